Context: an optimization exercise on an open-source flow, tuned for small area. The choices shown serve that exercise and are no tape-out recipe.
RTL that was checked went through simulation tests only; none was proved equivalent to the original.
Runs are listed by start time; runs that overlapped did not see each other's results, and the first one shown may already differ from the original design.
The series may have gaps, and a smaller design here may also do less where the tests do not look.
For runs 2 to 4, only the layout was checked, not whether the RTL still works.
The clock cells of runs 6 to 13 come from the design's own scripts or RTL, not from TritonCTS.
The flow treats the clock pin as an ideal source. Dropping or thinning the clock tree relies on that and would not hold on a real chip.
No activity file was given, so power comes from the tool's default toggle rates.

==> flow/design.v <==
module i2s(
    input               rst_i,
    input               lrck_i,
    input               bck_i,
    input               data_i,
    output reg          sync,
    output              sync2,
    output reg          sdo,
    output reg          sdo1,
    output reg          sdo2,
    output reg          sdo3
);
localparam  BIT = 16;
localparam  B= 0;
localparam  E = B+BIT;
localparam  IDLE = 0;
localparam  R_START = 1;
localparam  R_TRANSFER = 2;
localparam  R_DONE = 3;
localparam  L_START = 4;
localparam  L_TRANSFER = 5;
localparam  L_DONE = 6;
localparam  FLASH = 7;
reg     lrck_r;
reg     lrck_rr;
wire    left_start;
wire    right_start;
assign  left_start = lrck_r & ~lrck_rr;
assign  right_start = ~lrck_r & lrck_rr;
always @(negedge bck_i) begin
    if (!rst_i) begin
        lrck_r <= 0;
        lrck_rr <= 0;
    end
    else begin
        lrck_r <= lrck_i;
        lrck_rr <= lrck_r;
    end
end
reg             data_r;
reg[3:0]        state;
reg[5:0]        count;
reg[BIT-1:0]    val;
reg[BIT-1:0]    val_r;
reg[BIT-1:0]    val_rr;
reg[BIT-1:0]    l_val;
reg[BIT-1:0]    l_val_reverse;
reg[BIT-1:0]    r_val;
reg[BIT-1:0]    r_val_reverse;
always @(negedge bck_i) begin
    if (!rst_i) begin
        state <= IDLE;
        count <= 0;
        val <= 0;
        val_r <= 0;
        val_rr <= 0;
        l_val <= 0;
        r_val <= 0;
        data_r <= 0;
    end
    else begin
        data_r <= data_i;
        if (right_start)
            state <= R_TRANSFER;
        else if (left_start)
            state <= L_TRANSFER;
        else begin
            case(state)
                IDLE:
                    val <= 0;
                R_TRANSFER: begin
                    if (count == E) begin
                        count <= 0;
                        state <= R_DONE;
                    end
                    else if (count < E) begin
                        val <= {val, data_r};
                        count <= count + 1;
                    end
                end
                R_DONE: begin
                    val_r <= val;
                    val_rr <= val_r;
                    r_val <= {!val[BIT-1], val[BIT-2:0]};
                    r_val_reverse <= ~{!val[BIT-1], val[BIT-2:0]};
                    state <= IDLE;
                end
                L_TRANSFER: begin
                    if (count == E) begin
                        count <= 0;
                        state <= L_DONE;
                    end
                    else if (count < E) begin
                        val <= {val, data_r};
                        count <= count + 1;
                    end
                end
                L_DONE: begin
                    l_val <= {!val[BIT-1], val[BIT-2:0]};
                    l_val_reverse <= ~{!val[BIT-1], val[BIT-2:0]};
                    state <= IDLE;
                end
            endcase
        end
    end
end
localparam  WORD = BIT + 8;
reg [3:0]       state_w;
reg [5:0]       count_w;
reg [WORD-1:0]      key;
reg [WORD-1:0]      key1;
reg [WORD-1:0]      key2;
reg [WORD-1:0]      key3;
assign sync2= sync;
always @(posedge bck_i) begin
    if (!rst_i)  begin
        key <= {8'h06, WORD-1'h0};
        key1 <= {8'h06, WORD-1'h0};
        key2 <= {8'h06, WORD-1'h0};
        key3 <= {8'h06, WORD-1'h0};
        count_w <= 0;
        state_w <= FLASH;
    end
    else if (left_start) begin
        key <= {8'h08, l_val};
        key1 <= {8'h08, ~l_val+1'h1};
        key2 <= {8'h08, r_val};
        key3 <= {8'h08, ~r_val+1'h1};
        sync <= 0;
        state_w <= FLASH;
    end
    else if (right_start) begin
        key <= {8'h09, l_val};
        key1 <= {8'h09, ~l_val+1'h1};
        key2 <= {8'h09, r_val};
        key3 <= {8'h09, ~r_val+1'h1};
        sync <= 0;
        state_w <= FLASH;
    end
    else if (state_w == FLASH) begin
        if (count_w == WORD) begin
            state_w <= IDLE;
            count_w <= 0;
            sdo <= 0;
            sdo1 <= 0;
            sdo2 <= 0;
            sdo3 <= 0;
            sync <= 1;
        end
        else begin
            sdo <= key[WORD-1 - count_w];
            sdo1 <= key1[WORD-1 - count_w];
            sdo2 <= key2[WORD-1 - count_w];
            sdo3 <= key3[WORD-1 - count_w];
            count_w <= count_w + 1;
            sync <= 0;
        end
    end
end
endmodule
==> flow/run.sh <==
#!/bin/bash
# synth_recipe.tcl (not shown) runs the flow's synth.tcl, then flattens the netlist and writes it again
# the make line also repeats each setting of config.mk as NAME=value (left out here)
make -C /OpenROAD-flow-scripts/flow DESIGN_CONFIG=/design/flow/config.mk WORK_HOME=/design/flow/orfs CLKGATE_MAP_FILE= SYNTH_SCRIPT=/design/flow/synth_recipe.tcl finish
==> flow/config.mk <==
export PLATFORM = sky130hd
export DESIGN_NAME = i2s
export DESIGN_NICKNAME = i2s
export VERILOG_FILES = /design/flow/design.v
export SDC_FILE = /design/flow/constraint.sdc
export NUM_CORES = 4
export LEC_CHECK = 0
export CAP_MARGIN = 20
export CORE_MARGIN = 2
export CORE_UTILIZATION = 40
export SLEW_MARGIN = 20
==> flow/constraint.sdc <==
create_clock -name core_clock -period 10.0 [get_ports {bck_i}]
set_input_delay 2.0000 -clock core_clock [delete_from_list [all_inputs] [get_ports {bck_i}]]
set_output_delay 2.0000 -clock core_clock [all_outputs]
set_load 0.01 [all_outputs]
==> summary.md, run 1 <==
| Metric | Value |
|---|---|
| Outcome | complete, no violations |
| RSZ-0062 raised after global routing | no |
| DRT Wirelength | 14.8 mm |
| Initial core utilization | 0.409 |
| Hold Crit Start | key3[19] |
| Worst Path Required | 5.27 ns |
| Crit-path cells | clkdlybuf4s50_1, inv_2, a21oi_1 |
| Register-to-Register Path Depth | 7 |
| Share of the synthesized area in the top cell type | 0.423 |
| Residual DRC count | 0 |
| WHS Path Cells | 2 |
| VDD IR max | 131 uV |
| Gr usage total | 0.189 |
| CP max FO | 58 |
| Unique masters post-synth | 55 |
| CP max-delay cell | inv_2 |
| Ys async rst share | 0 |
| Die ar. | 0.0165 mm2 |
| Register share of total power | 0.411 |
| Logic gate share of total power | 0.069 |
| PostCTS Resize Cnt | 0 |
| Top-count cell post-synth | nand2_1 |
| Leakage | 2.78 nW |
| Routed via count | 5,352 |
| Reg2reg setup slack | ~2.5 ns |
| Core Box Area | around 0.015 mm2 |
| Input/output buffers | 9 |
| Die X | 128 um |
| Initial DRC count | 528 |
| Root Driver | clkbuf_16 |
| Max_cap viols | 0 |
| Syn Inst Count | ~740 |
| Net Sw Frac | 0.275 |
| Synth top cells by count | nand2_1 (151), dfxtp_1 (131), a21oi_1 (92) |
| Hpwl dp | between 10 and 15 mm |
| Largest net degree at the start of global routing | 59 |
| IO Pins | 10 |
| Post-synth top area cell | dfxtp_1 |
| Clk network pwr share | 0.520 |
| Worst-margin pin slew | 1.07 ns |
| CTS clk-pin slew, worst paths | about 0.060 ns |
| Worst slew margin | 0.285 |
| Die Y | 128 um |
| Fin worst setup slack | 1.87 ns |
| CP endpoint kind | flop |
| Initial antenna violation count | 0 |
| WHS Endpoint | key3[19] |
| P_int | 1.01 mW |
| CTS sink cnt | 136 |
| Final TNS setup | 0 ns |
| CTS buffer count | 17 |
| Clk Latency, worst-skew pair | 0.46 ns |
| Largest cells by area after synthesis | dfxtp_1 (42%), nand2_1 (9.1%), a21oi_1 (7.4%) |
| #FFs+latches synth | 136 |
| DP Worst Slack | ~1.4 ns |
| Family with the most delay on the worst path | buffers and inverters |
| Std cell rows | 45 |
| EDFF count, synth | 5 |
| Routed Antenna Nets | 0 |
| H-Tree Depth | 4 |
| Buf/Inv on CP | 2 |
| Post-CTS Setup Inserts | 0 |
| Final setup violation count | 0 |
| Clock Tree Buf Depth | 2 |
| Ys Warns | 1 |
| Crit-path max cell delay | 0.75 ns |
| Drt wl/cell | 15.1 um |
| Ant. Diodes | 0 |
| Worst Hold Class | flop to flop |
| Synthesized area per cell | around 8.4 um2 |
| # nets final | 792 |
| CTS tree | yes |
| Register area share after synthesis | 0.448 |
| Mapped Area | 0.00619 mm2 |
| Drt via density | between 5 and 6 |
| Layout cell share with drive strength beyond 1 | 0.0885 |
| GPL Wtd Cong | 0.855 |
| Primary FF master, synth | dfxtp_1 |
| Filler instances | ~1,400 |
| Worst Setup Start Kind | input port |
| Slew Viols, Final | 0 |
| Clock skew | 0.0404 ns |
| Grt total ovfl | 0 |
| First drt pass iteration count | 5 |
| Cell Pwr Density | 192 mW/mm2 |
| Crit path kind | input port to flop |
| Post-CTS Hold Buffers | 0 |
| Number of global-route vias before repair | 4,968 |
| Hold Slack | ~0.45 ns |
| Syn_nets | 749 |
| Layout area overhead | 16.4% |
| Tot Pwr | 1.39 mW |
| Critical R2R Launch | lrck_r |
| Worst flop-to-flop path endpoint | count_w[5] |
| Global-route wire length before repair | 24.7 mm |
| CP arrival | roughly 3.4 ns |
| Count of final hold-check violations | 0 |
| Psw | between 0.3 and 0.4 mW |
-- cell usage in the layout, fill, tap and decap left out, types with 4 or more instances in the layout --
| cell type | count |
|---|---|
| nor4_1 | 4 |
| buf_4 | 10 |
| ha_1 | 9 |
| dfxtp_1 | 131 |
| and2_1 | 6 |
| a21oi_1 | 92 |
| a22oi_1 | 10 |
| or3_1 | 9 |
| o211ai_1 | 4 |
| nor3_1 | 11 |
| nand2_1 | 151 |
| mux2i_1 | 9 |
| a31oi_1 | 5 |
| nor2_1 | 47 |
| clkbuf_16 | 18 |
| nand2b_1 | 4 |
| edfxtp_1 | 5 |
| o21ai_0 | 18 |
| mux2_2 | 4 |
| or4_1 | 4 |
| inv_1 | 78 |
| a32oi_1 | 4 |
| nand3b_1 | 28 |
| inv_4 | 5 |
| mux4_2 | 11 |
| xor2_1 | 11 |
| clkdlybuf4s50_1 | 9 |
| nand3_1 | 23 |
| xnor2_1 | 18 |
-- state kept, by name, summed over array words and instances (netlist names) --
name     count
sdo          1
state        3
l_val       16
val         16
key1        16
sdo3         1
sync         1
sdo1         1
state_w      1
lrck_r       1
sdo2         1
key2        15
r_val       16
key         16
data_r       1
lrck_rr      1
count_w      6
key3        17
count        6
-- power by group through the flow --
stage	Clock [mW]	Sequential (mW)	Combinational, mW
floorplan	0.0371	0.570	0.0802
global placement	0.0371	0.579	0.0941
detailed placement	0.0371	0.579	0.0955
CTS	0.735	0.570	0.0960
global route	0.774	0.571	0.106
finish	0.722	0.570	0.0955
-- tightest hold or removal path: cells and delay by family, from the launching register on --
| family | cells | cell delay, ns |
|---|---|---|
| buffers and inverters | 1 | 0.05 |
| AOI/OAI and AO/OA | 1 | 0.05 |
| DFF | 1 | 0.31 |
-- cells by family (layout without fill, tap and decap cells) --
| logic type | after synthesis | count (layout) | synth area share |
|---|---|---|---|
| DFF | 136 | 136 | 0.448 |
| buffers and inverters | 73 | 129 | 0.0454 |
| and+or+nand+nor | 305 | 305 | 0.233 |
| AOI/OAI and AO/OA | 158 | 158 | 0.150 |
| muxes | 24 | 24 | 0.0618 |
| adders and majority gates | 10 | 10 | 0.0202 |
| xor gates and xnor gates | 29 | 29 | 0.0410 |
-- how the worst max path moves through the flow --
stage / cells past startpoint / slack, ns / endpoint / from
after floorplan: 5 / 2.03 / count[1] / rst_i
after global placement: 3 / 1.46 / lrck_rr / rst_i
after detailed placement: 3 / 1.42 / r_val[13] / rst_i
after CTS: 3 / 1.88 / r_val[13] / rst_i
after global routing: 3 / 1.76 / r_val[13] / rst_i
final: 3 / 1.87 / r_val[13] / rst_i
-- stage by stage --
step | util | instance area, um2 | instances
floorplan | - | 6190 | 735
detailed placement | 0.422 | 6390 | 888
global placement | 0.422 | 6390 | 888
global route | 0.476 | 7210 | 979
finish | 0.476 | 7210 | 979
CTS | 0.476 | 7200 | 979
-- final cells by class --
cell class	instances	area (um2)	share of cell area
Timing Repair Buffer	19	165	0.0229
Tap cell	188	235	0.0326
Multi-Input combinational cell	526	3150	0.437
Inverter	18	67.6	0.00937
Clock inverter	74	368	0.0510
Sequential cell	136	2770	0.385
Clock buffer	18	450	0.0625
-- routing by layer --
metal	GRT usage	wire length, um	up-vias	part of all wire
li1	-	-	2637	-
met1	0.249	6850	2555	0.46
met2	0.296	6950	141	0.47
met3	0.0520	797	19	0.054
met4	0.0698	217	0	0.015
met5	0	0	-	0
==> run 2, diff against run 1 <==
==> flow/design.v (replaced) <==
module i2s(
    input               rst_i,
    input               lrck_i,
    input               bck_i,
    input               data_i,
    output              sync,
    output              sync2,
    output              sdo,
    output              sdo1,
    output              sdo2,
    output              sdo3
);
reg         lr;          
reg         rmode;       
reg [4:0]   cnt;
reg [8:0]   dl;          
reg [15:0]  ra;
reg [15:0]  rb;
wire        start = lrck_i ^ lr;
wire        data  = cnt[4];
wire [3:0]  m     = cnt[3:0];
wire [14:0] th;
assign th[0]  = ~(m[3] | m[2] | m[1] | m[0]);
assign th[1]  = ~(m[3] | m[2] | m[1]);
assign th[2]  = ~(m[3] | m[2] | (m[1] & m[0]));
assign th[3]  = ~(m[3] | m[2]);
assign th[4]  = ~(m[3] | (m[2] & (m[1] | m[0])));
assign th[5]  = ~(m[3] | (m[2] & m[1]));
assign th[6]  = ~(m[3] | (m[2] & m[1] & m[0]));
assign th[7]  = ~m[3];
assign th[8]  = ~(m[3] & (m[2] | m[1] | m[0]));
assign th[9]  = ~(m[3] & (m[2] | m[1]));
assign th[10] = ~(m[3] & (m[2] | (m[1] & m[0])));
assign th[11] = ~(m[3] & m[2]);
assign th[12] = ~(m[3] & m[2] & (m[1] | m[0]));
assign th[13] = ~(m[3] & m[2] & m[1]);
assign th[14] = ~(m[3] & m[2] & m[1] & m[0]);
wire        nza = |(ra[14:0] & th);
wire        nzb = |(rb[14:0] & th);
wire        din = dl[8] ^ (m == 4'd0);
wire        ra_in = !rmode & (lr ? din : ra[15]);
wire        rb_in = !rmode & (lr ? rb[15] : din);
always @(posedge bck_i) begin
    lr <= lrck_i;
    dl <= {dl[7:0], data_i};
    if (!rst_i) begin
        cnt <= 5'd7;
        rmode <= 1'b1;
    end else if (start) begin
        cnt <= 5'd7;
        rmode <= 1'b0;
    end else if (cnt != 5'd0) begin
        cnt <= cnt + 5'd1;
    end
    if (data) begin
        ra <= {ra[14:0], ra_in};
        rb <= {rb[14:0], rb_in};
    end
end
wire        hdr = rmode ? (cnt == 5'd27 || cnt == 5'd28)
                        : (cnt == 5'd12 || (cnt == 5'd15 && !lr));
wire        den = !rmode & data;
assign sync  = (cnt == 5'd0);
assign sync2 = sync;
assign sdo   = hdr | (den & ra[15]);
assign sdo1  = hdr | (den & (ra[15] ^ nza));
assign sdo2  = hdr | (den & rb[15]);
assign sdo3  = hdr | (den & (rb[15] ^ nzb));
endmodule
==> summary.md, run 2 <==
| Metric | Value |
|---|---|
| Layout cell share with drive strength beyond 1 | 0.0667 (was 0.0885) |
| Root Driver | clkbuf_8 (was clkbuf_16) |
| RSZ-0062 raised after global routing | no (unchanged) |
| # nets final | 158 (was 792) |
| Count of final hold-check violations | 0 (unchanged) |
| Commonest non-fill, non-tap cells in the layout | edfxtp_1 (32), dfxtp_1 (16), nand2_1 (13) (was nand2_1 (151), dfxtp_1 (131), a21oi_1 (92)) |
| Initial antenna violation count | 0 (unchanged) |
| Cell Pwr Density | 184 mW/mm2 (was 192 mW/mm2) |
| Crit-path cells | inv_2, ha_1, a22o_1, a221oi_1, o21ai_0, o31a_1, o31ai_1, clkdlybuf4s50_1 (was clkdlybuf4s50_1, inv_2, a21oi_1) |
| Drt via density | 5.65 (was 5.47) |
| Global-route wire length before repair | 5.58 mm (was 24.7 mm) |
| Leakage | 0.728 nW (was 2.78 nW) |
| Die X | 72.1 um (was 128 um) |
| Clock Tree Buf Depth | 2 (unchanged) |
| Synthesized area per cell | 13.5 um2 (was 8.43 um2) |
| IO Pins | 10 (unchanged) |
| CP arrival | 2.89 ns (was 3.40 ns) |
| Buf/Inv on CP | 2 (unchanged) |
| Input/output buffers | 9 (unchanged) |
| Fmax | roughly 0.20 GHz |
| Register-to-Register Path Depth | 6 (was 7) |
| Routed via count | 1,141 (was 5,352) |
| Commonest non-fill, non-tap cell in the layout | edfxtp_1 (was nand2_1) |
| Worst Hold Class | flop to flop (unchanged) |
| DRT Wirelength | 3.29 mm (was 14.8 mm) |
| Tot Pwr | 0.384 mW (was 1.39 mW) |
| GPL Wtd Cong | 0.904 (was 0.855) |
| Hpwl dp | 2.30 mm (was 10.0 mm) |
| Slew Viols, Final | 0 (unchanged) |
| H-Tree Depth | 2 (was 4) |
| Final min period | 4.89 ns |
| CP max-delay cell | clkdlybuf4s50_1 (was inv_2) |
| Initial core utilization | 0.420 (was 0.409) |
| Ant. Diodes | 0 (unchanged) |
| Biggest regs | ra (16), rb (16), dl (9) |
| Top-count cell post-synth | edfxtp_1 (was nand2_1) |
| Share of the synthesized area in the top cell type | 0.518 (was 0.423) |
| Routed Antenna Nets | 0 (unchanged) |
| Worst flop-to-flop path endpoint | cnt[1] (was count_w[5]) |
| Family with the most delay on the worst path | compound AO/OA/AOI/OAI gates (was buffers and inverters) |
| Primary FF master, synth | edfxtp_1 (was dfxtp_1) |
| Die ar. | 0.00520 mm2 (was 0.0165 mm2) |
| Post-synth top area cell | edfxtp_1 (was dfxtp_1) |
| Crit path kind | flop to output pin (was input port to flop) |
| First drt pass iteration count | 4 (was 5) |
| Grt total ovfl | 0 (unchanged) |
| Number of global-route vias before repair | 1,131 (was 4,968) |
| Max_cap viols | 0 (unchanged) |
| Ys async rst share | 0 (unchanged) |
| CTS sink cnt | 48 (was 136) |
| Post-CTS Hold Buffers | 0 (unchanged) |
| Final period util | 0.489 |
| Worst Setup Start Kind | flop (was input port) |
| Ys Warns | 1 (unchanged) |
| Reg2reg setup slack | 8.39 ns (was 2.49 ns) |
| Hold Slack | 0.332 ns (was 0.452 ns) |
| Syn Inst Count | 137 (was 735) |
| PostCTS Resize Cnt | 0 (unchanged) |
| Post-CTS Setup Inserts | 0 (unchanged) |
| Syn_nets | 146 (was 749) |
| Crit-path max cell delay | 0.59 ns (was 0.75 ns) |
| Residual DRC count | 0 (unchanged) |
| CTS clk-pin slew, worst paths | 0.09 ns (was 0.06 ns) |
| #FFs+latches synth | 48 (was 136) |
| EDFF count, synth | 32 (was 5) |
| Mapped Area | 0.00185 mm2 (was 0.00619 mm2) |
| Unique masters post-synth | 36 (was 55) |
| Outcome | complete, no violations (unchanged) |
| Crit path launch | cnt[1] (was rst_i) |
| Setup crit end | sdo1 (was r_val[13]) |
| Initial DRC count | 85 (was 528) |
| CP endpoint kind | output pin (was flop) |
| Clk Latency, worst-skew pair | 0.30 ns (was 0.46 ns) |
| Worst Path Required | 8.00 ns (was 5.27 ns) |
| Largest net degree at the start of global routing | 36 (was 59) |
| Die Y | 72.1 um (was 128 um) |
| Drt wl/cell | 16.3 um (was 15.1 um) |
| Worst path depth | 8 (was 3) |
| Worst-margin pin slew | 0.482 ns (was 1.07 ns) |
| Gr usage total | 0.142 (was 0.189) |
| Layout area overhead | 12.6% (was 16.4%) |
| Final Util | 0.473 (was 0.476) |
| CTS buffer count | 5 (was 17) |
| Synth top cells by count | edfxtp_1 (32), dfxtp_1 (16), nand2_1 (13) (was nand2_1 (151), dfxtp_1 (131), a21oi_1 (92)) |
| Std cell rows | 24 (was 45) |
| Clock skew | 0.00415 ns (was 0.0404 ns) |
| Largest cells by area after synthesis | edfxtp_1 (52%), dfxtp_1 (17%), ha_1 (3.4%) (was dfxtp_1 (42%), nand2_1 (9.1%), a21oi_1 (7.4%)) |
| Worst slew margin | 0.674 (was 0.285) |
| Core Box Area | 0.00441 mm2 (was 0.0151 mm2) |
| VDD IR max | 114 uV (was 131 uV) |
| Critical R2R Launch | cnt[1] (was lrck_r) |
| CTS tree | yes (unchanged) |
| Register area share after synthesis | 0.691 (was 0.448) |
| Final setup violation count | 0 (unchanged) |
| CP max FO | 8 (was 58) |
| Final TNS setup | 0 ns (unchanged) |
run 2: cell count changes after synthesis, moves of 10 or more:
cell,change
a22oi_1,-10
nand3_1,-21
mux4_2,-11
a21oi_1,-89
clkbuf_1,-45
edfxtp_1,+27
xnor2_1,-15
xor2_1,-10
nand2_1,-138
nand3b_1,-28
dfxtp_1,-115
nor2_1,-42
inv_1,-13
run 2: how the worst min path moves through the flow:
stage           from  endpoint  cells past startpoint  slack (ns)
2_1_floorplan  dl[0]     dl[1]                      0        0.31
3_3_place_gp   dl[0]     dl[1]                      0        0.32
3_5_place_dp   dl[0]     dl[1]                      0        0.31
4_1_cts        dl[0]     dl[1]                      0        0.33
5_1_grt        dl[7]     dl[8]                      0        0.34
6_report       dl[0]     dl[1]                      0        0.33
run 2: through the flow:
stage	instances	cell area, um2	setup slack (ns)
floorplan	137	1850	5.99
global placement	194	1980	5.44
detailed placement	194	1980	5.45
CTS	202	2090	5.10
global route	202	2090	4.92
finish	202	2090	5.11
run 2: layout make-up:
| type | instances | area (um2) |
|---|---|---|
| Fill cell | 398 | 2330 |
| Sequential cell | 48 | 1280 |
| Multi-Input combinational cell | 77 | 509 |
| Timing Repair Buffer | 10 | 97.6 |
| Clock buffer | 6 | 93.8 |
| Tap cell | 52 | 65.1 |
| Inverter | 7 | 26.3 |
| Clock inverter | 2 | 15.0 |
run 2: kinds of logic after synthesis:
group | after synthesis | synth area share
xor+xnor | 4 | 0.0189
flops | 48 | 0.691
compound gates | 33 | 0.129
simple gates | 35 | 0.0931
buf+inv | 12 | 0.0344
fa+ha+maj | 5 | 0.0337
run 2: where the power goes:
group / total (mW) / switching, mW / internal, mW
logic: 0.0282 / 0.0159 / 0.0123
registers: 0.227 / 0.00798 / 0.219
clock network: 0.129 / 0.0639 / 0.0654
total: 0.384 / 0.0878 / 0.296
run 2: worst register-to-register path, stage by stage (launching register included):
cell     delay (ns)
dfxtp_1        0.39
inv_2          0.15
ha_1           0.33
and3_1         0.38
nand2_1        0.08
o21ai_0        0.10
nand2_1        0.09
run 2: per-layer routing:
metal | global-route usage | vias to the layer above | routed length, um
met3 | 0.0431 | 6 | 180
li1 | - | 542 | -
met5 | 0 | - | 0
met2 | 0.205 | 40 | 1460
met4 | 0.0566 | 0 | 55
met1 | 0.201 | 553 | 1600
==> run 3, diff against run 2 <==
--- a/flow/config.mk
+++ b/flow/config.mk
@@ -10,2 +10,3 @@
 export CORE_UTILIZATION = 40
+export CTS_BUF_LIST = sky130_fd_sc_hd__clkbuf_4 sky130_fd_sc_hd__clkbuf_8
 export SLEW_MARGIN = 20
==> summary.md, run 3 <==
| Metric | Value |
|---|---|
| CTS sink cnt | 48 (unchanged) |
| CP max FO | 8 (unchanged) |
| Initial antenna violation count | 0 (unchanged) |
| Final TNS setup | 0 ns (unchanged) |
| CP endpoint kind | output pin (unchanged) |
| Syn_nets | 146 (unchanged) |
| DP Worst Slack | 5.45 ns (unchanged) |
| Final setup violation count | 0 (unchanged) |
| Commonest non-fill, non-tap cell in the layout | edfxtp_1 (unchanged) |
| Share of the synthesized area in the top cell type | 0.518 (unchanged) |
| PostCTS Resize Cnt | 0 (unchanged) |
| GPL Wtd Cong | 0.904 (unchanged) |
| Post-synth top area cell | edfxtp_1 (unchanged) |
| Final period util | 0.489 (unchanged) |
| Worst Setup Start Kind | flop (unchanged) |
| # nets final | 158 (unchanged) |
| H-Tree Depth | 2 (unchanged) |
| Worst Path Required | 8.00 ns (about the same) |
| Crit-path max cell delay | 0.59 ns (about the same) |
| VDD IR max | 114 uV (about the same) |
| CTS clk-pin slew, worst paths | 0.09 ns (about the same) |
| Core Box Area | 0.00441 mm2 (unchanged) |
| First drt pass iteration count | 4 (unchanged) |
| #FFs+latches synth | 48 (unchanged) |
| Drt via density | 5.65 (unchanged) |
| Hpwl dp | 2.30 mm (unchanged) |
| Post-CTS Hold Buffers | 0 (unchanged) |
| Max_cap viols | 0 (unchanged) |
| Biggest regs | ra (16), rb (16), dl (9) (unchanged) |
| Layout area overhead | 12.9% (was 12.6%) |
| IO Pins | 10 (unchanged) |
| CP max-delay cell | clkdlybuf4s50_1 (unchanged) |
| Initial core utilization | 0.420 (unchanged) |
| Routed via count | 1,141 (unchanged) |
| Critical R2R Launch | cnt[1] (unchanged) |
| CTS buffer count | 5 (unchanged) |
| EDFF count, synth | 32 (unchanged) |
| WHS Path Cells | 0 (unchanged) |
| Crit path kind | flop to output pin (unchanged) |
| Outcome | complete, no violations (unchanged) |
| Worst slew margin | 0.674 (unchanged) |
| Slew Viols, Final | 0 (unchanged) |
| WHS Endpoint | dl[1] (unchanged) |
| Worst flop-to-flop path endpoint | cnt[1] (unchanged) |
| Die ar. | 0.00520 mm2 (unchanged) |
| Fmax | 0.204 GHz (unchanged) |
| DRT Wirelength | 3.29 mm (about the same) |
| Final min period | 4.89 ns (unchanged) |
| Clock skew | 0.00415 ns (unchanged) |
| Ys Warns | 1 (unchanged) |
| Fin worst setup slack | 5.11 ns (unchanged) |
| Worst Hold Class | flop to flop (unchanged) |
| Grt total ovfl | 0 (unchanged) |
| Commonest non-fill, non-tap cells in the layout | edfxtp_1 (32), dfxtp_1 (16), nand2_1 (13) (unchanged) |
| Layout cell share with drive strength beyond 1 | 0.0667 (unchanged) |
| Count of final hold-check violations | 0 (unchanged) |
| Input/output buffers | 9 (unchanged) |
| Primary FF master, synth | edfxtp_1 (unchanged) |
| Ant. Diodes | 0 (unchanged) |
| Gr usage total | 0.142 (unchanged) |
| Post-CTS Setup Inserts | 0 (unchanged) |
| Unique masters post-synth | 36 (unchanged) |
| Mapped Area | 0.00185 mm2 (unchanged) |
| Global-route wire length before repair | 5.58 mm (unchanged) |
| Clock Tree Buf Depth | 2 (unchanged) |
| Final Util | 0.474 (was 0.473) |
| Die Y | 72.1 um (unchanged) |
| Ys async rst share | 0 (unchanged) |
| CP arrival | 2.89 ns (about the same) |
| Register-to-Register Path Depth | 6 (unchanged) |
| Cell Pwr Density | 188 mW/mm2 (was 184 mW/mm2) |
| Hold Crit Start | dl[0] (unchanged) |
| RSZ-0062 raised after global routing | no (unchanged) |
| Largest net degree at the start of global routing | 36 (unchanged) |
| Initial DRC count | 85 (unchanged) |
| Syn Inst Count | 137 (unchanged) |
| Die X | 72.1 um (unchanged) |
| Largest cells by area after synthesis | edfxtp_1 (52%), dfxtp_1 (17%), ha_1 (3.4%) (unchanged) |
| Reg2reg setup slack | 8.39 ns (about the same) |
| Drt wl/cell | 16.3 um (about the same) |
| Std cell rows | 24 (unchanged) |
| Root Driver | clkbuf_8 (unchanged) |
| Residual DRC count | 0 (unchanged) |
| Final Cell Area | 0.00209 mm2 (about the same) |
| Crit-path cells | inv_2, ha_1, a22o_1, a221oi_1, o21ai_0, o31a_1, o31ai_1, clkdlybuf4s50_1 (unchanged) |
| Placement Cell Area | 0.00198 mm2 (unchanged) |
| Leakage | 0.730 nW (was 0.728 nW) |
| Worst-margin pin slew | 0.482 ns (unchanged) |
| Top-count cell post-synth | edfxtp_1 (unchanged) |
| Synth top cells by count | edfxtp_1 (32), dfxtp_1 (16), nand2_1 (13) (unchanged) |
| Synthesized area per cell | 13.5 um2 (unchanged) |
| Clk Latency, worst-skew pair | 0.30 ns (about the same) |
| CTS tree | yes (unchanged) |
| Routed Antenna Nets | 0 (unchanged) |
| Register area share after synthesis | 0.691 (unchanged) |
| Number of global-route vias before repair | 1,131 (unchanged) |
-- run 3: worst max-delay path by stage --
stage,slack [ns],endpoint,startpoint
floorplan,5.99,sdo1,cnt[4]
global route,4.92,sdo1,cnt[1]
finish,5.11,sdo1,cnt[1]
global placement,5.44,sdo1,cnt[3]
CTS,5.10,sdo1,cnt[1]
detailed placement,5.45,sdo1,cnt[3]
-- run 3: stage by stage --
| stage | cells | total power, mW | hold slack (ns) |
|---|---|---|---|
| after floorplan | 137 | 0.250 | 0.310 |
| after global placement | 194 | 0.259 | 0.316 |
| after detailed placement | 194 | 0.259 | 0.312 |
| after CTS | 202 | 0.400 | 0.335 |
| after global routing | 202 | 0.411 | 0.344 |
| final | 202 | 0.394 | 0.332 |
-- run 3: logic make-up (layout without fill, tap and decap cells) --
kind of cell	Yosys count	after routing	synth area share
AO/OA/AOI/OAI	33	33	0.129
XOR/XNOR	4	4	0.0189
adder cells (fa/ha/maj)	5	5	0.0337
buffers and inverters	12	25	0.0344
flip-flops	48	48	0.691
AND/OR/NAND/NOR	35	35	0.0931
-- run 3: worst max-delay path: cells and delay by family, from the launching register on --
family / cells / cell delay, ns
buffers and inverters: 2 / 0.72
adder cells (fa/ha/maj): 1 / 0.30
flip-flops: 1 / 0.46
AO/OA/AOI/OAI: 5 / 1.12
-- run 3: layout make-up --
| type | count | area [um2] |
|---|---|---|
| Tap cell | 52 | 65.1 |
| Sequential cell | 48 | 1280 |
| Multi-Input combinational cell | 77 | 509 |
| Fill cell | 397 | 2320 |
| Inverter | 7 | 26.3 |
| Timing Repair Buffer | 10 | 97.6 |
| Clock inverter | 3 | 45.0 |
| Clock buffer | 5 | 68.8 |
-- run 3: per-layer routing --
layer	wire length [um]	up-vias	part of all wire	global-route usage
met3	180	6	0.055	0.0431
met1	1600	553	0.49	0.201
li1	-	542	-	-
met2	1460	40	0.44	0.205
met4	55	0	0.017	0.0566
met5	0	-	0	0
-- run 3: report_power, final --
| part | total, mW | leakage (nW) | switching, mW | internal, mW |
|---|---|---|---|---|
| Combinational | 0.0282 | 0.248 | 0.0159 | 0.0123 |
| Sequential | 0.227 | 0.423 | 0.00798 | 0.219 |
| Clock | 0.139 | 0.0591 | 0.0636 | 0.0755 |
==> run 4, diff against run 3 <==
==> flow/design.v (replaced) <==
module i2s(input rst_i, input lrck_i, input bck_i, input data_i,
    output sync, output sync2, output sdo, output sdo1, output sdo2, output sdo3);
reg lr; reg rmode; reg [4:0] cnt; reg [8:0] dl; reg [15:0] ra; reg [15:0] rb;
wire start = lrck_i ^ lr;
wire data = cnt[4];
wire [3:0] m = cnt[3:0];
wire [14:0] th;
assign th[0]  = ~(m[3] | m[2] | m[1] | m[0]);
assign th[1]  = ~(m[3] | m[2] | m[1]);
assign th[2]  = ~(m[3] | m[2] | (m[1] & m[0]));
assign th[3]  = ~(m[3] | m[2]);
assign th[4]  = ~(m[3] | (m[2] & (m[1] | m[0])));
assign th[5]  = ~(m[3] | (m[2] & m[1]));
assign th[6]  = ~(m[3] | (m[2] & m[1] & m[0]));
assign th[7]  = ~m[3];
assign th[8]  = ~(m[3] & (m[2] | m[1] | m[0]));
assign th[9]  = ~(m[3] & (m[2] | m[1]));
assign th[10] = ~(m[3] & (m[2] | (m[1] & m[0])));
assign th[11] = ~(m[3] & m[2]);
assign th[12] = ~(m[3] & m[2] & (m[1] | m[0]));
assign th[13] = ~(m[3] & m[2] & m[1]);
assign th[14] = ~(m[3] & m[2] & m[1] & m[0]);
wire nza = |(ra[14:0] & th);
wire nzb = |(rb[14:0] & th);
wire din = dl[8] ^ th[0];
wire ra_in = !rmode & (lr ? din : ra[15]);
wire rb_in = !rmode & (lr ? rb[15] : din);
always @(posedge bck_i) begin
    lr <= lrck_i;
    dl <= {dl[7:0], data_i};
    if (!rst_i) begin cnt <= 5'd7; rmode <= 1'b1; end
    else if (start) begin cnt <= 5'd7; rmode <= 1'b0; end
    else if (cnt != 5'd0) cnt <= cnt + 5'd1;
    if (data) begin ra <= {ra[14:0], ra_in}; rb <= {rb[14:0], rb_in}; end
end
wire hdr = rmode ? (cnt == 5'd27 || cnt == 5'd28) : (cnt == 5'd12 || (cnt == 5'd15 && !lr));
wire den = !rmode & data;
assign sync = (cnt == 5'd0);
assign sync2 = sync;
assign sdo  = hdr | (den & ra[15]);
assign sdo1 = hdr | (den & (ra[15] ^ nza));
assign sdo2 = hdr | (den & rb[15]);
assign sdo3 = hdr | (den & (rb[15] ^ nzb));
endmodule
==> flow/flow/run.sh (new file) <==
#!/bin/bash
# The standard layout (standard.sh: standard synthesis and the ORFS steps),
# with smaller port buffers and a clock tree without dummy loads.
set -euo pipefail
bash standard.sh \
  "BUFFER_PORTS_ARGS=-buffer_cell sky130_fd_sc_hd__buf_1" \
  "CTS_ARGS=-sink_clustering_enable -repair_clock_nets -dont_use_dummy_load -sink_clustering_size 50 -sink_clustering_max_diameter 300 -buf_list sky130_fd_sc_hd__clkbuf_8 -root_buf sky130_fd_sc_hd__clkbuf_8" \
  finish > standard_flow.log 2>&1
==> flow/standard.sh (new file) <==
#!/bin/bash
# synth_recipe.tcl (not shown) runs the flow's synth.tcl, then flattens the netlist and writes it again
# the make line also repeats each setting of config.mk as NAME=value (left out here)
make -C /OpenROAD-flow-scripts/flow DESIGN_CONFIG=/design/flow/config.mk WORK_HOME=/design/flow/orfs CLKGATE_MAP_FILE= SYNTH_SCRIPT=/design/flow/synth_recipe.tcl "${@:-finish}"
--- a/flow/config.mk
+++ b/flow/config.mk
@@ -10,3 +10,2 @@
 export CORE_UTILIZATION = 40
-export CTS_BUF_LIST = sky130_fd_sc_hd__clkbuf_4 sky130_fd_sc_hd__clkbuf_8
 export SLEW_MARGIN = 20
removed: flow/run.sh
==> summary.md, run 4 <==
| Metric | Value |
|---|---|
| WHS Path Cells | 0 (unchanged) |
| Mapped Area | 0.00184 mm2 (was 0.00185 mm2) |
| # nets final | 160 (was 158) |
| Register area | 0.00128 mm2 (unchanged) |
| Gr usage total | 0.140 (was 0.142) |
| Clock skew | 0.0193 ns (was 0.00415 ns) |
| Ant. Diodes | 0 (unchanged) |
| CTS clk-pin slew, worst paths | 0.07 ns (was 0.09 ns) |
| Worst Path Required | 8.00 ns (about the same) |
| #FFs+latches synth | 48 (unchanged) |
| Global-route wire length before repair | 5.32 mm (was 5.58 mm) |
| Hpwl dp | 2.30 mm (about the same) |
| Net Sw Frac | 0.223 (was 0.222) |
| GR Util met3 | 0.0436 (was 0.0431) |
| Compound-cell area share of the yosys netlist | 0.117 (was 0.129) |
| Final TNS setup | 0 ns (unchanged) |
| Clk network pwr share | 0.280 (was 0.353) |
| Initial antenna violation count | 0 (unchanged) |
| Register area share after synthesis | 0.695 (was 0.691) |
| Adder-cell area share of the yosys netlist | 0.0339 (was 0.0337) |
| Drt via density | 5.73 (was 5.65) |
| Post-CTS Setup Inserts | 0 (unchanged) |
| IO Pins | 10 (unchanged) |
| Root Driver | clkbuf_8 (unchanged) |
| Cell Pwr Density | 177 mW/mm2 (was 188 mW/mm2) |
| Core Box Area | 0.00438 mm2 (was 0.00441 mm2) |
| Worst slew margin | 0.504 (was 0.674) |
| Synthesized area per cell | 13.5 um2 (about the same) |
| Routed via count | 1,152 (was 1,141) |
| Max_cap viols | 0 (unchanged) |
| Die Y | 71.9 um (was 72.1 um) |
| Largest cells by area after synthesis | edfxtp_1 (52%), dfxtp_1 (17%), nand2_1 (3.7%) (was edfxtp_1 (52%), dfxtp_1 (17%), ha_1 (3.4%)) |
| Crit path kind | flop to output pin (unchanged) |
| Most Crowded Layer GR | met1 (was met2) |
| RSZ-0062 raised after global routing | no (unchanged) |
| Largest net degree at the start of global routing | 37 (was 36) |
| Logic gate share of total power | 0.077 (was 0.072) |
| Ys Warns | 1 (unchanged) |
| H-Tree Depth | 2 (unchanged) |
| CP arrival | 2.46 ns (was 2.89 ns) |
| Syn_nets | 146 (unchanged) |
| Final min period | 4.46 ns (was 4.89 ns) |
| Input/output buffers | 9 (unchanged) |
| Slew Viols, Final | 0 (unchanged) |
| Synth top cells by count | edfxtp_1 (32), nand2_1 (18), dfxtp_1 (16) (was edfxtp_1 (32), dfxtp_1 (16), nand2_1 (13)) |
| Worst-margin pin slew | 0.743 ns (was 0.482 ns) |
| CP max FO | 13 (was 8) |
| Largest family of logic cells by synthesized area | compound AO/OA/AOI/OAI gates (unchanged) |
| Fmax | 0.224 GHz (was 0.204 GHz) |
| VDD IR max | 92.4 uV (was 114 uV) |
| Worst Setup Start Kind | flop (unchanged) |
| CP endpoint kind | output pin (unchanged) |
| Drt wl/cell | 16.0 um (was 16.3 um) |
| Layout area overhead | 8.55% (was 12.9%) |
| Unique masters post-synth | 30 (was 36) |
| Routed Antenna Nets | 0 (unchanged) |
| Primary FF master, synth | edfxtp_1 (unchanged) |
| DRT Wirelength | 3.23 mm (was 3.29 mm) |
| Syn Inst Count | 137 (unchanged) |
| Die ar. | 0.00517 mm2 (was 0.00520 mm2) |
| Placement Cell Area | 0.00193 mm2 (was 0.00198 mm2) |
| GPL Wtd Cong | 0.867 (was 0.904) |
| Number of global-route vias before repair | 1,081 (was 1,131) |
| PostCTS Resize Cnt | 0 (unchanged) |
| Commonest non-fill, non-tap cells in the layout | edfxtp_1 (32), nand2_1 (18), dfxtp_1 (16) (was edfxtp_1 (32), dfxtp_1 (16), nand2_1 (13)) |
| CTS buffer count | 5 (unchanged) |
| EDFF count, synth | 32 (unchanged) |
| Std cell rows | 24 (unchanged) |
| Multi-input logic area | 522 um2 (was 509 um2) |
| Tot Pwr | 0.354 mW (was 0.394 mW) |
| Multiplexer share of the synthesized area | 0 (unchanged) |
| Clock Tree Buf Depth | 2 (unchanged) |
| Post-synth top area cell | edfxtp_1 (unchanged) |
| CTS sink cnt | 48 (unchanged) |
| Clk Latency, worst-skew pair | 0.30 ns (about the same) |
| Grt total ovfl | 0 (unchanged) |
| Final period util | 0.446 (was 0.489) |
| Filler instances | 400 (was 397) |
| First drt pass iteration count | 6 (was 4) |
| Share of the synthesized area in the top cell type | 0.521 (was 0.518) |
| Biggest regs | ra (16), rb (16), dl (9) (unchanged) |
| Leakage | 0.660 nW (was 0.730 nW) |
| Commonest non-fill, non-tap cell in the layout | edfxtp_1 (unchanged) |
| Initial core utilization | 0.420 (about the same) |
| Simple-Gate Fraction of Synth Area | 0.113 (was 0.0931) |
| GR Layer Usage met2 | 0.192 (was 0.205) |
| Worst Hold Class | flop to flop (unchanged) |
| Final Util | 0.456 (was 0.474) |
| P_int | 0.275 mW (was 0.306 mW) |
| Residual DRC count | 0 (unchanged) |
| Count of final hold-check violations | 0 (unchanged) |
| Initial DRC count | 159 (was 85) |
| Post-CTS Hold Buffers | 0 (unchanged) |
| Post-Synth XOR/XNOR Area | 0.0190 (was 0.0189) |
| Final Cell Area | 0.00200 mm2 (was 0.00209 mm2) |
| CTS tree | yes (unchanged) |
| Final setup violation count | 0 (unchanged) |
| Psw | 0.0790 mW (was 0.0875 mW) |
| Register share of total power | 0.643 (was 0.575) |
| Ys async rst share | 0 (unchanged) |
| Grt met1 use | 0.199 (was 0.201) |
| Die X | 71.9 um (was 72.1 um) |
| Register-to-Register Path Depth | 6 (unchanged) |
| Top-count cell post-synth | edfxtp_1 (unchanged) |
| Layout cell share with drive strength beyond 1 | 0.0537 (was 0.0667) |
| Outcome | complete, no violations (unchanged) |
==> run 4: cell type report <==
cell class / instances / share of cell area
clock buffer: 5 / 0.0344
sequential: 48 / 0.640
tap: 52 / 0.0325
timing repair buffer: 10 / 0.0206
multi-input combinational: 80 / 0.261
inverter: 6 / 0.0113
==> run 4: critical path: stages, from the launching register on <==
cell and delay [ns]:
dfxtp_1 0.61, nand3_1 0.14, ha_1 0.23, a222oi_1 0.33, o211ai_1 0.17, o31a_1 0.33, o31ai_1 0.19, buf_1 0.18
==> run 4: stage by stage <==
step | std cells | hold slack [ns] | setup slack (ns)
detailed placement | 196 | 0.313 | 5.87
floorplan | 137 | 0.310 | 5.98
global placement | 196 | 0.316 | 5.90
global route | 201 | 0.337 | 5.36
CTS | 201 | 0.334 | 5.56
finish | 201 | 0.330 | 5.54
==> run 4: cell families (layout without fill, tap and decap cells) <==
logic type / Yosys count / in the layout
AND/OR/NAND/NOR: 42 / 42
flip-flops: 48 / 48
XOR/XNOR: 4 / 4
buffers and inverters: 9 / 21
adder cells (fa/ha/maj): 5 / 5
AO/OA/AOI/OAI: 29 / 29
==> run 4: path summary, 6_finish.rpt <==
check	to	startpoint	slack [ns]
setup / recovery	sdo3	cnt[2]	5.54
hold reg to reg	dl[1]	dl[0]	0.33
hold / removal	dl[1]	dl[0]	0.33
setup reg to reg	cnt[1]	cnt[0]	8.11
==> run 4: power by group through the flow <==
stage | registers [mW] | logic [mW] | clock network (mW)
2_1_floorplan | 0.229 | 0.0218 | 0
3_3_place_gp | 0.232 | 0.0271 | 0
5_1_grt | 0.229 | 0.0310 | 0.110
4_1_cts | 0.228 | 0.0271 | 0.103
6_report | 0.228 | 0.0274 | 0.0990
3_5_place_dp | 0.232 | 0.0271 | 0
==> run 4: per-layer routing <==
| layer | wire length (um) | part of all wire |
|---|---|---|
| met1 | 1530 | 0.47 |
| met2 | 1280 | 0.40 |
| met3 | 282 | 0.087 |
| met4 | 129 | 0.040 |
| met5 | 0 | 0 |
==> run 5, diff against run 4 <==
==> flow/design.v (replaced) <==
module i2s(
    input               rst_i,
    input               lrck_i,
    input               bck_i,
    input               data_i,
    output              sync,
    output              sync2,
    output              sdo,
    output              sdo1,
    output              sdo2,
    output              sdo3
);
reg         lr;          
reg         rmode;       
reg [4:0]   cnt;
reg [8:0]   dl;          
reg [15:0]  ra;
reg [15:0]  rb;
wire        start = lrck_i ^ lr;
wire        data  = cnt[4];
wire [3:0]  m     = cnt[3:0];
wire [14:0] th;
assign th[0]  = ~(m[3] | m[2] | m[1] | m[0]);
assign th[1]  = ~(m[3] | m[2] | m[1]);
assign th[2]  = ~(m[3] | m[2] | (m[1] & m[0]));
assign th[3]  = ~(m[3] | m[2]);
assign th[4]  = ~(m[3] | (m[2] & (m[1] | m[0])));
assign th[5]  = ~(m[3] | (m[2] & m[1]));
assign th[6]  = ~(m[3] | (m[2] & m[1] & m[0]));
assign th[7]  = ~m[3];
assign th[8]  = ~(m[3] & (m[2] | m[1] | m[0]));
assign th[9]  = ~(m[3] & (m[2] | m[1]));
assign th[10] = ~(m[3] & (m[2] | (m[1] & m[0])));
assign th[11] = ~(m[3] & m[2]);
assign th[12] = ~(m[3] & m[2] & (m[1] | m[0]));
assign th[13] = ~(m[3] & m[2] & m[1]);
assign th[14] = ~(m[3] & m[2] & m[1] & m[0]);
wire        nza = |(ra[14:0] & th);
wire        nzb = |(rb[14:0] & th);
wire        din = dl[8] ^ th[0];
wire        ra_in = !rmode & (lr ? din : ra[15]);
wire        rb_in = !rmode & (lr ? rb[15] : din);
always @(posedge bck_i) begin
    lr <= lrck_i;
    dl <= {dl[7:0], data_i};
    if (!rst_i) begin
        cnt <= 5'd7;
        rmode <= 1'b1;
    end else if (start) begin
        cnt <= 5'd7;
        rmode <= 1'b0;
    end else if (cnt != 5'd0) begin
        cnt <= cnt + 5'd1;
    end
    if (data) begin
        ra <= {ra[14:0], ra_in};
        rb <= {rb[14:0], rb_in};
    end
end
wire        hdr = rmode ? (cnt == 5'd27 || cnt == 5'd28)
                        : (cnt == 5'd12 || (cnt == 5'd15 && !lr));
wire        den = !rmode & data;
assign sync  = (cnt == 5'd0);
assign sync2 = sync;
assign sdo   = hdr | (den & ra[15]);
assign sdo1  = hdr | (den & (ra[15] ^ nza));
assign sdo2  = hdr | (den & rb[15]);
assign sdo3  = hdr | (den & (rb[15] ^ nzb));
endmodule
==> summary.md, run 5 <==
| Metric | Value |
|---|---|
| Std cell rows | 24 (unchanged) |
| CP endpoint kind | output pin (unchanged) |
| Synth top cells by count | edfxtp_1 (32), nand2_1 (18), dfxtp_1 (16) (unchanged) |
| Worst Setup Start Kind | flop (unchanged) |
| Synthesized area per cell | 13.5 um2 (unchanged) |
| Mapped Area | 0.00184 mm2 (unchanged) |
| Final Util | 0.456 (unchanged) |
| Fmax | 0.224 GHz (unchanged) |
| GR Util met3 | 0.0436 (unchanged) |
| Worst-margin pin slew | 0.743 ns (unchanged) |
| Input/output buffers | 9 (unchanged) |
| Final setup violation count | 0 (unchanged) |
| Number of global-route vias before repair | 1,081 (unchanged) |
| Drt wl/cell | 16.0 um (unchanged) |
| First drt pass iteration count | 6 (unchanged) |
| Hold Slack | 0.330 ns (unchanged) |
| Final TNS setup | 0 ns (unchanged) |
| Largest net degree at the start of global routing | 37 (unchanged) |
| EDFF count, synth | 32 (unchanged) |
| Root Driver | clkbuf_8 (unchanged) |
| Largest cells by area after synthesis | edfxtp_1 (52%), dfxtp_1 (17%), nand2_1 (3.7%) (unchanged) |
| Commonest non-fill, non-tap cell in the layout | edfxtp_1 (unchanged) |
| Core Box Area | 0.00438 mm2 (unchanged) |
| Final min period | 4.46 ns (unchanged) |
| Buf/Inv on CP | 1 (unchanged) |
| Worst Hold Class | flop to flop (unchanged) |
| Count of final hold-check violations | 0 (unchanged) |
| Unique masters post-synth | 30 (unchanged) |
| PostCTS Resize Cnt | 0 (unchanged) |
| Layout area overhead | 8.55% (unchanged) |
| Final period util | 0.446 (unchanged) |
| Initial core utilization | 0.420 (unchanged) |
| Ant. Diodes | 0 (unchanged) |
| Routed via count | 1,152 (unchanged) |
| Syn Inst Count | 137 (unchanged) |
| VDD IR max | 92.4 uV (unchanged) |
| Syn_nets | 146 (unchanged) |
| CTS buffer count | 5 (unchanged) |
| Die X | 71.9 um (unchanged) |
| Tot Pwr | 0.354 mW (unchanged) |
| CTS sink cnt | 48 (unchanged) |
| CP arrival | 2.46 ns (about the same) |
| CP max-delay cell | dfxtp_1 (unchanged) |
| Biggest regs | ra (16), rb (16), dl (9) (unchanged) |
| Worst Path Required | 8.00 ns (about the same) |
| Final non-filler cell total | 201 (unchanged) |
| RSZ-0062 raised after global routing | no (unchanged) |
| CTS tree | yes (unchanged) |
| Commonest non-fill, non-tap cells in the layout | edfxtp_1 (32), nand2_1 (18), dfxtp_1 (16) (unchanged) |
| DRT Wirelength | 3.23 mm (unchanged) |
| Clock Tree Buf Depth | 2 (unchanged) |
| Primary FF master, synth | edfxtp_1 (unchanged) |
| Clock skew | 0.0193 ns (unchanged) |
| Family with the most delay on the worst path | compound AO/OA/AOI/OAI gates (unchanged) |
| Die ar. | 0.00517 mm2 (unchanged) |
| IO Pins | 10 (unchanged) |
| CP max FO | 13 (unchanged) |
| GR Layer Usage met2 | 0.192 (unchanged) |
| Post-synth top area cell | edfxtp_1 (unchanged) |
| Crit-path max cell delay | 0.61 ns (about the same) |
| Critical R2R Launch | cnt[0] (unchanged) |
| Crit path kind | flop to output pin (unchanged) |
| Residual DRC count | 0 (unchanged) |
| CTS clk-pin slew, worst paths | 0.07 ns (about the same) |
| Die Y | 71.9 um (unchanged) |
| Initial antenna violation count | 0 (unchanged) |
| Post-CTS Hold Buffers | 0 (unchanged) |
| Ys Warns | 1 (unchanged) |
| Routed Antenna Nets | 0 (unchanged) |
| # nets final | 160 (unchanged) |
| Slew Viols, Final | 0 (unchanged) |
| Most Crowded Layer GR | met1 (unchanged) |
| Hpwl dp | 2.30 mm (unchanged) |
| Layout cell share with drive strength beyond 1 | 0.0537 (unchanged) |
| Grt total ovfl | 0 (unchanged) |
| #FFs+latches synth | 48 (unchanged) |
| Gr usage total | 0.140 (unchanged) |
| Register area share after synthesis | 0.695 (unchanged) |
| Post-CTS Setup Inserts | 0 (unchanged) |
| GPL Wtd Cong | 0.867 (unchanged) |
| Grt met1 use | 0.199 (unchanged) |
| H-Tree Depth | 2 (unchanged) |
| Crit path launch | cnt[2] (unchanged) |
| Leakage | 0.660 nW (unchanged) |
| Drt via density | 5.73 (unchanged) |
| Clk Latency, worst-skew pair | 0.30 ns (about the same) |
| Top-count cell post-synth | edfxtp_1 (unchanged) |
| Global-route wire length before repair | 5.32 mm (unchanged) |
| Max_cap viols | 0 (unchanged) |
| Ys async rst share | 0 (unchanged) |
| Outcome | complete, no violations (unchanged) |
| Placed cells | 196 (unchanged) |
| Initial DRC count | 159 (unchanged) |
| Cell Pwr Density | 177 mW/mm2 (unchanged) |
| Filler instances | 400 (unchanged) |
| Worst slew margin | 0.504 (unchanged) |
| Share of the synthesized area in the top cell type | 0.521 (unchanged) |
| Hold Crit Start | dl[0] (unchanged) |
| Crit-path cells | nand3_1, ha_1, a222oi_1, o211ai_1, o31a_1, o31ai_1, buf_1 (unchanged) |
-- run 5: cell counts in the layout (fill, tap and decap cells not counted) --
Identical to the previous run, type by type.
-- run 5: per-stage QoR --
stage	instance area [um2]	setup WS, ns
5_1_grt	2000	5.36
3_5_place_dp	1930	5.87
3_3_place_gp	1930	5.90
2_1_floorplan	1840	5.98
6_report	2000	5.54
4_1_cts	2000	5.56
-- run 5: worst paths after layout --
check | to | cells after the start | slack (ns)
min | dl[1] | 0 | 0.33
max reg2reg | cnt[1] | 6 | 8.11
min reg2reg | dl[1] | 0 | 0.33
max | sdo3 | 7 | 5.54
-- run 5: cell type report --
type                            instances  area, um2  area share
Clock buffer                            5       68.8      0.0344
Tap cell                               52       65.1      0.0325
Timing Repair Buffer                   10       41.3      0.0206
Sequential cell                        48       1280       0.640
Multi-Input combinational cell         80        522       0.261
Inverter                                6       22.5      0.0113
-- run 5: cells by family (layout without fill, tap and decap cells) --
kind of cell | Yosys count | after routing | share of synthesized area
xor gates and xnor gates | 4 | 4 | 0.0190
and+or+nand+nor | 42 | 42 | 0.113
DFF | 48 | 48 | 0.695
adders and majority gates | 5 | 5 | 0.0339
AOI/OAI and AO/OA | 29 | 29 | 0.117
buffers and inverters | 9 | 21 | 0.0217
-- run 5: report_power, final --
part / internal (mW) / switching (mW) / leakage (nW) / total [mW]
clock: 0.0450 / 0.0540 / 0.0359 / 0.0990
combinational: 0.0115 / 0.0159 / 0.201 / 0.0274
sequential: 0.219 / 0.00910 / 0.423 / 0.228
total: 0.275 / 0.0790 / 0.660 / 0.354
-- run 5: layer usage --
metal / part of all wire / up-vias
met3: 0.087 / 11
met2: 0.40 / 59
li1: - / 546
met5: 0 / -
met1: 0.47 / 536
met4: 0.040 / 0
-- run 5: worst register-to-register path, cell delays in order, from the launching register on --
cell and delay, ns:
dfxtp_1 0.36, inv_1 0.17, ha_1 0.30, nor4b_2 0.66, nand2_1 0.10, o21ai_0 0.12
nand2_1 0.07
==> run 6, diff against run 5 <==
==> flow/flow/run.sh (replaced) <==
#!/bin/bash
# Own layout flow: the standard flow (standard.sh), with
#  - the standard synthesis, whose combinational logic is then mapped again
#    for area (flow/resyn.sh; flip-flops, their names and cell types kept),
#  - buf_1 port buffers instead of the default cell,
#  - a hand-made clock buffering (flow/pre_cts.tcl) in place of TritonCTS.
# Each tool's output goes to a log file in the work folder.
set -euo pipefail
work=$(pwd)
res=$work/orfs/results/$FLOW_PLATFORM/i2s/base
bash standard.sh synth > log_standard_synth.log 2>&1
cp "$res/1_2_yosys.v" "$work/standard_1_2_yosys.v"
bash flow/resyn.sh "$work/standard_1_2_yosys.v" "$work/resyn.v" > log_resyn.log 2>&1
cp "$work/resyn.v" "$res/1_2_yosys.v"
rm -f "$res/1_synth.odb"
bash standard.sh \
  "BUFFER_PORTS_ARGS=-buffer_cell sky130_fd_sc_hd__buf_1" \
  "PRE_CTS_TCL=$work/flow/pre_cts.tcl" \
  finish > log_standard_layout.log 2>&1
==> flow/flow/clkbuf.tcl (new file) <==
# Clock buffering for a small design: the clock port drives a few buffers,
# one per group of flip-flops (groups split by position), each buffer placed
# at its group's centre.
proc split_groups { items n } {
  # items: list of {x y obj}; split into n groups (n = 1, 2, 3, 4, 6, 8)
  if { $n <= 1 } { return [list $items] }
  set xs [lmap i $items {lindex $i 0}]
  set ys [lmap i $items {lindex $i 1}]
  set w [expr {[tcl::mathfunc::max {*}$xs] - [tcl::mathfunc::min {*}$xs]}]
  set h [expr {[tcl::mathfunc::max {*}$ys] - [tcl::mathfunc::min {*}$ys]}]
  set axis [expr {$w >= $h ? 0 : 1}]
  set sorted [lsort -integer -index $axis $items]
  set na [expr {$n / 2}]
  set nb [expr {$n - $na}]
  set cut [expr {int(round([llength $sorted] * double($na) / $n))}]
  return [concat [split_groups [lrange $sorted 0 [expr {$cut - 1}]] $na] \
                 [split_groups [lrange $sorted $cut end] $nb]]
}

proc my_clock_buffers { clk_port buf_cell n } {
  set block [ord::get_db_block]
  set clknet [[$block findBTerm $clk_port] getNet]
  set master [[ord::get_db] findMaster $buf_cell]
  set items {}
  foreach it [$clknet getITerms] {
    set inst [$it getInst]
    set bb [$inst getBBox]
    lappend items [list [expr {([$bb xMin] + [$bb xMax]) / 2}] [expr {([$bb yMin] + [$bb yMax]) / 2}] $it]
  }
  set i 0
  foreach grp [split_groups $items $n] {
    set net [odb::dbNet_create $block "clknet_leaf_$i"]
    $net setSigType CLOCK
    set b [odb::dbInst_create $block $master "clkbuf_leaf_$i"]
    set sx 0
    set sy 0
    foreach g $grp {
      set it [lindex $g 2]
      $it disconnect
      $it connect $net
      incr sx [lindex $g 0]
      incr sy [lindex $g 1]
    }
    set k [llength $grp]
    $b setLocation [expr {$sx / $k}] [expr {$sy / $k}]
    $b setPlacementStatus PLACED
    [$b findITerm A] connect $clknet
    [$b findITerm X] connect $net
    puts "clkbuf_leaf_$i: $buf_cell drives $k sinks"
    incr i
  }
}
==> flow/flow/pre_cts.tcl (new file) <==
# PRE_CTS hook: buffer the clock by hand (see clkbuf.tcl) and skip TritonCTS,
# which for this small design builds a two-level tree of five buffers.
source [file join [file dirname [info script]] clkbuf.tcl]
my_clock_buffers bck_i sky130_fd_sc_hd__clkbuf_8 3
proc clock_tree_synthesis { args } {
  puts "clock_tree_synthesis skipped: the clock is buffered by pre_cts.tcl"
}
==> flow/flow/resyn.sh (new file) <==
#!/bin/bash
# Re-maps the combinational logic of the standard synthesis netlist ($1) with
# an area-oriented ABC script and writes the result to $2. The flip-flops are
# kept as they are (same instances, names and cell types); every other cell is
# read as its liberty function and mapped again. Several ABC scripts are tried
# and the smallest result is kept.
set -euo pipefail
in=$1
out=$2
lib=$FLOW_HOME/platforms/sky130hd/lib/sky130_fd_sc_hd__tt_025C_1v80.lib
flops=$(grep -o 'sky130_fd_sc_hd__[a-z0-9]*df[a-z0-9]*_[0-9]*' "$in" | sort -u | tr '\n' ' ')
scripts=(
  "strash; dc2; dch -f; amap; topo"
  "strash; dch; amap; topo"
  "strash; balance; dc2; dch -f; amap; topo"
  "strash; irw; dc2; dch -f; amap; topo"
  "strash; dc2; dch -f; amap -m; topo"
)
best=""
best_area=""
i=0
for s in "${scripts[@]}"; do
  echo "$s" | tr ';' '\n' > resyn_$i.abc
  cat > resyn_$i.ys <<EOY
read_liberty -ignore_miss_func $lib
read_verilog $in
hierarchy -top $FLOW_TOP
blackbox $flops
flatten
opt_clean -purge
abc -liberty $lib -script resyn_$i.abc
opt_clean -purge
hilomap -singleton -hicell sky130_fd_sc_hd__conb_1 HI -locell sky130_fd_sc_hd__conb_1 LO
insbuf -buf sky130_fd_sc_hd__buf_4 A X
splitnets
opt_clean -purge
select $FLOW_TOP
write_verilog -noattr -nohex -nodec -selected resyn_$i.v
tee -o resyn_$i.stat stat -liberty $lib
EOY
  yosys -q resyn_$i.ys > resyn_$i.log 2>&1
  area=$(grep -o "Chip area for module.*: [0-9.]*" resyn_$i.stat | awk '{print $NF}')
  echo "script $i ($s): area $area"
  if [[ -z "$best_area" ]] || awk "BEGIN{exit !($area < $best_area)}"; then
    best=$i
    best_area=$area
  fi
  i=$((i + 1))
done
echo "kept script $best: area $best_area"
cp resyn_$best.v "$out"
==> summary.md, run 6 <==
| Metric | Value |
|---|---|
| Layout cell share with drive strength beyond 1 | 0.0274 (was 0.0537) |
| IO Pins | 10 (unchanged) |
| Largest net degree at the start of global routing | 23 (was 37) |
| Fmax | 0.213 GHz (was 0.224 GHz) |
| Placement Cell Area | 0.00182 mm2 (was 0.00193 mm2) |
| First drt pass iteration count | 4 (was 6) |
| Placed cells | 193 (was 196) |
| CP max FO | 7 (was 13) |
| Count of final hold-check violations | 0 (unchanged) |
| Crit-path cells | clkinv_1, nor2_1, clkinv_1, nor2_1, nor2_1, a222oi_1, o221ai_1, a2111oi_0, nand4_1, o311ai_0, buf_1 (was nand3_1, ha_1, a222oi_1, o211ai_1, o31a_1, o31ai_1, buf_1) |
| Crit path launch | cnt[1] (was cnt[2]) |
| Worst Hold Class | flop to flop (unchanged) |
| Worst Path Required | 8.00 ns (about the same) |
| Routed Antenna Nets | 0 (unchanged) |
| Die X | 69.6 um (was 71.9 um) |
| Most used cell, CP | nor2_1 |
| Syn_nets | 138 (was 146) |
| CP endpoint kind | output pin (unchanged) |
| Initial antenna violation count | 0 (unchanged) |
| CP arrival | 2.70 ns (was 2.46 ns) |
| Crit path kind | flop to output pin (unchanged) |
| Initial core utilization | 0.422 (was 0.420) |
| Global-route wire length before repair | 5.09 mm (was 5.32 mm) |
| Final period util | 0.470 (was 0.446) |
| Grt total ovfl | 0 (unchanged) |
| Layout area overhead | 7.99% (was 8.55%) |
| Drt wl/cell | 15.4 um (was 16.0 um) |
| Cell Pwr Density | 167 mW/mm2 (was 177 mW/mm2) |
| Routed via count | 1,082 (was 1,152) |
| Final min period | 4.70 ns (was 4.46 ns) |
| Leakage | 0.578 nW (was 0.660 nW) |
| Gr usage total | 0.125 (was 0.140) |
| Biggest regs | ra (16), rb (16), dl (9) (unchanged) |
| Slew Viols, Final | 0 (unchanged) |
| Core Box Area | 0.00409 mm2 (was 0.00438 mm2) |
| Ant. Diodes | 0 (unchanged) |
| Commonest non-fill, non-tap cell in the layout | edfxtp_1 (unchanged) |
| Clk Latency, worst-skew pair | 0.16 ns (was 0.30 ns) |
| Final non-filler cell total | 196 (was 201) |
| Crit-path max cell delay | 0.46 ns (was 0.61 ns) |
| Worst slew margin | 0.475 (was 0.504) |
| Residual DRC count | 0 (unchanged) |
| Post-CTS Setup Inserts | 0 (unchanged) |
| DP Worst Slack | 5.50 ns (was 5.87 ns) |
| Family with the most delay on the worst path | compound AO/OA/AOI/OAI gates (unchanged) |
| CP max-delay cell | a2111oi_0 (was dfxtp_1) |
| Hold Crit Start | dl[5] (was dl[0]) |
| Final Util | 0.455 (was 0.456) |
| Fin worst setup slack | 5.30 ns (was 5.54 ns) |
| Final TNS setup | 0 ns (unchanged) |
| Tot Pwr | 0.310 mW (was 0.354 mW) |
| Clock skew | 0.00702 ns (was 0.0193 ns) |
| RSZ-0062 raised after global routing | no (unchanged) |
| PostCTS Resize Cnt | 0 (unchanged) |
| Critical R2R Launch | cnt[4] (was cnt[0]) |
| Hold Slack | 0.334 ns (was 0.330 ns) |
| Final Cell Area | 0.00186 mm2 (was 0.00200 mm2) |
| Die Y | 69.6 um (was 71.9 um) |
| DRT Wirelength | 3.03 mm (was 3.23 mm) |
| Initial DRC count | 146 (was 159) |
| Hpwl dp | 2.20 mm (was 2.30 mm) |
| Filler instances | 391 (was 400) |
| Mapped Area | 0.00172 mm2 (was 0.00184 mm2) |
| Final setup violation count | 0 (unchanged) |
| Drt via density | 5.52 (was 5.73) |
| Buf/Inv on CP | 3 (was 1) |
| Die ar. | 0.00485 mm2 (was 0.00517 mm2) |
| CTS clk-pin slew, worst paths | 0.10 ns (was 0.07 ns) |
| Input/output buffers | 9 (unchanged) |
| Syn Inst Count | 134 (was 137) |
| Post-CTS Hold Buffers | 0 (unchanged) |
| Std cell rows | 23 (was 24) |
| Outcome | complete, no violations (unchanged) |
| Ys Warns | 1 (unchanged) |
| Max_cap viols | 0 (unchanged) |
| Synthesized area per cell | 12.9 um2 (was 13.5 um2) |
| Commonest non-fill, non-tap cells in the layout | edfxtp_1 (32), dfxtp_1 (16), nor2_1 (15) (was edfxtp_1 (32), nand2_1 (18), dfxtp_1 (16)) |
| Number of global-route vias before repair | 1,070 (was 1,081) |
| GPL Wtd Cong | 0.853 (was 0.867) |
| Worst-margin pin slew | 0.787 ns (was 0.743 ns) |
| Worst Setup Start Kind | flop (unchanged) |
| VDD IR max | 120 uV (was 92.4 uV) |
| # nets final | 152 (was 160) |
## run 6: final cells by class
class / count / area (um2) / area share
Sequential cell: 48 / 1280 / 0.689
Multi-Input combinational cell: 71 / 382 / 0.205
Timing Repair Buffer: 10 / 41.3 / 0.0222
Buffer: 3 / 41.3 / 0.0222
Tap cell: 50 / 62.6 / 0.0336
Inverter: 14 / 52.6 / 0.0282
## run 6: routing by layer
metal,track usage,routed length (um)
met5,0,0
met1,0.198,1470
met4,0.0128,31
met3,0.00872,109
met2,0.197,1410
## run 6: final timing paths
| path | slack [ns] | end | cells past startpoint |
|---|---|---|---|
| worst max-delay path | 5.30 | sdo1 | 11 |
| worst min-delay path | 0.33 | dl[6] | 0 |
| worst max register to register | 8.24 | cnt[3] | 3 |
| worst min register to register | 0.33 | dl[6] | 0 |
## run 6: report_power, final
part	total, mW	leakage (nW)	internal (mW)	switching [mW]
sequential	0.220	0.423	0.216	0.00386
clock	0.0747	0.0216	0.0278	0.0469
combinational	0.0157	0.133	0.00507	0.0107
==> run 7, diff against run 6 <==
--- a/flow/design.v
+++ b/flow/design.v
@@ -21,21 +21,17 @@
 wire [3:0]  m     = cnt[3:0];
-wire [14:0] th;
-assign th[0]  = ~(m[3] | m[2] | m[1] | m[0]);
-assign th[1]  = ~(m[3] | m[2] | m[1]);
-assign th[2]  = ~(m[3] | m[2] | (m[1] & m[0]));
-assign th[3]  = ~(m[3] | m[2]);
-assign th[4]  = ~(m[3] | (m[2] & (m[1] | m[0])));
-assign th[5]  = ~(m[3] | (m[2] & m[1]));
-assign th[6]  = ~(m[3] | (m[2] & m[1] & m[0]));
-assign th[7]  = ~m[3];
-assign th[8]  = ~(m[3] & (m[2] | m[1] | m[0]));
-assign th[9]  = ~(m[3] & (m[2] | m[1]));
-assign th[10] = ~(m[3] & (m[2] | (m[1] & m[0])));
-assign th[11] = ~(m[3] & m[2]);
-assign th[12] = ~(m[3] & m[2] & (m[1] | m[0]));
-assign th[13] = ~(m[3] & m[2] & m[1]);
-assign th[14] = ~(m[3] & m[2] & m[1] & m[0]);
-wire        nza = |(ra[14:0] & th);
-wire        nzb = |(rb[14:0] & th);
-wire        din = dl[8] ^ th[0];
+function automatic mor2(input [1:0] v, input s);
+    mor2 = s ? v[1] : (v[1] | v[0]);
+endfunction
+function automatic mor4(input [3:0] v, input [1:0] s);
+    mor4 = s[1] ? mor2(v[3:2], s[0]) : ((|v[3:2]) | mor2(v[1:0], s[0]));
+endfunction
+function automatic mor8(input [7:0] v, input [2:0] s);
+    mor8 = s[2] ? mor4(v[7:4], s[1:0]) : ((|v[7:4]) | mor4(v[3:0], s[1:0]));
+endfunction
+function automatic mor16(input [15:0] v, input [3:0] s);
+    mor16 = s[3] ? mor8(v[15:8], s[2:0]) : ((|v[15:8]) | mor8(v[7:0], s[2:0]));
+endfunction
+wire        nza = mor16({1'b0, ra[14:0]}, m);
+wire        nzb = mor16({1'b0, rb[14:0]}, m);
+wire        din = dl[8] ^ (m == 4'd0);
 wire        ra_in = !rmode & (lr ? din : ra[15]);
--- a/flow/flow/resyn.sh
+++ b/flow/flow/resyn.sh
@@ -29,2 +29,3 @@
 flatten
+rename -hide w:*.* w:_*
 opt_clean -purge
==> summary.md, run 7 <==
| Metric | Value |
|---|---|
| Outcome | complete, no violations (unchanged) |
| Psw | 0.0639 mW (was 0.0615 mW) |
| IO Pins | 10 (unchanged) |
| RSZ-0062 raised after global routing | no (unchanged) |
| Final period util | 0.439 (was 0.470) |
| Core Box Area | 0.00406 mm2 (was 0.00409 mm2) |
| # nets final | 146 (was 152) |
| Clock skew | 0.00828 ns (was 0.00702 ns) |
| CP max FO | 13 (was 7) |
| Logic gate share of total power | 0.057 (was 0.051) |
| P_int | 0.251 mW (was 0.249 mW) |
| Final setup violation count | 0 (unchanged) |
| Routed via count | 1,081 (was 1,082) |
| VDD IR max | 98.5 uV (was 120 uV) |
| Filler instances | 359 (was 391) |
| Post-CTS Setup Inserts | 0 (unchanged) |
| Leakage | 0.572 nW (was 0.578 nW) |
| GPL Wtd Cong | 0.868 (was 0.853) |
| Initial DRC count | 86 (was 146) |
| Layout area overhead | 8.08% (was 7.99%) |
| Final Cell Area | 0.00184 mm2 (was 0.00186 mm2) |
| Worst Setup Start Kind | flop (unchanged) |
| CTS clk-pin slew, worst paths | 0.09 ns (was 0.10 ns) |
| Biggest regs | ra (16), rb (16), dl (9) (unchanged) |
| Initial core utilization | 0.420 (was 0.422) |
| First drt pass iteration count | 4 (unchanged) |
| Syn_nets | 132 (was 138) |
| Number of global-route vias before repair | 1,069 (was 1,070) |
| Die X | 69.3 um (was 69.6 um) |
| Ys Warns | 1 (unchanged) |
| Family with the most delay on the worst path | simple AND/OR/NAND/NOR gates (was compound AO/OA/AOI/OAI gates) |
| Clk network pwr share | 0.233 (was 0.241) |
| Slew Viols, Final | 0 (unchanged) |
| Cell Pwr Density | 171 mW/mm2 (was 167 mW/mm2) |
| Mapped Area | 0.00170 mm2 (was 0.00172 mm2) |
| Worst slew margin | 0.536 (was 0.475) |
| DP Worst Slack | 5.85 ns (was 5.50 ns) |
| Global-route wire length before repair | 5.28 mm (was 5.09 mm) |
| Placement Cell Area | 0.00180 mm2 (was 0.00182 mm2) |
| Fin worst setup slack | 5.61 ns (was 5.30 ns) |
| Die Y | 69.3 um (was 69.6 um) |
| PostCTS Resize Cnt | 0 (unchanged) |
| Drt via density | 5.69 (was 5.52) |
| Max_cap viols | 0 (unchanged) |
| Setup crit end | sdo (was sdo1) |
| Routed Antenna Nets | 0 (unchanged) |
| Crit path launch | cnt[2] (was cnt[1]) |
| Residual DRC count | 0 (unchanged) |
| Worst path depth | 7 (was 11) |
| Final TNS setup | 0 ns (unchanged) |
| Fmax | 0.228 GHz (was 0.213 GHz) |
| Final min period | 4.39 ns (was 4.70 ns) |
| Tot Pwr | 0.315 mW (was 0.310 mW) |
| Post-CTS Hold Buffers | 0 (unchanged) |
| Worst-margin pin slew | 0.695 ns (was 0.787 ns) |
| Commonest non-fill, non-tap cells in the layout | edfxtp_1 (32), dfxtp_1 (16), o21ai_0 (15), a21oi_1 (15), clkinv_1 (11) (was edfxtp_1 (32), dfxtp_1 (16), nor2_1 (15)) |
| Drt wl/cell | 16.2 um (was 15.4 um) |
| Worst flop-to-flop path endpoint | cnt[4] (was cnt[3]) |
| Reg2reg setup slack | 8.11 ns (was 8.24 ns) |
| Clk Latency, worst-skew pair | 0.16 ns (about the same) |
| CP endpoint kind | output pin (unchanged) |
| Count of final hold-check violations | 0 (unchanged) |
| Net Sw Frac | 0.203 (was 0.198) |
| Ant. Diodes | 0 (unchanged) |
| Std cell rows | 23 (unchanged) |
| CP arrival | 2.39 ns (was 2.70 ns) |
| Commonest non-fill, non-tap cell in the layout | edfxtp_1 (unchanged) |
| Register-to-Register Path Depth | 6 (was 3) |
| Initial antenna violation count | 0 (unchanged) |
| Register share of total power | 0.709 (was 0.708) |
| Hpwl dp | 2.23 mm (was 2.20 mm) |
| Crit-path cells | clkinv_1, nor2_1, a22oi_1, or4_1, o41a_1, o21ai_0, buf_1 (was clkinv_1, nor2_1, clkinv_1, nor2_1, nor2_1, a222oi_1, o221ai_1, a2111oi_0, nand4_1, o311ai_0, buf_1) |
| Worst Hold Class | flop to flop (unchanged) |
| Syn Inst Count | 128 (was 134) |
| Die ar. | 0.00480 mm2 (was 0.00485 mm2) |
| Largest net degree at the start of global routing | 23 (unchanged) |
| Crit-path max cell delay | 0.52 ns (was 0.46 ns) |
| Crit path kind | flop to output pin (unchanged) |
| Gr usage total | 0.128 (was 0.125) |
| Layout cell share with drive strength beyond 1 | 0.0286 (was 0.0274) |
| Worst Path Required | 8.00 ns (about the same) |
| DRT Wirelength | 3.09 mm (was 3.03 mm) |
| Input/output buffers | 9 (unchanged) |
| Synthesized area per cell | 13.3 um2 (was 12.9 um2) |
| Critical R2R Launch | cnt[2] (was cnt[4]) |
| CP max-delay cell | dfxtp_1 (was a2111oi_0) |
| Buf/Inv on CP | 2 (was 3) |
| Grt total ovfl | 0 (unchanged) |
==> run 7: worst min-delay path by stage <==
stage           from     to  slack [ns]  cells past startpoint
2_1_floorplan  dl[0]  dl[1]        0.31                      0
3_3_place_gp   dl[5]  dl[6]        0.31                      0
3_5_place_dp   dl[6]  dl[7]        0.31                      0
4_1_cts        dl[6]  dl[7]        0.31                      0
5_1_grt        dl[3]  dl[4]        0.34                      0
6_report       dl[7]  dl[8]        0.33                      0
==> run 7: area by class of cell <==
type                            instances  area, um2  share of cell area
Tap cell                               50       62.6              0.0340
Inverter                               11       41.3              0.0224
Sequential cell                        48       1280               0.696
Timing Repair Buffer                   10       41.3              0.0224
Multi-Input combinational cell         68        374               0.203
Buffer                                  3       41.3              0.0224
==> run 7: power by group through the flow <==
stage | registers (mW) | clock network [mW] | logic (mW)
final | 0.224 | 0.0736 | 0.0180
after global routing | 0.225 | 0.0836 | 0.0206
after CTS | 0.228 | 0.0561 | 0.0178
after detailed placement | 0.228 | 0 | 0.0177
after global placement | 0.228 | 0 | 0.0169
after floorplan | 0.227 | 0 | 0.0122
==> run 7: per-layer routing <==
metal / vias to the layer above / track usage / wire length (um)
li1: 513 / - / -
met1: 521 / 0.189 / 1460
met5: - / 0 / 0
met3: 6 / 0.0116 / 124
met2: 41 / 0.202 / 1430
met4: 0 / 0.0414 / 71
==> run 7: per-stage QoR <==
step | hold WS [ns] | util | std cells
2_1_floorplan | 0.310 | - | 128
3_3_place_gp | 0.312 | 0.444 | 187
3_5_place_dp | 0.312 | 0.444 | 187
4_1_cts | 0.312 | 0.454 | 190
5_1_grt | 0.343 | 0.454 | 190
6_report | 0.333 | 0.454 | 190
==> run 8, diff against run 7 <==
--- a/flow/flow/pre_cts.tcl
+++ b/flow/flow/pre_cts.tcl
@@ -3,3 +3,3 @@
 source [file join [file dirname [info script]] clkbuf.tcl]
-my_clock_buffers bck_i sky130_fd_sc_hd__clkbuf_8 3
+my_clock_buffers bck_i sky130_fd_sc_hd__clkbuf_4 4
 proc clock_tree_synthesis { args } {
--- a/flow/config.mk
+++ b/flow/config.mk
@@ -9,3 +9,3 @@
 export CORE_MARGIN = 2
-export CORE_UTILIZATION = 40
+export CORE_UTILIZATION = 70
 export SLEW_MARGIN = 20
==> summary.md, run 8 <==
| Metric | Value |
|---|---|
| Worst-margin pin slew | 0.577 ns (was 0.695 ns) |
| Ant. Diodes | 0 (unchanged) |
| Final setup violation count | 0 (unchanged) |
| Syn_nets | 132 (unchanged) |
| VDD IR max | 153 uV (was 98.5 uV) |
| Layout cell share with drive strength beyond 1 | 0.0355 (was 0.0286) |
| Filler instances | 134 (was 359) |
| Final period util | 0.446 (was 0.439) |
| DP Worst Slack | 5.80 ns (was 5.85 ns) |
| Hold Slack | 0.344 ns (was 0.333 ns) |
| Die Y | 53.3 um (was 69.3 um) |
| Biggest regs | ra (16), rb (16), dl (9) (unchanged) |
| DRT Wirelength | 3.35 mm (was 3.09 mm) |
| Layout area overhead | 5.80% (was 8.08%) |
| Routed via count | 1,173 (was 1,081) |
| Fin worst setup slack | 5.54 ns (was 5.61 ns) |
| Psw | 0.0623 mW (was 0.0639 mW) |
| Die X | 53.3 um (was 69.3 um) |
| Routed Antenna Nets | 0 (unchanged) |
| Residual DRC count | 0 (unchanged) |
| Tot Pwr | 0.305 mW (was 0.315 mW) |
| Clk Latency, worst-skew pair | 0.17 ns (was 0.16 ns) |
| Outcome | complete, no violations (unchanged) |
| Drt via density | 6.94 (was 5.69) |
| Slew Viols, Final | 0 (unchanged) |
| Register share of total power | 0.732 (was 0.709) |
| Register area | 0.00128 mm2 (unchanged) |
| Net Sw Frac | 0.204 (was 0.203) |
| GPL Wtd Cong | 0.788 (was 0.868) |
| Initial core utilization | 0.756 (was 0.420) |
| Mapped Area | 0.00170 mm2 (unchanged) |
| Final TNS setup | 0 ns (unchanged) |
| Gr usage total | 0.266 (was 0.128) |
| Fmax | 0.224 GHz (was 0.228 GHz) |
| Worst slew margin | 0.612 (was 0.536) |
| CTS clk-pin slew, worst paths | 0.11 ns (was 0.09 ns) |
| Number of global-route vias before repair | 1,115 (was 1,069) |
| Worst Path Required | 8.00 ns (about the same) |
| Commonest non-fill, non-tap cells in the layout | edfxtp_1 (32), dfxtp_1 (16), o21ai_0 (15), a21oi_1 (15), clkinv_1 (11) (unchanged) |
| Clk network pwr share | 0.204 (was 0.233) |
| P_int | 0.243 mW (was 0.251 mW) |
| First drt pass iteration count | 4 (unchanged) |
| Initial antenna violation count | 0 (unchanged) |
| Post-CTS Setup Inserts | 0 (unchanged) |
| CP arrival | 2.46 ns (was 2.39 ns) |
| Global-route wire length before repair | 5.42 mm (was 5.28 mm) |
| Worst Setup Start Kind | flop (unchanged) |
| Die ar. | 0.00285 mm2 (was 0.00480 mm2) |
| Drt wl/cell | 19.8 um (was 16.2 um) |
| Multi-input logic area | 374 um2 (unchanged) |
| Crit path kind | flop to output pin (unchanged) |
| Clock skew | 0.00617 ns (was 0.00828 ns) |
| Cell Pwr Density | 169 mW/mm2 (was 171 mW/mm2) |
| Syn Inst Count | 128 (unchanged) |
| IO Pins | 10 (unchanged) |
| CP endpoint kind | output pin (unchanged) |
| Initial DRC count | 73 (was 86) |
| Input/output buffers | 9 (unchanged) |
| Std cell rows | 17 (was 23) |
| Grt total ovfl | 0 (unchanged) |
| Hpwl dp | 2.25 mm (was 2.23 mm) |
| Max_cap viols | 0 (unchanged) |
| Ys Warns | 1 (unchanged) |
| Final min period | 4.46 ns (was 4.39 ns) |
| # nets final | 147 (was 146) |
| Count of final hold-check violations | 0 (unchanged) |
| Commonest non-fill, non-tap cell in the layout | edfxtp_1 (unchanged) |
| Worst Hold Class | flop to flop (unchanged) |
| CP max FO | 13 (unchanged) |
| Leakage | 0.568 nW (was 0.572 nW) |
| Logic gate share of total power | 0.064 (was 0.057) |
| Synthesized area per cell | 13.3 um2 (unchanged) |
| Core Box Area | 0.00225 mm2 (was 0.00406 mm2) |
| PostCTS Resize Cnt | 0 (unchanged) |
| Largest net degree at the start of global routing | 39 (was 23) |
| Post-CTS Hold Buffers | 0 (unchanged) |
| RSZ-0062 raised after global routing | no (unchanged) |
run 8: cell type report:
cell class,count,area share
Tap cell,28,0.0194
Multi-Input combinational cell,68,0.207
Sequential cell,48,0.711
Buffer,4,0.0167
Timing Repair Buffer,10,0.0229
Inverter,11,0.0229
run 8: power by group through the flow:
stage                     logic (mW)  registers (mW)  clock network (mW)
after floorplan               0.0122           0.227                   0
after global placement        0.0174           0.227                   0
after detailed placement      0.0187           0.227                   0
after CTS                     0.0191           0.228              0.0479
after global routing          0.0216           0.224              0.0708
final                         0.0195           0.223              0.0623
run 8: metal layers:
layer	up-vias	track usage	share of wire
met4	0	0.0726	0.032
li1	524	-	-
met5	-	0	0
met1	542	0.373	0.37
met2	91	0.447	0.50
met3	16	0.0254	0.11
run 8: final timing paths:
| path | from | end | slack, ns | cells after the start |
|---|---|---|---|---|
| worst max register to register | cnt[1] | ra[0] | 7.89 | 7 |
| worst min-delay path | dl[3] | dl[4] | 0.34 | 0 |
| worst max-delay path | cnt[2] | sdo2 | 5.54 | 7 |
| worst min register to register | dl[3] | dl[4] | 0.34 | 0 |
run 8: worst max-delay path: stages (launching register included):
cell and delay [ns]:
dfxtp_1 0.55, clkinv_1 0.43, nor2_1 0.33, a22oi_1 0.11
or4_1 0.42, o41a_1 0.17, o21ai_0 0.11, buf_1 0.17
run 8: stage by stage:
stage / cell area [um2] / utilization / cells
after floorplan: 1700 / - / 128
after global placement: 1770 / 0.786 / 165
after detailed placement: 1770 / 0.786 / 165
after CTS: 1800 / 0.800 / 169
after global routing: 1800 / 0.800 / 169
final: 1800 / 0.800 / 169
==> run 9, diff against run 8 <==
--- a/flow/flow/resyn.sh
+++ b/flow/flow/resyn.sh
@@ -10,2 +10,4 @@
 lib=$FLOW_HOME/platforms/sky130hd/lib/sky130_fd_sc_hd__tt_025C_1v80.lib
+# the platform's don't-use cells (all lpflow and probe cells) stay out
+dont_use=$(grep -o 'cell *( *"sky130_fd_sc_hd__\(lpflow\|probe\)[a-z0-9_]*"' "$lib" | grep -o 'sky130_fd_sc_hd__[a-z0-9_]*' | sed 's/^/-dont_use /' | tr '\n' ' ')
 flops=$(grep -o 'sky130_fd_sc_hd__[a-z0-9]*df[a-z0-9]*_[0-9]*' "$in" | sort -u | tr '\n' ' ')
@@ -14,5 +16,8 @@
   "strash; dch; amap; topo"
+  "strash; dch; amap; strash; dch; amap; topo"
+  "strash; drw; drf; dch -f; amap; topo"
+  "strash; rewrite; refactor; dch -f; amap; topo"
+  "strash; dch -f; amap; mfs2 -a; strash; dch -f; amap; topo"
   "strash; balance; dc2; dch -f; amap; topo"
   "strash; irw; dc2; dch -f; amap; topo"
-  "strash; dc2; dch -f; amap -m; topo"
 )
@@ -31,3 +36,3 @@
 opt_clean -purge
-abc -liberty $lib -script resyn_$i.abc
+abc -liberty $lib $dont_use -script resyn_$i.abc
 opt_clean -purge
@@ -51,2 +56,12 @@
 echo "kept script $best: area $best_area"
+# the flip-flops must be the same instances, and no don't-use cell may appear
+regs() { grep -o "sky130_fd_sc_hd__[a-z0-9]*df[a-z0-9]*_[0-9]* *[^ (]*" "$1" | sort; }
+if [[ "$(regs "$in")" != "$(regs resyn_$best.v)" ]]; then
+  echo "flip-flops differ" >&2
+  exit 1
+fi
+if grep -q 'sky130_fd_sc_hd__\(lpflow\|probe\)' resyn_$best.v; then
+  echo "don't-use cell in the result" >&2
+  exit 1
+fi
 cp resyn_$best.v "$out"
--- a/flow/config.mk
+++ b/flow/config.mk
@@ -9,3 +9,4 @@
 export CORE_MARGIN = 2
-export CORE_UTILIZATION = 70
+export CORE_UTILIZATION = 80
+export GPL_TIMING_DRIVEN = 0
 export SLEW_MARGIN = 20
==> summary.md, run 9 <==
| Metric | Value |
|---|---|
| Outcome | complete, no violations (unchanged) |
| Post-CTS Hold Buffers | 0 (unchanged) |
| VDD IR max | 157 uV (was 153 uV) |
| Grt met1 use | 0.454 (was 0.373) |
| Initial DRC count | 84 (was 73) |
| Drt wl/cell | 20.5 um (was 19.8 um) |
| CTS clk-pin slew, worst paths | 0.11 ns (about the same) |
| Most Crowded Layer GR | met2 (unchanged) |
| Routed via count | 1,181 (was 1,173) |
| Most used cell, CP | o21ai_0 |
| # nets final | 148 (was 147) |
| Layout cell share with drive strength beyond 1 | 0.0423 (was 0.0355) |
| GR Layer Usage met2 | 0.513 (was 0.447) |
| Ys Warns | 1 (unchanged) |
| Syn_nets | 133 (was 132) |
| Final period util | 0.463 (was 0.446) |
| Layout area overhead | 5.83% (was 5.80%) |
| Routed Antenna Nets | 0 (unchanged) |
| Die Y | 50.0 um (was 53.3 um) |
| PostCTS Resize Cnt | 0 (unchanged) |
| Crit path kind | flop to output pin (unchanged) |
| Number of global-route vias before repair | 1,102 (was 1,115) |
| Final min period | 4.63 ns (was 4.46 ns) |
| Initial core utilization | 0.855 (was 0.756) |
| CP arrival | 2.63 ns (was 2.46 ns) |
| DRT Wirelength | 3.47 mm (was 3.35 mm) |
| Initial antenna violation count | 0 (unchanged) |
| Reg2reg setup slack | 8.07 ns (was 7.89 ns) |
| Core Box Area | 0.00198 mm2 (was 0.00225 mm2) |
| CP max-delay cell | dfxtp_1 (unchanged) |
| Input/output buffers | 9 (unchanged) |
| Count of final hold-check violations | 0 (unchanged) |
| Grt total ovfl | 0 (unchanged) |
| GPL Wtd Cong | 0.840 (was 0.788) |
| Biggest regs | ra (16), rb (16), dl (9) (unchanged) |
| Buf/Inv on CP | 2 (unchanged) |
| Largest net degree at the start of global routing | 38 (was 39) |
| Crit-path max cell delay | 0.58 ns (was 0.55 ns) |
| Hold Crit Start | dl[7] (was dl[3]) |
| Family with the most delay on the worst path | compound AO/OA/AOI/OAI gates (was simple AND/OR/NAND/NOR gates) |
| Commonest non-fill, non-tap cell in the layout | edfxtp_1 (unchanged) |
| Syn Inst Count | 129 (was 128) |
| Post-CTS Setup Inserts | 0 (unchanged) |
| Hold Slack | 0.337 ns (was 0.344 ns) |
| Residual DRC count | 0 (unchanged) |
| Max_cap viols | 0 (unchanged) |
| CP max FO | 12 (was 13) |
| Clock skew | 0.00887 ns (was 0.00617 ns) |
| Ant. Diodes | 0 (unchanged) |
| Hpwl dp | 2.42 mm (was 2.25 mm) |
| First drt pass iteration count | 5 (was 4) |
| Leakage | 0.570 nW (was 0.568 nW) |
| RSZ-0062 raised after global routing | no (unchanged) |
| Global-route wire length before repair | 5.71 mm (was 5.42 mm) |
| Worst-margin pin slew | 0.809 ns (was 0.577 ns) |
| Final setup violation count | 0 (unchanged) |
| Clk Latency, worst-skew pair | 0.17 ns (about the same) |
| Mapped Area | 0.00169 mm2 (was 0.00170 mm2) |
| Worst Hold Class | flop to flop (unchanged) |
| Worst Path Required | 8.00 ns (about the same) |
| Commonest non-fill, non-tap cells in the layout | edfxtp_1 (32), a21oi_1 (20), dfxtp_1 (15) (was edfxtp_1 (32), dfxtp_1 (16), o21ai_0 (15), a21oi_1 (15), clkinv_1 (11)) |
| Worst slew margin | 0.461 (was 0.612) |
| Register-to-Register Path Depth | 7 (unchanged) |
| WHS Endpoint | dl[8] (was dl[4]) |
| Die X | 50.0 um (was 53.3 um) |
| Final TNS setup | 0 ns (unchanged) |
| WHS Path Cells | 0 (unchanged) |
| IO Pins | 10 (unchanged) |
| CP endpoint kind | output pin (unchanged) |
| Critical R2R Launch | cnt[1] (unchanged) |
| Fmax | 0.216 GHz (was 0.224 GHz) |
| Synthesized area per cell | 13.1 um2 (was 13.3 um2) |
| Crit-path cells | clkinv_1, a21oi_1, nor2_1, o41ai_1, o21ai_0, o21ai_0, buf_1 (was clkinv_1, nor2_1, a22oi_1, or4_1, o41a_1, o21ai_0, buf_1) |
| Std cell rows | 16 (was 17) |
| GR Util met3 | 0.0182 (was 0.0254) |
| Gr usage total | 0.307 (was 0.266) |
| Die ar. | 0.00250 mm2 (was 0.00285 mm2) |
| Worst Setup Start Kind | flop (unchanged) |
| Slew Viols, Final | 0 (unchanged) |
| Drt via density | 6.99 (was 6.94) |
| Worst flop-to-flop path endpoint | ra[0] (unchanged) |
| Cell Pwr Density | 167 mW/mm2 (was 169 mW/mm2) |
-- run 9: layout make-up --
| class | instances | area (um2) |
|---|---|---|
| sequential | 48 | 1280 |
| multi-input combinational | 71 | 372 |
| fill | 67 | 189 |
| buffer | 5 | 37.5 |
| timing repair buffer | 9 | 33.8 |
| inverter | 9 | 33.8 |
| tap | 27 | 33.8 |
-- run 9: worst max path at each step --
| stage | start | end | slack [ns] | cells past startpoint |
|---|---|---|---|---|
| 5_1_grt | cnt[2] | sdo1 | 5.23 | 7 |
| 3_5_place_dp | cnt[2] | sdo1 | 5.79 | 7 |
| 2_1_floorplan | cnt[2] | sdo1 | 6.31 | 6 |
| 3_3_place_gp | cnt[2] | sdo1 | 5.99 | 7 |
| 6_report | cnt[2] | sdo1 | 5.37 | 7 |
| 4_1_cts | cnt[2] | sdo1 | 5.68 | 7 |
-- run 9: routing by layer --
| metal | vias up | routed length (um) |
|---|---|---|
| met5 | - | 0 |
| met4 | 0 | 45 |
| met3 | 8 | 454 |
| met2 | 114 | 1740 |
| met1 | 534 | 1220 |
| li1 | 525 | - |
-- run 9: stage by stage --
step | cells | cell area, um2 | setup slack, ns | utilization | power [mW]
2_1_floorplan | 129 | 1690 | 6.31 | - | 0.234
3_3_place_gp | 165 | 1760 | 5.99 | 0.889 | 0.238
3_5_place_dp | 165 | 1760 | 5.79 | 0.890 | 0.241
4_1_cts | 169 | 1790 | 5.68 | 0.905 | 0.289
5_1_grt | 169 | 1790 | 5.23 | 0.905 | 0.308
6_report | 169 | 1790 | 5.37 | 0.905 | 0.300
-- run 9: report_power, final --
part | total, mW | switching (mW) | internal [mW]
logic | 0.0155 | 0.0105 | 0.00494
clock network | 0.0619 | 0.0427 | 0.0192
registers | 0.222 | 0.00639 | 0.216
==> run 10, diff against run 9 <==
--- a/flow/config.mk
+++ b/flow/config.mk
@@ -8,5 +8,4 @@
 export CAP_MARGIN = 20
-export CORE_MARGIN = 2
-export CORE_UTILIZATION = 80
-export GPL_TIMING_DRIVEN = 0
+export CORE_AREA = 2.3 2.72 61.64 59.84
+export DIE_AREA = 0 0 64 64
 export SLEW_MARGIN = 20
==> summary.md, run 10 <==
| Metric | Value |
|---|---|
| Outcome | complete, no violations (unchanged) |
| Std cell rows | 21 (was 16) |
| Post-CTS Setup Inserts | 0 (unchanged) |
| Placement Cell Area | 0.00179 mm2 (was 0.00176 mm2) |
| Initial DRC count | 44 (was 84) |
| Clock skew | 0.00898 ns (was 0.00887 ns) |
| Initial core utilization | 0.500 (was 0.855) |
| Layout cell share with drive strength beyond 1 | 0.0352 (was 0.0423) |
| Drt via density | 5.39 (was 6.99) |
| Die Y | 64 um (was 50.0 um) |
| Synthesized area per cell | 13.1 um2 (unchanged) |
| CP arrival | 2.26 ns (was 2.63 ns) |
| Gr usage total | 0.147 (was 0.307) |
| Syn Inst Count | 129 (unchanged) |
| CP max FO | 12 (unchanged) |
| First drt pass iteration count | 4 (was 5) |
| Leakage | 0.570 nW (about the same) |
| Reg2reg setup slack | 8.30 ns (was 8.07 ns) |
| Worst Setup Start Kind | flop (unchanged) |
| DRT Wirelength | 2.82 mm (was 3.47 mm) |
| Final non-filler cell total | 188 (was 169) |
| Crit-path max cell delay | 0.53 ns (was 0.58 ns) |
| CP endpoint kind | output pin (unchanged) |
| IO Pins | 10 (unchanged) |
| Number of global-route vias before repair | 1,030 (was 1,102) |
| Final period util | 0.426 (was 0.463) |
| Ys Warns | 1 (unchanged) |
| Global-route wire length before repair | 4.96 mm (was 5.71 mm) |
| Largest net degree at the start of global routing | 25 (was 38) |
| Worst-margin pin slew | 0.556 ns (was 0.809 ns) |
| Final min period | 4.26 ns (was 4.63 ns) |
| CP max-delay cell | dfxtp_1 (unchanged) |
| Max_cap viols | 0 (unchanged) |
| DP Worst Slack | 6.00 ns (was 5.79 ns) |
| Routed Antenna Nets | 0 (unchanged) |
| Die X | 64 um (was 50.0 um) |
| Worst Path Required | 8.00 ns (about the same) |
| Final Cell Area | 0.00182 mm2 (was 0.00179 mm2) |
| Crit-path cells | clkinv_1, a21oi_1, nor2_1, o41ai_1, o21ai_0, o21ai_0, buf_1 (unchanged) |
| Hpwl dp | 1.93 mm (was 2.42 mm) |
| Clk Latency, worst-skew pair | 0.17 ns (about the same) |
| Biggest regs | ra (16), rb (16), dl (9) (unchanged) |
| Most used cell, CP | o21ai_0 (unchanged) |
| Mapped Area | 0.00169 mm2 (unchanged) |
| Slew Viols, Final | 0 (unchanged) |
| VDD IR max | 115 uV (was 157 uV) |
| Fmax | 0.235 GHz (was 0.216 GHz) |
| Cell Pwr Density | 164 mW/mm2 (was 167 mW/mm2) |
| Fin worst setup slack | 5.74 ns (was 5.37 ns) |
| Commonest non-fill, non-tap cells in the layout | edfxtp_1 (32), a21oi_1 (20), dfxtp_1 (16) (was edfxtp_1 (32), a21oi_1 (20), dfxtp_1 (15)) |
| Final TNS setup | 0 ns (unchanged) |
| Drt wl/cell | 15.0 um (was 20.5 um) |
| Routed via count | 1,014 (was 1,181) |
| Worst slew margin | 0.629 (was 0.461) |
| Count of final hold-check violations | 0 (unchanged) |
| GPL Wtd Cong | 0.794 (was 0.840) |
| Final Util | 0.536 (was 0.905) |
| PostCTS Resize Cnt | 0 (unchanged) |
| Final setup violation count | 0 (unchanged) |
| Initial antenna violation count | 0 (unchanged) |
| Ant. Diodes | 0 (unchanged) |
| RSZ-0062 raised after global routing | no (unchanged) |
| # nets final | 148 (unchanged) |
| CTS clk-pin slew, worst paths | 0.12 ns (was 0.11 ns) |
| Commonest non-fill, non-tap cell in the layout | edfxtp_1 (unchanged) |
| Post-CTS Hold Buffers | 0 (unchanged) |
| Placed cells | 184 (was 165) |
| Syn_nets | 133 (unchanged) |
| Crit path kind | flop to output pin (unchanged) |
| Grt total ovfl | 0 (unchanged) |
| Worst Hold Class | flop to flop (unchanged) |
| Input/output buffers | 9 (unchanged) |
| Layout area overhead | 7.16% (was 5.83%) |
| Die ar. | 0.00410 mm2 (was 0.00250 mm2) |
| Core Box Area | 0.00339 mm2 (was 0.00198 mm2) |
| Residual DRC count | 0 (unchanged) |
==> run 10: power breakdown <==
part	total, mW	internal [mW]	switching [mW]	leakage [nW]
clock	0.0634	0.0192	0.0442	0.0184
combinational	0.0143	0.00504	0.00930	0.129
sequential	0.221	0.216	0.00472	0.423
total	0.298	0.240	0.0582	0.570
==> run 10: per-layer routing <==
| metal | GRT usage | share of wire |
|---|---|---|
| met4 | 0.0163 | 0 |
| met1 | 0.233 | 0.52 |
| met2 | 0.225 | 0.44 |
| met3 | 0.0158 | 0.039 |
| met5 | 0 | 0 |
==> run 10: metrics by stage <==
step | total power, mW | hold slack [ns]
after detailed placement | 0.239 | 0.314
after floorplan | 0.234 | 0.310
after CTS | 0.287 | 0.318
final | 0.298 | 0.340
after global placement | 0.239 | 0.312
after global routing | 0.311 | 0.348
==> run 10: final cells by class <==
| type | count | area [um2] |
|---|---|---|
| timing repair buffer | 10 | 41.3 |
| buffer | 4 | 30.0 |
| fill | 295 | 1570 |
| tap | 46 | 57.6 |
| inverter | 9 | 33.8 |
| multi-input combinational | 71 | 372 |
| sequential | 48 | 1280 |
==> run 10: path summary, 6_finish.rpt <==
check,cells past startpoint,start,to
setup reg to reg,5,cnt[2],cnt[4]
hold / removal,0,dl[3],dl[4]
setup / recovery,7,cnt[2],sdo1
hold reg to reg,0,dl[3],dl[4]
==> run 10: worst max-delay path: cells and delay by family (launching register included) <==
family	cells	cell delay [ns]
simple gates	1	0.06
buf+inv	2	0.55
flops	1	0.53
compound gates	4	0.95
==> run 11, diff against run 10 <==
--- a/flow/flow/pre_cts.tcl
+++ b/flow/flow/pre_cts.tcl
@@ -3,3 +3,3 @@
 source [file join [file dirname [info script]] clkbuf.tcl]
-my_clock_buffers bck_i sky130_fd_sc_hd__clkbuf_4 4
+my_clock_buffers bck_i sky130_fd_sc_hd__clkbuf_8 3
 proc clock_tree_synthesis { args } {
==> summary.md, run 11 <==
| Metric | Value |
|---|---|
| Outcome | complete, no violations (unchanged) |
| Worst-margin pin slew | 0.561 ns (was 0.556 ns) |
| Commonest non-fill, non-tap cell in the layout | edfxtp_1 (unchanged) |
| Std cell rows | 21 (unchanged) |
| Residual DRC count | 0 (unchanged) |
| Number of global-route vias before repair | 1,030 (unchanged) |
| Layout cell share with drive strength beyond 1 | 0.0284 (was 0.0352) |
| Mapped Area | 0.00169 mm2 (unchanged) |
| Final TNS setup | 0 ns (unchanged) |
| Leakage | 0.573 nW (was 0.570 nW) |
| Post-CTS Hold Buffers | 0 (unchanged) |
| Clock skew | 0.00610 ns (was 0.00898 ns) |
| Commonest non-fill, non-tap cells in the layout | edfxtp_1 (32), a21oi_1 (20), dfxtp_1 (16) (unchanged) |
| Worst slew margin | 0.626 (was 0.629) |
| Fmax | 0.237 GHz (was 0.235 GHz) |
| Drt wl/cell | 15.2 um (was 15.0 um) |
| Initial DRC count | 44 (unchanged) |
| Register share of total power | 0.715 (was 0.739) |
| Most used cell, CP | o21ai_0 (unchanged) |
| Syn_nets | 133 (unchanged) |
| Post-CTS Setup Inserts | 0 (unchanged) |
| GPL Wtd Cong | 0.794 (unchanged) |
| RSZ-0062 raised after global routing | no (unchanged) |
| Die Y | 64 um (unchanged) |
| Hpwl dp | 1.93 mm (unchanged) |
| Clk network pwr share | 0.238 (was 0.213) |
| Final min period | 4.22 ns (was 4.26 ns) |
| CP arrival | 2.22 ns (was 2.26 ns) |
| Placed cells | 184 (unchanged) |
| Family with the most delay on the worst path | compound AO/OA/AOI/OAI gates (unchanged) |
| CP max-delay cell | dfxtp_1 (unchanged) |
| Logic gate share of total power | 0.046 (was 0.048) |
| Hold Slack | 0.336 ns (was 0.340 ns) |
| Crit-path cells | clkinv_1, a21oi_1, nor2_1, o41ai_1, o21ai_0, o21ai_0, buf_1 (unchanged) |
| Gr usage total | 0.148 (was 0.147) |
| Crit-path max cell delay | 0.52 ns (was 0.53 ns) |
| Synthesized area per cell | 13.1 um2 (unchanged) |
| P_int | 0.249 mW (was 0.240 mW) |
| Count of final hold-check violations | 0 (unchanged) |
| First drt pass iteration count | 5 (was 4) |
| Ys Warns | 1 (unchanged) |
| Core Box Area | 0.00339 mm2 (unchanged) |
| Final setup violation count | 0 (unchanged) |
| Grt total ovfl | 0 (unchanged) |
| Input/output buffers | 9 (unchanged) |
| Layout area overhead | 7.83% (was 7.16%) |
| Filler instances | 299 (was 295) |
| Buf/Inv on CP | 2 (unchanged) |
| Global-route wire length before repair | 5.01 mm (was 4.96 mm) |
| PostCTS Resize Cnt | 0 (unchanged) |
| DRT Wirelength | 2.84 mm (was 2.82 mm) |
| Die ar. | 0.00410 mm2 (unchanged) |
| # nets final | 147 (was 148) |
| Slew Viols, Final | 0 (unchanged) |
| Initial antenna violation count | 0 (unchanged) |
| Drt via density | 5.58 (was 5.39) |
| Cell Pwr Density | 169 mW/mm2 (was 164 mW/mm2) |
| Initial core utilization | 0.500 (unchanged) |
| CP max FO | 12 (unchanged) |
| Worst Setup Start Kind | flop (unchanged) |
| Clk Latency, worst-skew pair | 0.15 ns (was 0.17 ns) |
| Die X | 64 um (unchanged) |
| Final period util | 0.422 (was 0.426) |
| Worst Path Required | 8.00 ns (about the same) |
| CTS clk-pin slew, worst paths | 0.10 ns (was 0.12 ns) |
| Ant. Diodes | 0 (unchanged) |
| Syn Inst Count | 129 (unchanged) |
| CP endpoint kind | output pin (unchanged) |
| Crit path kind | flop to output pin (unchanged) |
| Net Sw Frac | 0.194 (was 0.195) |
| Largest net degree at the start of global routing | 25 (unchanged) |
| IO Pins | 10 (unchanged) |
| Max_cap viols | 0 (unchanged) |
| Psw | 0.0597 mW (was 0.0582 mW) |
| Worst Hold Class | flop to flop (unchanged) |
| Final non-filler cell total | 187 (was 188) |
| Routed via count | 1,044 (was 1,014) |
| Biggest regs | ra (16), rb (16), dl (9) (unchanged) |
| Routed Antenna Nets | 0 (unchanged) |
| VDD IR max | 104 uV (was 115 uV) |
run 11: path summary, 6_finish.rpt:
path,start,slack [ns],cells after the start,end
setup / recovery,cnt[2],5.78,7,sdo1
hold / removal,dl[3],0.34,0,dl[4]
setup reg to reg,cnt[1],8.31,6,ra[0]
hold reg to reg,dl[3],0.34,0,dl[4]
run 11: power groups by stage:
| stage | clock network, mW | logic [mW] | registers [mW] |
|---|---|---|---|
| 5_1_grt | 0.0842 | 0.0167 | 0.221 |
| 6_report | 0.0734 | 0.0143 | 0.220 |
| 3_5_place_dp | 0 | 0.0142 | 0.225 |
| 4_1_cts | 0.0561 | 0.0143 | 0.225 |
| 2_1_floorplan | 0 | 0.0102 | 0.224 |
| 3_3_place_gp | 0 | 0.0140 | 0.225 |
run 11: area by class of cell:
cell class / instances / area (um2) / share of cell area
flip-flops and latches: 48 / 1280 / 0.701
multi-input cells: 71 / 372 / 0.203
well taps: 46 / 57.6 / 0.0315
repair buffers: 10 / 41.3 / 0.0226
plain buffers: 3 / 41.3 / 0.0226
inverters: 9 / 33.8 / 0.0185
run 11: stage by stage:
stage               power [mW]  utilization  setup WS [ns]  area (um2)
floorplan                0.234            -           6.31        1690
global placement         0.239        0.527           6.04        1790
detailed placement       0.239        0.527           6.00        1790
CTS                      0.296        0.539           5.98        1830
global route             0.322        0.539           5.41        1830
finish                   0.308        0.539           5.78        1830
run 11: metal layers:
metal	share of wire	vias up	global-route usage	wire, um
li1	-	515	-	-
met1	0.51	500	0.243	1460
met2	0.44	23	0.224	1260
met3	0.030	6	0.0106	86
met4	0.014	0	0.0136	39
met5	0	-	0	0
run 11: worst register-to-register path: cells and delay by family (launching register included):
kind	cells	cell delay, ns
compound gates	3	0.36
buf+inv	1	0.22
flops	1	0.38
simple gates	2	0.49
==> run 12, diff against run 11 <==
==> flow/flow/clkbuf.tcl (replaced) <==
# Clock buffering for a small design: the clock port drives a few buffers,
# one per group of flip-flops, each buffer placed at its group's centre. The
# groups come from splitting the flip-flops by position in turn along the
# longer side, in proportion to each buffer's weight (its share of the sinks).

# items: list of {x y obj}; bufs: list of {cell weight}. Returns a list of
# {cell items} pairs.
proc split_groups { items bufs } {
  if { [llength $bufs] <= 1 } { return [list [list [lindex $bufs 0 0] $items]] }
  set xs [lmap i $items {lindex $i 0}]
  set ys [lmap i $items {lindex $i 1}]
  set w [expr {[tcl::mathfunc::max {*}$xs] - [tcl::mathfunc::min {*}$xs]}]
  set h [expr {[tcl::mathfunc::max {*}$ys] - [tcl::mathfunc::min {*}$ys]}]
  set axis [expr {$w >= $h ? 0 : 1}]
  set sorted [lsort -integer -index $axis $items]
  set nb [llength $bufs]
  set half [expr {$nb / 2}]
  set ba [lrange $bufs 0 [expr {$half - 1}]]
  set bb [lrange $bufs $half end]
  set wa 0.0
  foreach b $ba { set wa [expr {$wa + [lindex $b 1]}] }
  set wt $wa
  foreach b $bb { set wt [expr {$wt + [lindex $b 1]}] }
  set cut [expr {int(round([llength $sorted] * $wa / $wt))}]
  return [concat [split_groups [lrange $sorted 0 [expr {$cut - 1}]] $ba] \
                 [split_groups [lrange $sorted $cut end] $bb]]
}

proc my_clock_buffers { clk_port bufs } {
  set block [ord::get_db_block]
  set clknet [[$block findBTerm $clk_port] getNet]
  set items {}
  foreach it [$clknet getITerms] {
    set inst [$it getInst]
    set bb [$inst getBBox]
    lappend items [list [expr {([$bb xMin] + [$bb xMax]) / 2}] [expr {([$bb yMin] + [$bb yMax]) / 2}] $it]
  }
  set i 0
  foreach grp [split_groups $items $bufs] {
    lassign $grp cell members
    set master [[ord::get_db] findMaster $cell]
    set net [odb::dbNet_create $block "clknet_leaf_$i"]
    $net setSigType CLOCK
    set b [odb::dbInst_create $block $master "clkbuf_leaf_$i"]
    set sx 0
    set sy 0
    foreach g $members {
      set it [lindex $g 2]
      $it disconnect
      $it connect $net
      incr sx [lindex $g 0]
      incr sy [lindex $g 1]
    }
    set k [llength $members]
    $b setLocation [expr {$sx / $k}] [expr {$sy / $k}]
    $b setPlacementStatus PLACED
    [$b findITerm A] connect $clknet
    [$b findITerm X] connect $net
    puts "clkbuf_leaf_$i: $cell drives $k sinks"
    incr i
  }
}
--- a/flow/flow/pre_cts.tcl
+++ b/flow/flow/pre_cts.tcl
@@ -3,3 +3,8 @@
 source [file join [file dirname [info script]] clkbuf.tcl]
-my_clock_buffers bck_i sky130_fd_sc_hd__clkbuf_8 3
+my_clock_buffers bck_i {
+  {sky130_fd_sc_hd__clkbuf_8 1.8}
+  {sky130_fd_sc_hd__clkbuf_4 1.0}
+  {sky130_fd_sc_hd__clkbuf_4 1.0}
+  {sky130_fd_sc_hd__clkbuf_4 1.0}
+}
 proc clock_tree_synthesis { args } {
==> summary.md, run 12 <==
| Metric | Value |
|---|---|
| Net Sw Frac | 0.195 (was 0.194) |
| DRT Wirelength | 2.84 mm (about the same) |
| Highest routed metal layer | met4 (unchanged) |
| Placement Cell Area | 0.00179 mm2 (unchanged) |
| WHS Path Cells | 0 (unchanged) |
| Placed cells | 184 (unchanged) |
| Crit-path max cell delay | 0.53 ns (was 0.52 ns) |
| Tot Pwr | 0.304 mW (was 0.308 mW) |
| Wire length on met2 | 1.18 mm (was 1.26 mm) |
| Buf/Inv on CP | 2 (unchanged) |
| Hold Crit Start | dl[3] (unchanged) |
| Global-route wire length before repair | 5.02 mm (was 5.01 mm) |
| VDD IR max | 103 uV (was 104 uV) |
| CP arrival | 2.24 ns (was 2.22 ns) |
| Initial DRC count | 52 (was 44) |
| Filler instances | 295 (was 299) |
| Final setup violation count | 0 (unchanged) |
| Biggest regs | ra (16), rb (16), dl (9) (unchanged) |
| CP max FO | 12 (unchanged) |
| Worst flop-to-flop path endpoint | ra[0] (unchanged) |
| Crit path kind | flop to output pin (unchanged) |
| Final Cell Area | 0.00182 mm2 (was 0.00183 mm2) |
| Worst Hold Class | flop to flop (unchanged) |
| Input/output buffers | 9 (unchanged) |
| P_int | 0.245 mW (was 0.249 mW) |
| Family with the most delay on the worst path | compound AO/OA/AOI/OAI gates (unchanged) |
| PostCTS Resize Cnt | 0 (unchanged) |
| First drt pass iteration count | 4 (was 5) |
| Residual DRC count | 0 (unchanged) |
| Synthesized area per cell | 13.1 um2 (unchanged) |
| Routed via count | 1,023 (was 1,044) |
| Critical R2R Launch | cnt[1] (unchanged) |
| Gr usage total | 0.149 (was 0.148) |
| Routed Antenna Nets | 0 (unchanged) |
| Worst path depth | 7 (unchanged) |
| Routed wl met3 | 105 um (was 86 um) |
| Final min period | 4.24 ns (was 4.22 ns) |
| Final Util | 0.537 (was 0.539) |
| Ys Warns | 1 (unchanged) |
| Die X | 64 um (unchanged) |
| Multi-input logic area | 372 um2 (unchanged) |
| CP endpoint kind | output pin (unchanged) |
| Post-CTS Setup Inserts | 0 (unchanged) |
| Slew Viols, Final | 0 (unchanged) |
| CP max-delay cell | dfxtp_1 (unchanged) |
| Register-to-Register Path Depth | 6 (unchanged) |
| Count of final hold-check violations | 0 (unchanged) |
| Initial core utilization | 0.500 (unchanged) |
| WHS Endpoint | dl[4] (unchanged) |
| Drt wl/cell | 15.1 um (was 15.2 um) |
| Die Y | 64 um (unchanged) |
| Psw | 0.0593 mW (was 0.0597 mW) |
| Fin worst setup slack | 5.76 ns (was 5.78 ns) |
| Most used cell, CP | o21ai_0 (unchanged) |
| Worst Setup Start Kind | flop (unchanged) |
| RSZ-0062 raised after global routing | no (unchanged) |
| Final period util | 0.424 (was 0.422) |
| Register area | 0.00128 mm2 (unchanged) |
| Reg2reg setup slack | 8.31 ns (about the same) |
| Final non-filler cell total | 188 (was 187) |
| Logic gate share of total power | 0.047 (was 0.046) |
| Ant. Diodes | 0 (unchanged) |
| Mapped Area | 0.00169 mm2 (unchanged) |
| Post-CTS Hold Buffers | 0 (unchanged) |
| Cell Pwr Density | 167 mW/mm2 (was 169 mW/mm2) |
| Grt total ovfl | 0 (unchanged) |
| Std cell rows | 21 (unchanged) |
| Register share of total power | 0.726 (was 0.715) |
| WL met1 | 1.53 mm (was 1.46 mm) |
| GPL Wtd Cong | 0.794 (unchanged) |
| Worst Path Required | 8.00 ns (about the same) |
| Layout area overhead | 7.53% (was 7.83%) |
| Drt via density | 5.44 (was 5.58) |
| Layout cell share with drive strength beyond 1 | 0.0352 (was 0.0284) |
| Clock skew | 0.00407 ns (was 0.00610 ns) |
| Worst-margin pin slew | 0.560 ns (was 0.561 ns) |
| Final TNS setup | 0 ns (unchanged) |
| Fmax | 0.236 GHz (was 0.237 GHz) |
| Clk Latency, worst-skew pair | 0.16 ns (was 0.15 ns) |
| Crit-path cells | clkinv_1, a21oi_1, nor2_1, o41ai_1, o21ai_0, o21ai_0, buf_1 (unchanged) |
| Worst slew margin | 0.626 (about the same) |
| Hold Slack | 0.339 ns (was 0.336 ns) |
| # nets final | 148 (was 147) |
| Syn_nets | 133 (unchanged) |
| CTS clk-pin slew, worst paths | 0.10 ns (about the same) |
| Largest net degree at the start of global routing | 25 (unchanged) |
| Hpwl dp | 1.93 mm (unchanged) |
| Number of global-route vias before repair | 1,015 (was 1,030) |
| Syn Inst Count | 129 (unchanged) |
| Max_cap viols | 0 (unchanged) |
| IO Pins | 10 (unchanged) |
| Core Box Area | 0.00339 mm2 (unchanged) |
| Commonest non-fill, non-tap cell in the layout | edfxtp_1 (unchanged) |
| Clk network pwr share | 0.227 (was 0.238) |
| Outcome | complete, no violations (unchanged) |
| Initial antenna violation count | 0 (unchanged) |
| DP Worst Slack | 6.00 ns (unchanged) |
| Die ar. | 0.00410 mm2 (unchanged) |
| Leakage | 0.572 nW (was 0.573 nW) |
| Commonest non-fill, non-tap cells in the layout | edfxtp_1 (32), a21oi_1 (20), dfxtp_1 (16) (unchanged) |
==> run 12: cell type report <==
| class | instances | share of cell area |
|---|---|---|
| tap | 46 | 0.0316 |
| multi-input combinational | 71 | 0.204 |
| buffer | 4 | 0.0199 |
| timing repair buffer | 10 | 0.0227 |
| inverter | 9 | 0.0185 |
| sequential | 48 | 0.703 |
==> run 12: worst max path at each step <==
stage                       from   end  slack (ns)
after floorplan           cnt[2]  sdo1        6.31
after global placement    cnt[2]  sdo1        6.04
after detailed placement  cnt[2]  sdo1        6.00
after CTS                 cnt[2]  sdo1        5.98
after global routing      cnt[2]  sdo1        5.40
final                     cnt[2]  sdo1        5.76
==> run 12: power by group through the flow <==
stage | combinational [mW] | sequential, mW | clock (mW)
after floorplan | 0.0102 | 0.224 | 0
after global placement | 0.0140 | 0.225 | 0
after detailed placement | 0.0142 | 0.225 | 0
after CTS | 0.0143 | 0.225 | 0.0522
after global routing | 0.0167 | 0.222 | 0.0796
final | 0.0143 | 0.220 | 0.0690
==> run 12: per-layer routing <==
layer,vias up,GRT usage
li1,523,-
met1,479,0.245
met2,17,0.219
met3,4,0.0176
met4,0,0.0136
met5,-,0
==> run 13, diff against run 12 <==
--- a/flow/flow/run.sh
+++ b/flow/flow/run.sh
@@ -5,2 +5,4 @@
 #  - buf_1 port buffers instead of the default cell,
+#  - flip-flops sized up in place of the buffers that timing-driven
+#    placement puts after them (flow/pre_resize.tcl),
 #  - a hand-made clock buffering (flow/pre_cts.tcl) in place of TritonCTS.
@@ -17,2 +19,3 @@
   "BUFFER_PORTS_ARGS=-buffer_cell sky130_fd_sc_hd__buf_1" \
+  "PRE_RESIZE_TCL=$work/flow/pre_resize.tcl" \
   "PRE_CTS_TCL=$work/flow/pre_cts.tcl" \
==> flow/flow/pre_resize.tcl (new file) <==
# PRE_RESIZE hook: undo the buffers that timing-driven global placement put
# after flip-flops (for this design, the shift enable that drives 32 enable
# pins), and give those flip-flops the next drive strength instead, which
# drives the net alone in less area. repair_design then checks the nets.
foreach inst [get_cells -quiet place*] {
  set cell [get_property $inst ref_name]
  if { ![string match sky130_fd_sc_hd__buf_* $cell] } { continue }
  set in_net [get_nets -of_objects [get_pins -of_objects $inst -filter "direction == input"]]
  set drvr ""
  foreach p [get_pins -quiet -of_objects $in_net -filter "direction == output"] {
    set drvr [get_cells -of_objects $p]
  }
  if { $drvr eq "" } { continue }
  set dcell [get_property $drvr ref_name]
  if { ![regexp {^(sky130_fd_sc_hd__e?dfxtp)_1$} $dcell -> base] } { continue }
  puts "pre_resize: removing [get_full_name $inst] ($cell) after [get_full_name $drvr] ($dcell), which becomes ${base}_2"
  remove_buffers $inst
  replace_cell $drvr ${base}_2
}
==> summary.md, run 13 <==
| Metric | Value |
|---|---|
| Net Sw Frac | 0.196 (was 0.195) |
| Logic gate share of total power | 0.044 (was 0.047) |
| CP endpoint kind | output pin (unchanged) |
| Global-route wire length before repair | 4.87 mm (was 5.02 mm) |
| CP max FO | 12 (unchanged) |
| Syn Inst Count | 129 (unchanged) |
| Final TNS setup | 0 ns (unchanged) |
| Cell Pwr Density | 167 mW/mm2 (about the same) |
| Post-CTS Setup Inserts | 0 (unchanged) |
| P_int | 0.244 mW (was 0.245 mW) |
| Layout cell share with drive strength beyond 1 | 0.0355 (was 0.0352) |
| Clk Latency, worst-skew pair | 0.16 ns (about the same) |
| Commonest non-fill, non-tap cells in the layout | edfxtp_1 (32), a21oi_1 (20), dfxtp_1 (15) (was edfxtp_1 (32), a21oi_1 (20), dfxtp_1 (16)) |
| Slew Viols, Final | 0 (unchanged) |
| Ant. Diodes | 0 (unchanged) |
| Drt wl/cell | 15.5 um (was 15.1 um) |
| Tot Pwr | 0.304 mW (about the same) |
| Max_cap viols | 0 (unchanged) |
| Crit path kind | flop to output pin (unchanged) |
| Final min period | 4.32 ns (was 4.24 ns) |
| Drt via density | 5.63 (was 5.44) |
| Worst-margin pin slew | 0.854 ns (was 0.560 ns) |
| Die ar. | 0.00410 mm2 (unchanged) |
| Clock skew | 0.00966 ns (was 0.00407 ns) |
| Register share of total power | 0.728 (was 0.726) |
| Die Y | 64 um (unchanged) |
| Grt total ovfl | 0 (unchanged) |
| RSZ-0062 raised after global routing | no (unchanged) |
| CTS clk-pin slew, worst paths | 0.10 ns (about the same) |
| Placement Cell Area | 0.00178 mm2 (was 0.00179 mm2) |
| Syn_nets | 133 (unchanged) |
| PostCTS Resize Cnt | 0 (unchanged) |
| Routed Antenna Nets | 0 (unchanged) |
| VDD IR max | 115 uV (was 103 uV) |
| Final period util | 0.432 (was 0.424) |
| Layout area overhead | 7.16% (was 7.53%) |
| Fmax | 0.231 GHz (was 0.236 GHz) |
| Initial DRC count | 33 (was 52) |
| # nets final | 147 (was 148) |
| Outcome | complete, no violations (unchanged) |
| Mapped Area | 0.00169 mm2 (unchanged) |
| Die X | 64 um (unchanged) |
| Final setup violation count | 0 (unchanged) |
| Input/output buffers | 9 (unchanged) |
| Worst Hold Class | flop to flop (unchanged) |
| Worst slew margin | 0.430 (was 0.626) |
| Final Cell Area | 0.00182 mm2 (about the same) |
| Leakage | 0.568 nW (was 0.572 nW) |
| Number of global-route vias before repair | 1,003 (was 1,015) |
| Worst Path Required | 8.00 ns (about the same) |
| Largest net degree at the start of global routing | 38 (was 25) |
| Gr usage total | 0.144 (was 0.149) |
| Core Box Area | 0.00339 mm2 (unchanged) |
| Commonest non-fill, non-tap cell in the layout | edfxtp_1 (unchanged) |
| Initial core utilization | 0.500 (unchanged) |
| CP arrival | 2.32 ns (was 2.24 ns) |
| Residual DRC count | 0 (unchanged) |
| Reg2reg setup slack | 8.27 ns (was 8.31 ns) |
| Worst Setup Start Kind | flop (unchanged) |
| Routed via count | 1,053 (was 1,023) |
| IO Pins | 10 (unchanged) |
| Psw | 0.0596 mW (was 0.0593 mW) |
| Count of final hold-check violations | 0 (unchanged) |
| Hpwl dp | 1.84 mm (was 1.93 mm) |
| Ys Warns | 1 (unchanged) |
| Post-CTS Hold Buffers | 0 (unchanged) |
| Synthesized area per cell | 13.1 um2 (unchanged) |
| First drt pass iteration count | 4 (unchanged) |
| GPL Wtd Cong | 0.794 (unchanged) |
| Std cell rows | 21 (unchanged) |
| Clk network pwr share | 0.227 (about the same) |
| DRT Wirelength | 2.89 mm (was 2.84 mm) |
| Initial antenna violation count | 0 (unchanged) |
| Biggest regs | ra (16), rb (16), dl (9) (unchanged) |
[run 13: cell type report]
cell class              instances  area (um2)
flip-flops and latches         48        1280
multi-input cells              71         372
inverters                       9        33.8
well taps                      46        57.6
plain buffers                   4        36.3
fillers                       305        1570
repair buffers                  9        33.8
[run 13: per-stage QoR]
stage | setup slack (ns) | utilization | instances | hold slack (ns)
after global routing | 5.45 | 0.536 | 187 | 0.347
after CTS | 5.90 | 0.536 | 187 | 0.318
after floorplan | 6.31 | - | 129 | 0.310
final | 5.68 | 0.536 | 187 | 0.340
after global placement | 6.04 | 0.527 | 184 | 0.312
after detailed placement | 5.91 | 0.525 | 183 | 0.314
[run 13: power by group through the flow]
stage / registers, mW / logic, mW / clock network, mW
after floorplan: 0.224 / 0.0102 / 0
after global placement: 0.225 / 0.0140 / 0
after detailed placement: 0.226 / 0.0132 / 0
after CTS: 0.226 / 0.0133 / 0.0522
after global routing: 0.222 / 0.0156 / 0.0784
final: 0.221 / 0.0135 / 0.0691
[run 13: final timing paths]
| path | startpoint | to | cells past startpoint |
|---|---|---|---|
| worst max-delay path | cnt[2] | sdo1 | 7 |
| worst min-delay path | dl[6] | dl[7] | 0 |
| worst max register to register | cnt[1] | ra[0] | 7 |
| worst min register to register | dl[6] | dl[7] | 0 |
[run 13: per-layer routing]
metal  up-vias  track usage  part of all wire
met4         0       0.0272             0.021
met5         -            0                 0
met2        25        0.210              0.42
li1        520            -                 -
met1       502        0.238              0.53
met3         6       0.0106             0.033
[run 13: worst max-delay path, stage by stage, from the launching register on]
cell	delay, ns
dfxtp_1	0.53
clkinv_1	0.38
a21oi_1	0.24
nor2_1	0.06
o41ai_1	0.46
o21ai_0	0.13
o21ai_0	0.19
buf_1	0.17

separate check: timing with driven ports:
How much do the figures lean on ideal ports? The routed layouts below were timed once more, with nothing changed but the port constraints. Step 1: set_driving_cell puts a clkbuf_16 on bck_i and a buf_2 on each other input, an assumption about the parent block. Step 2, shift: input delay + t, output delay - t, t = (earliest + latest rising clock arrival at the registers) / 2. This alone moves slack from input paths to output paths. a / b / c = ideal / step 1 / step 2; a / b = the first two.
run | t, ns | setup WS [ns] | worst setup path at the end
run 2 | 0.324 | 5.108 / 5.081 / 5.404 | register to output
run 3 | 0.324 | 5.108 / 5.081 / 5.404 | register to output
run 4 | 0.315 | 5.543 / 5.518 / 5.833 | register to output
run 5 | 0.315 | 5.543 / 5.518 / 5.833 | register to output
run 6 | 0.196 | 5.295 / 5.251 / 5.447 | register to output
run 7 | 0.192 | 5.612 / 5.570 / 5.762 | register to output
run 8 | 0.209 | 5.537 / 5.495 / 5.704 | register to output
run 9 | 0.208 | 5.372 / 5.331 / 5.539 | register to output
run 10 | 0.213 | 5.740 / 5.697 / 5.910 | register to output
run 11 | 0.194 | 5.776 / 5.732 / 5.925 | register to output
run 12 | 0.206 | 5.765 / 5.717 / 5.923 | register to output
run 13 | 0.207 | 5.677 / 5.629 / 5.836 | register to output
After both steps setup and hold are still met in every run listed.
